Context: an optimization exercise on an open-source flow, tuned for a short achievable clock period and few clock cycles. The choices shown serve that exercise and are no tape-out recipe.
Function was checked by simulation only, so behaviour that the tests miss may differ from the original.
The runs stand in the order in which they began. Some may have run side by side, so a run need not build on the results above it, and the first need not be the original design.
The series may have gaps, and a smaller design here may also do less where the tests do not look.
No activity file was given, so power comes from the tool's default toggle rates.

File: design/flow/config.mk
export PLATFORM = sky130hd
export DESIGN_NAME = mips_multi_cycle
export DESIGN_NICKNAME = mips_multi_cycle
export VERILOG_FILES = /design/flow/design.v
export SDC_FILE = /design/flow/constraint.sdc
export NUM_CORES = 4
export LEC_CHECK = 0
export CAP_MARGIN = 20
export CORE_MARGIN = 2
export CORE_UTILIZATION = 40
export PLACE_DENSITY = 0.6
export SLEW_MARGIN = 20
File: design/flow/constraint.sdc
create_clock -name core_clock -period 7.5 [get_ports {clk}]
set_input_delay 1.5000 -clock core_clock [delete_from_list [all_inputs] [get_ports {clk}]]
set_output_delay 1.5000 -clock core_clock [all_outputs]
set_load 0.01 [all_outputs]
File: design/flow/design.v
module alu (a, b, ctrl, y, zero);
  input [31:0] a, b;
  input [2:0] ctrl;
  output [31:0] y;
  output zero;
  assign y =  (ctrl == 3'b000) ? (a & b) :
              (ctrl == 3'b001) ? (a | b) : 
              (ctrl == 3'b010) ? (a + b) :
              (ctrl == 3'b110) ? (a - b) : ((a<b) ? 32'd1: 32'd0);
  assign zero = (y == 32'd0) ? 1'b1 : 1'b0;
endmodule
module alu_controller (alu_op, func, operation);
  input [1:0] alu_op;
  input [5:0] func;
  output [2:0] operation;
  reg [2:0] operation;
  always @(alu_op, func)
  begin
    operation = 3'b000;
    if (alu_op == 2'b00)         
      operation = 3'b010;
    else if (alu_op == 2'b01)    
      operation = 3'b110;
    else if(alu_op == 2'b11)
      operation = 3'b111;
    else
      begin
        case (func)
          6'b100000: operation = 3'b010;   
          6'b100011: operation = 3'b110;   
          6'b100100: operation = 3'b000;   
          6'b100101: operation = 3'b001;   
          6'b101010: operation = 3'b111;   
          default:   operation = 3'b000;
        endcase
      end
  end
endmodule
module controller( clk, rst, opcode, func, zero, reg_dst, mem_to_reg, reg_write, 
                   pc_src, operation, PCsig, lord, IRwrite, mem_read,
                  mem_write, alu_srca, alu_srcb);
    input [5:0] opcode;
    input [5:0] func;
    input clk, rst, zero;
    output  reg_write, mem_write, mem_read, PCsig, lord, IRwrite, alu_srca;
    output [1:0] reg_dst, mem_to_reg, pc_src, alu_srcb;
    output [2:0] operation;
    reg     reg_write, mem_write, lord, IRwrite, mem_read, alu_srca, pcwrite, pcwritecond;
    reg [1:0] reg_dst, mem_to_reg, pc_src, alu_srcb;         
    reg [1:0] alu_op;       
    reg [3:0] ps, ns;
   parameter [3:0] IF=4'b0000, ID=4'b0001, memadr=4'b0010, memlw=4'b0011, lw=4'b0100, sw=4'b0101, exe=4'b0110,
		 rt=4'b0111, beq=4'b1000, J=4'b1001, addi=4'b1010 ,  slti=4'b1011, rti=4'b1100, Jr=4'b1101, Jal=4'b1110;
    alu_controller ALU_CTRL(alu_op, func, operation);
    always @(*)begin
	ns = IF;
	case(ps)
		IF: ns = ID;
		ID: ns = (opcode==6'b001001) ? addi :
			 (opcode==6'b000010) ? J:
			 (opcode==6'b000100) ? beq :
			 (opcode==6'b000000) ? exe :
		         (opcode==6'b000110) ? Jr :
			 (opcode==6'b001010) ? slti :
			 (opcode==6'b100011) ? memadr : 
			 (opcode==6'b101011) ? memadr:
			 (opcode==6'b000011) ? Jal :  IF;
		memadr: ns = (opcode==6'b101011) ? sw : memlw;
		memlw: ns = lw;
		lw: ns = IF;
		sw: ns = IF; 
		exe: ns = rt; 
		rt: ns = IF; 
		beq: ns = IF; 
		J: ns = IF;
		addi: ns = rti;
		slti: ns = rti;
		rti: ns = IF;
		Jr: ns = IF; 
		Jal: ns = IF; 
		default: ns = IF;
	endcase
    end
    always @(*)begin
	alu_op = 2'b00;
	{reg_dst, mem_to_reg, reg_write, mem_write, mem_read, lord, IRwrite, alu_srca, alu_srcb, pcwrite, pcwritecond, pc_src}=20'b0;
	case (ps)
		IF: begin  
			mem_read = 1'b1; alu_srca = 1'b0; lord = 1'b0; IRwrite=1'b1; alu_srcb = 2'b01; alu_op = 2'b00; pcwrite = 1'b1; pc_src = 2'b00;
			end
		ID: begin  
			{alu_srca,alu_srcb,alu_op}=5'b01100; end
		memadr: begin  
			{alu_srca,alu_srcb,alu_op}=5'b11000; end
		memlw: begin  
			mem_read = 1'b1; lord = 1'b1;end
		lw: begin  
			{reg_dst,reg_write,mem_to_reg}=5'b00101;end
		sw: begin  
			mem_write = 1'b1; lord = 1'b1;end
		exe: begin  
			{alu_srca,alu_srcb, alu_op}=5'b10010; end
		rt: begin  
			{reg_dst,reg_write,mem_to_reg}=5'b01100; end 
		beq: begin  
			{alu_srca,alu_srcb,alu_op,pcwritecond,pc_src}=8'b10001110; end
		J: begin  
			{pcwrite,pc_src}=3'b101; end 
		addi: begin  
			{alu_srca, alu_srcb, alu_op}=5'b11000; end
		slti: begin  
			{alu_op, alu_srcb, alu_srca}=5'b11101;end
		rti: begin  
			{reg_dst,reg_write,mem_to_reg}=5'b00100; end
		Jr: begin  
			{pcwrite, pc_src}=3'b111; end
		Jal: begin  
			{reg_dst, mem_to_reg, reg_write, pc_src, pcwrite}= 8'b10101011; end
	endcase
    end
    always @(posedge clk)begin
	if(rst) ps<=IF;
	else ps<=ns;
    end
    assign PCsig = (zero & pcwritecond) | pcwrite;
endmodule
module mux2to1_32b (i0, i1, sel, y);
  input [31:0] i0, i1;
  input sel;
  output [31:0] y;
  assign y = (sel==1'b1) ? i1 : i0;
endmodule
module mux4to1_32b (i0, i1, i2, i3, sel, y);
  input [31:0] i0, i1, i2, i3;
  input [1:0]sel;
  output [31:0] y;
  assign y = (sel==2'b00) ? i0 :
	     (sel==2'b01) ? i1 :
	     (sel==2'b10) ? i2 :
	     (sel==2'b11) ? i3 : 32'bx;
endmodule
module mux4to1_5b (i0, i1, i2, i3, sel, y);
  input [4:0] i0, i1, i2, i3;
  input [1:0]sel;
  output [4:0] y;
  assign y = (sel==2'b00) ? i0 :
	     (sel==2'b01) ? i1 :
	     (sel==2'b10) ? i2 :
	     (sel==2'b11) ? i3 : 5'bx;
endmodule
module reg_32b (d_in, sclr, ld, clk, d_out);
  input [31:0] d_in;
  input sclr, ld, clk;
  output [31:0] d_out;
  reg [31:0] d_out;
  always @(posedge clk)
  begin
    if (sclr==1'b1)
      d_out <= 32'd0;
    else if (ld)
      d_out <= d_in;
  end
endmodule
module reg_file (wr_data, rd_reg1, rd_reg2, wr_reg, reg_write, rst, clk, rd_data1, rd_data2);
  input [31:0] wr_data;
  input [4:0] rd_reg1, rd_reg2, wr_reg;
  input reg_write, rst, clk;
  output [31:0] rd_data1, rd_data2;
  reg [31:0] register_file [0:31];
  integer i;
  assign rd_data1 = (rd_reg1 == 5'b0) ? 32'd0 : register_file[rd_reg1];
  assign rd_data2 = (rd_reg2 == 5'b0) ? 32'd0 : register_file[rd_reg2];
  always @(posedge clk)
    if (rst == 1'b1)
      for (i=0; i<32 ; i=i+1 )
        register_file[i] <= 32'd0;
    else if (reg_write == 1'b1)
      if(wr_reg != 5'd0)
        register_file[wr_reg] <= wr_data;
endmodule
module shl2 (d_in, d_out);
  input [31:0] d_in;
  output [31:0] d_out;
  assign d_out = d_in << 2;
endmodule
module shl26 (d_in, d_out);
  input [25:0] d_in;
  output [27:0] d_out;
  assign d_out = d_in << 2;
endmodule
module sign_ext (d_in, d_out);
  input [15:0] d_in;
  output [31:0] d_out;
  assign d_out = {{16{d_in[15]}}, d_in};
endmodule
module datapath ( clk, rst, data_adr, data, wdata, reg_dst, mem_to_reg, pc_src, alu_ctrl, reg_write,zero,
                  PCsig, lord, IRwrite, alu_srca, alu_srcb, instt);
  input  clk, rst;
  input  reg_write, PCsig, lord, IRwrite, alu_srca;
  input [1:0] reg_dst, mem_to_reg, pc_src, alu_srcb;
  input  [2:0] alu_ctrl;
  output [31:0]data_adr;
  output [31:0]wdata;
  output [31:0] instt;
  input [31:0]data;
  output zero;
  wire [31:0] pc_out;
  wire [31:0] read_data1, read_data2, A, B;
  wire [31:0] sgn_ext_out;
  wire [31:0] alu_out;
  wire [27:0] shl2_out;
  wire [31:0] shl22_out;
  wire [31:0] muxa_out;
  wire [31:0] muxb_out; 
  wire [31:0] mux3_out;
  wire [31:0] MemAdr;
  wire [31:0] ALU_out;
  wire [31:0] memout;
  wire [31:0] mdr;
  wire [31:0] inst;
  wire [31:0] instt;
  wire [4:0]  mux1_out;
  wire [31:0] mux12_out;
  reg_32b PC(mux3_out, rst, PCsig, clk, pc_out);
  mux2to1_32b MUX_11(pc_out , ALU_out, lord, MemAdr); 
  reg_32b IR(memout, rst, IRwrite, clk, inst); 
  shl26 SHIFT1(inst[25:0], shl2_out);
  reg_32b MDR(memout, rst, 1'b1, clk, mdr); 
  mux4to1_5b MUX_1(inst[20:16], inst[15:11], 5'd31,,reg_dst, mux1_out);
  mux4to1_32b MUX_12(ALU_out, mdr, pc_out,, mem_to_reg, mux12_out);
  reg_file  RF(mux12_out, inst[25:21], inst[20:16], mux1_out, reg_write, rst, clk, read_data1, read_data2);
  reg_32b Areg(read_data1, rst, 1'b1, clk, A);
  reg_32b Breg(read_data2, rst, 1'b1, clk, B);
  sign_ext SGN_EXT(inst[15:0], sgn_ext_out);
  shl2 SHIFT2(sgn_ext_out, shl22_out);
  mux2to1_32b MUX_A(pc_out, A, alu_srca, muxa_out);
  mux4to1_32b MUX_B(B, 32'd4, sgn_ext_out, shl22_out, alu_srcb, muxb_out);
  alu ALU(muxa_out, muxb_out, alu_ctrl, alu_out, zero);
  reg_32b aluout(alu_out, rst, 1'b1, clk, ALU_out);
  mux4to1_32b pcsrc(alu_out, {pc_out[31:28],shl2_out}, ALU_out, A, pc_src, mux3_out);  
  assign data_adr = MemAdr;
  assign memout = data;
  assign wdata = B;
  assign instt = inst;
endmodule
module mips_multi_cycle (rst, clk, memwrite, memread, adr, inst, writedata);
  input rst, clk;
  output [31:0] adr, writedata;
  input [31:0] inst;
  output memread, memwrite;
  wire [31:0] data_adr, wdata;
  wire reg_write,zero, PCsig, lord, IRwrite, alu_srca;
  wire [1:0] reg_dst, mem_to_reg, pc_src, alu_srcb;
  wire [2:0] alu_ctrl;
  wire [31:0] instt;
  datapath DP( clk, rst, data_adr, inst, wdata, reg_dst, mem_to_reg, pc_src, alu_ctrl, reg_write,zero,
                  PCsig, lord, IRwrite, alu_srca, alu_srcb, instt);
  controller CU( clk, rst, instt[31:26], instt[5:0], zero, reg_dst, mem_to_reg, reg_write, 
                   pc_src, alu_ctrl, PCsig, lord, IRwrite, memread, memwrite, alu_srca, alu_srcb);
  assign adr = data_adr;
  assign writedata = wdata;
endmodule
File: design/flow/run.sh
#!/bin/bash
# synth_recipe.tcl (not shown) runs the flow's synth.tcl, then flattens the netlist and writes it again
# the make line also repeats each setting of config.mk as NAME=value (left out here)
make -C /OpenROAD-flow-scripts/flow DESIGN_CONFIG=/design/flow/config.mk WORK_HOME=/design/flow/orfs CLKGATE_MAP_FILE= SYNTH_SCRIPT=/design/flow/synth_recipe.tcl finish
==> flow_summary.json, run 1 <==
{
  "grt_pass1_vias": 47800,
  "irDropWorstVdd_uv": 203,
  "cpMostUsedCell": "mux2i_1",
  "grt_overflow": 0,
  "grt_pass1_wl_um": 346000,
  "path_cells": "mux2_2 -> a22o_1 -> ha_1 -> nor2b_1 -> a211oi_1 -> o221ai_1 -> o211ai_1 -> nand2_1 -> mux2i_1 -> o32ai_1 -> nand4_1 -> nor4_2 -> a31oi_4 -> buf_4 -> mux2i_1",
  "r2r-start": "DP.MUX_B.sel[0]",
  "critPathCaptureType": "register",
  "final_common_cell": "nor2_1",
  "ys_top_cells_by_area": "edfxtp_1 (46%), mux4_2 (17%), nor2_1 (7.0%), dfxtp_1 (6.4%), mux2i_1 (4.7%)",
  "grt_max_degree": 90,
  "ys_types": 100,
  "io_buffers": 99,
  "worst-setup-path-type": "reg -> reg",
  "nNetsFinal": 5438,
  "dp_hpwl_um": 153000,
  "ys.flop_type": "edfxtp_1",
  "r2r_end": "DP.PC.d_out[10]",
  "p_leak_nw": 25.0,
  "holdCritPathClass": "reg -> reg",
  "synth_top_cell_area_share_pct": 46.0,
  "ys_warn_count": 41,
  "via_per_inst": 6.30,
  "fin_skew_ns": 0.0361,
  "drive_gt1_share_pct": 21.1,
  "die_h_um": 413,
  "cts_setup_buffers": 0,
  "cpMaxStageDelayCell": "o32ai_1",
  "die_w_um": 413,
  "netlist_area_sq_um": 66800,
  "stdcell_count": 7611,
  "clkLatencyLatePin_ns": 0.80,
  "globalRouteMet2Util_pct": 46.1,
  "clk_pin_slew_ns": 0.06,
  "cts_sinks": 1237,
  "post-route-period-util_pct": 86.1,
  "cp-startpoint": "DP.MUX_B.sel[0]",
  "clockRootBuffer": "clkbuf_16",
  "hold_viol": 0,
  "antenna_found_initial": 9,
  "wire_per_inst_um": 32.1,
  "crit_path_end": "DP.PC.d_out[10]",
  "floorplan.initialDensity_pct": 40.1,
  "period_needed_ns": 6.46,
  "worst_slew_pin_slew_ns": 1.20,
  "gp_congestion": 0.944,
  "holdBufCountCts": 0,
  "power_density_nw_per_um2": 337,
  "areaGrowthSynthToFinish_pct": 11.9,
  "htreeDepth": 4,
  "slew_violations": 0,
  "core_sq_um": 166000,
  "final_cell_mix": "nor2_1 (1242), edfxtp_1 (1024), mux4_2 (496)",
  "io_pins": 100,
  "synth_area_per_cell_sq_um": 12.5,
  "drv_cap": 0,
  "arrival_ns": 7.11,
  "setup_violations": 0,
  "dp.cells": 7370,
  "cpPeakStageDelay_ns": 0.83,
  "r2r_setup_slack_ns": 1.04,
  "fin_setup_tns_ns": 0,
  "clockBufferDepth": 3,
  "grt_busiest_layer": "met2",
  "synth-seq-cells": 1237,
  "use_met3_pct": 6.11,
  "synth_cells": 5354,
  "ys_seq_area_share_pct": 52.4,
  "row_count": 150,
  "cts_made_buffers": 132,
  "grt_use_met1_pct": 36.8,
  "vias": 48000,
  "synth_top_area_cell": "edfxtp_1",
  "drt.antenna.violating_nets": 0,
  "drtPass1Iterations": 6,
  "crit_path_start_kind": "register",
  "reg2reg_depth": 15,
  "first_iter_violations": 6183,
  "drt-total-wl_um": 244000,
  "rsz0062_at_grt": "no",
  "path_max_fanout": 14,
  "max_freq_mhz": 155,
  "outcome": "timing/DRC/antenna clean",
  "synth-edff-count": 1024,
  "drc_errors": 0,
  "async_reset_ff_share_pct": 0,
  "cts_tree": "done",
  "post_cts_resized": 0,
  "critPathRequiredTime_ns": 8.15,
  "dieArea_sq_um": 170000,
  "track_usage_pct": 28.4,
  "slew_headroom_pct": 19.0
}
[routing by layer]
layer	wire length, um	vias to the layer above
met1	92100	24500
met4	11300	2
met2	116000	2788
met3	24900	596
met5	13	-
li1	-	20000
[sequential cells by signal (all words and copies together) (netlist names), 2 cells and up]
name and flops:
CU.ALU_CTRL.alu_op 2, DP.MUX_12.sel 2, DP.RF.register_file 1024, DP.Breg.d_out 32
CU.ps 4, DP.MDR.d_out 32, DP.Areg.d_out 32, DP.IR.d_out 32
DP.pcsrc.sel 2, DP.MUX_B.sel 2, DP.PC.d_out 32, DP.aluout.d_out 32
[layout make-up]
cell class / count / area (sq um)
Antenna cell: 1 / 2.50
Clock buffer: 178 / 3630
Clock inverter: 62 / 509
Fill cell: 15000 / 91700
Inverter: 121 / 455
Multi-Input combinational cell: 3527 / 29900
Sequential cell: 1237 / 35100
Tap cell: 2204 / 2760
Timing Repair Buffer: 281 / 2450
[Yosys cell counts (all sizes together) (101+ instances only)]
cell    number
clkbuf     399
a21oi      172
dfxtp      213
edfxtp    1024
ha         102
nand2      214
buf        101
nor2      1245
mux2i      313
mux2       120
mux4       496
inv        120
[kinds of logic after synthesis]
| group | count (synthesis) | synth area share, % |
|---|---|---|
| buffers and inverters | 621 | 3.57 |
| flip-flops | 1237 | 52.4 |
| XOR/XNOR | 12 | 0.157 |
| AND/OR/NAND/NOR | 1739 | 10.9 |
| AO/OA/AOI/OAI | 711 | 7.59 |
| other | 1 | 0.00561 |
| adder cells (fa/ha/maj) | 104 | 1.97 |
| multiplexers | 929 | 23.4 |
[worst min path at each step]
stage / from / end / slack [ns] / cells after the start
final: DP.PC.d_out[25] / DP.PC.d_out[25] / 0.52 / 2
after global routing: DP.PC.d_out[5] / DP.PC.d_out[5] / 0.54 / 2
after floorplan: DP.PC.d_out[10] / DP.PC.d_out[10] / 0.46 / 2
after CTS: DP.PC.d_out[16] / DP.PC.d_out[16] / 0.51 / 2
after detailed placement: DP.PC.d_out[14] / DP.PC.d_out[14] / 0.50 / 2
after global placement: DP.PC.d_out[20] / DP.PC.d_out[20] / 0.49 / 2
[critical path: cells and delay by family (launching register included)]
family | cells | cell delay [ns]
buf+inv | 1 | 0.35
fa+ha+maj | 1 | 0.56
flops | 1 | 0.69
simple gates | 4 | 1.31
compound gates | 6 | 2.66
mux | 3 | 0.73
[where the power goes]
| group | internal [mW] | switching, mW |
|---|---|---|
| registers | 7.93 | 0.682 |
| logic | 3.75 | 6.41 |
| clock network | 3.62 | 2.81 |
[stage by stage]
stage	area [sq um]	hold WS (ns)	power (mW)	setup WS, ns	util (%)
after global routing	74800	0.539	26.0	0.831	44.9
after global placement	70600	0.486	18.7	1.17	42.4
after detailed placement	70600	0.505	18.7	1.16	42.4
after CTS	74700	0.513	25.0	1.11	44.9
final	74800	0.517	25.2	1.04	44.9
after floorplan	66900	0.461	14.9	2.57	-
Testbench counts, summed over its fixed seeds: cycles 200,976.
==> run 2, diff against run 1 <==
==> design/flow/design.v (replaced) <==
module pfx_pg (gh, ph, gl, pl, g, p);
  input gh, ph, gl, pl;
  output g, p;
  assign g = gh | (ph & gl);
  assign p = ph & pl;
endmodule
module pfx_g (gh, ph, gl, g);
  input gh, ph, gl;
  output g;
  assign g = gh | (ph & gl);
endmodule
module pfx_tree (g0, p0, c);
  input [31:0] g0, p0;
  output [31:0] c;
  wire [31:0] g [0:5];
  wire [31:0] p [0:5];
  assign g[0] = g0;
  assign p[0] = p0;
  genvar l, i;
  generate
    for (l = 0; l < 5; l = l + 1) begin : lv
      for (i = 0; i < 32; i = i + 1) begin : bt
        if (i >= (2 << l)) begin : pg
          pfx_pg n (g[l][i], p[l][i], g[l][i - (1 << l)], p[l][i - (1 << l)], g[l+1][i], p[l+1][i]);
        end else if (i >= (1 << l)) begin : go
          pfx_g n (g[l][i], p[l][i], g[l][i - (1 << l)], g[l+1][i]);
          assign p[l+1][i] = p[l][i];
        end else begin : th
          assign g[l+1][i] = g[l][i];
          assign p[l+1][i] = p[l][i];
        end
      end
    end
  endgenerate
  assign c = g[5];
endmodule
module add32 (a, b, s);
  input [31:0] a, b;
  output [31:0] s;
  wire [31:0] p0 = a ^ b;
  wire [31:0] c;
  pfx_tree t (a & b, p0, c);
  assign s = p0 ^ {c[30:0], 1'b0};
endmodule
module sub32 (a, b, s, ltu);
  input [31:0] a, b;
  output [31:0] s;
  output ltu;
  wire [31:0] nb = ~b;
  wire [31:0] p0 = a ^ nb;
  wire [31:0] g0 = a & nb;
  wire [31:0] c;
  pfx_tree t ({g0[31:1], a[0] | nb[0]}, p0, c);
  assign s = p0 ^ {c[30:0], 1'b1};
  assign ltu = ~c[31];
endmodule
module addw (a, b, s, co);
  parameter W = 16;
  parameter L = 4;
  input [W-1:0] a, b;
  output [W-1:0] s;
  output co;
  wire [W-1:0] g [0:L];
  wire [W-1:0] p [0:L];
  assign g[0] = a & b;
  assign p[0] = a ^ b;
  genvar l, i;
  generate
    for (l = 0; l < L; l = l + 1) begin : lv
      for (i = 0; i < W; i = i + 1) begin : bt
        if (i >= (2 << l)) begin : pg
          pfx_pg n (g[l][i], p[l][i], g[l][i - (1 << l)], p[l][i - (1 << l)], g[l+1][i], p[l+1][i]);
        end else if (i >= (1 << l)) begin : go
          pfx_g n (g[l][i], p[l][i], g[l][i - (1 << l)], g[l+1][i]);
          assign p[l+1][i] = p[l][i];
        end else begin : th
          assign g[l+1][i] = g[l][i];
          assign p[l+1][i] = p[l][i];
        end
      end
    end
  endgenerate
  assign s = p[0] ^ {g[L][W-2:0], 1'b0};
  assign co = g[L][W-1];
endmodule
module mips_multi_cycle (rst, clk, memwrite, memread, adr, inst, writedata);
  input rst, clk;
  output [31:0] adr, writedata;
  input [31:0] inst;
  output memread, memwrite;
  localparam [5:0] OP_R = 6'h00, OP_J = 6'h02, OP_JAL = 6'h03, OP_BEQ = 6'h04, OP_JR = 6'h06,
                   OP_ADDI = 6'h09, OP_SLTI = 6'h0A, OP_LW = 6'h23, OP_SW = 6'h2B;
  reg [31:0] adr_q, wdata_q, pc_f;
  reg        memwrite_q, memread_q, mcyc;
  reg        m_lw;
  reg [4:0]  m_rt;
  reg        e_v;
  reg [31:0] e_a, e_b, e_sd, e_bt;
  reg        e_fa, e_fb, e_fsd;                   
  reg        e_add, e_sub, e_and, e_or, e_slt;    
  reg        e_lw, e_sw, e_beq, e_jr;
  reg [4:0]  e_wr;
  reg [31:0] R;
  reg [4:0]  w_rd;
  reg [31:0] rf [1:31];
  localparam ICK = 4;
  localparam ICN = 1 << ICK;
  reg             ic_v   [0:ICN-1];
  reg [12:ICK+2]  ic_tag [0:ICN-1];
  reg [31:0]      ic_d   [0:ICN-1];
  reg             ic_fill;
  reg             icp_hit;
  reg [31:0]      icp_word;
  wire [31:0]     pc4_f   = pc_f + 32'd4;
  wire [ICK-1:0]  ic_idx  = pc_f[ICK+1:2];
  wire [ICK-1:0]  icn_idx = pc4_f[ICK+1:2];
  wire            icn_hit = ic_v[icn_idx] && (ic_tag[icn_idx] == pc4_f[12:ICK+2]) &&
                            (pc4_f[31:13] == 19'd0);
  wire            icc_hit = ic_v[ic_idx] && (ic_tag[ic_idx] == pc_f[12:ICK+2]) &&
                            (pc_f[31:13] == 19'd0);
  wire [31:0] fw = mcyc ? icp_word : inst;
  wire [5:0] f_op = fw[31:26];
  wire [5:0] f_fn = fw[5:0];
  wire [4:0] f_rs = fw[25:21];
  wire [4:0] f_rt = fw[20:16];
  wire [4:0] f_rd = fw[15:11];
  wire f_isR    = f_op == OP_R;
  wire f_isJ    = f_op == OP_J;
  wire f_isJAL  = f_op == OP_JAL;
  wire f_isBEQ  = f_op == OP_BEQ;
  wire f_isJR   = f_op == OP_JR;
  wire f_isADDI = f_op == OP_ADDI;
  wire f_isSLTI = f_op == OP_SLTI;
  wire f_isLW   = f_op == OP_LW;
  wire f_isSW   = f_op == OP_SW;
  wire f_use_rs  = f_isR | f_isADDI | f_isSLTI | f_isLW | f_isSW | f_isBEQ | f_isJR;
  wire f_use_rtb = f_isR | f_isBEQ;           
  wire f_imm     = f_isADDI | f_isSLTI | f_isLW | f_isSW;
  wire [4:0] f_wr = f_isR ? f_rd :
                    (f_isADDI | f_isSLTI | f_isLW) ? f_rt :
                    f_isJAL ? 5'd31 : 5'd0;
  wire f_sub = f_isR && (f_fn == 6'h23);
  wire f_or  = f_isR && (f_fn == 6'h25);
  wire f_slt = (f_isR && (f_fn == 6'h2A)) || f_isSLTI;
  wire f_add = (f_isR && (f_fn == 6'h20)) || !(f_isR || f_isSLTI);
  wire f_and = f_isR && !(f_fn == 6'h20 || f_fn == 6'h23 || f_fn == 6'h25 || f_fn == 6'h2A);
  wire [31:0] f_sext = {{16{fw[15]}}, fw[15:0]};
  wire [15:0] bt_lo;
  wire        bt_c;
  addw #(16) BTA (pc4_f[17:2], fw[15:0], bt_lo, bt_c);
  wire [13:0] pc_hi   = pc4_f[31:18];
  wire [13:0] pc_hi_p = pc_hi + 14'd1;
  wire [13:0] pc_hi_m = pc_hi - 14'd1;
  wire [13:0] bt_hi = (bt_c && !fw[15]) ? pc_hi_p : (!bt_c && fw[15]) ? pc_hi_m : pc_hi;
  wire [31:0] f_btarget = {bt_hi, bt_lo, 2'b00};
  wire f_bsame = f_isBEQ && (f_rs == f_rt);     
  wire [31:0] f_jtarget = {pc4_f[31:28], fw[25:0], 2'b00};
  wire [4:0] e_wr_alu = (e_v && !e_lw) ? e_wr : 5'd0;     
  wire [4:0] e_wr_ld  = (e_v &&  e_lw) ? e_wr : 5'd0;     
  wire fE_rs = (e_wr_alu != 5'd0) && (e_wr_alu == f_rs);
  wire fE_rt = (e_wr_alu != 5'd0) && (e_wr_alu == f_rt);
  wire lu_rs = (e_wr_ld != 5'd0) && (e_wr_ld == f_rs);
  wire lu_rt = (e_wr_ld != 5'd0) && (e_wr_ld == f_rt);
  wire fW_rs = (w_rd != 5'd0) && (w_rd == f_rs);
  wire fW_rt = (w_rd != 5'd0) && (w_rd == f_rt);
  wire fM_rs = m_lw && (m_rt != 5'd0) && (m_rt == f_rs);
  wire fM_rt = m_lw && (m_rt != 5'd0) && (m_rt == f_rt);
  wire [4:0] i_rs = inst[25:21], i_rt = inst[20:16];
  wire [4:0] c_rs = icp_word[25:21], c_rt = icp_word[20:16];
  wire [31:0] rfi_rs = (i_rs == 5'd0) ? 32'd0 : rf[i_rs];
  wire [31:0] rfi_rt = (i_rt == 5'd0) ? 32'd0 : rf[i_rt];
  wire [31:0] rfc_rs = (c_rs == 5'd0) ? 32'd0 : rf[c_rs];
  wire [31:0] rfc_rt = (c_rt == 5'd0) ? 32'd0 : rf[c_rt];
  wire [31:0] rf_rs = mcyc ? rfc_rs : rfi_rs;
  wire [31:0] rf_rt = mcyc ? rfc_rt : rfi_rt;
  wire [31:0] rs_val = fW_rs ? R : fM_rs ? inst : rf_rs;
  wire [31:0] rt_val = fW_rt ? R : fM_rt ? inst : rf_rt;
  wire [31:0] r31_val = (w_rd == 5'd31) ? R : (m_lw && m_rt == 5'd31) ? inst : rf[31];
  wire f_jr31 = f_isJR && (f_rs == 5'd31) && !fE_rs;
  wire f_lu = (lu_rs && f_use_rs) || (lu_rt && (f_use_rtb || f_isSW));
  wire [31:0] opA = e_fa ? R : e_a;
  wire [31:0] opB = e_fb ? R : e_b;
  wire [31:0] sd  = e_fsd ? R : e_sd;
  wire c_ab = !e_fa && !e_fb;
  wire c_rb =  e_fa && !e_fb;
  wire c_ar = !e_fa &&  e_fb;
  wire c_rr =  e_fa &&  e_fb;
  wire [31:0] add_ab, add_rb, add_ar, sub_ab, sub_rb, sub_ar;
  wire        ltu_ab, ltu_rb, ltu_ar;
  add32 ADD_AB (e_a, e_b, add_ab);
  add32 ADD_RB (R, e_b, add_rb);
  add32 ADD_AR (e_a, R, add_ar);
  sub32 SUB_AB (e_a, e_b, sub_ab, ltu_ab);
  sub32 SUB_RB (R, e_b, sub_rb, ltu_rb);
  sub32 SUB_AR (e_a, R, sub_ar, ltu_ar);
  wire [31:0] add_r = ({32{c_ab}} & add_ab) | ({32{c_rb}} & add_rb) |
                      ({32{c_ar}} & add_ar) | ({32{c_rr}} & {R[30:0], 1'b0});
  wire [31:0] sub_r = ({32{c_ab}} & sub_ab) | ({32{c_rb}} & sub_rb) | ({32{c_ar}} & sub_ar);
  wire        ltu   = (c_ab & ltu_ab) | (c_rb & ltu_rb) | (c_ar & ltu_ar);
  wire        eq    = (c_ab & (e_a == e_b)) | (c_rb & (R == e_b)) | (c_ar & (e_a == R)) | c_rr;
  wire [31:0] result = ({32{e_add}} & add_r) | ({32{e_sub}} & sub_r) |
                       ({32{e_and}} & (opA & opB)) | ({32{e_or}} & (opA | opB)) |
                       {31'd0, e_slt & ltu};
  wire redirE = e_v && ((e_beq && eq) || e_jr);
  wire [31:0] tE = e_jr ? opA : e_bt;
  wire e_mem = e_v && (e_lw || e_sw);
  wire fetch_ok = mcyc ? icp_hit : 1'b1;
  wire accept = fetch_ok && !f_lu;           
  wire f_jmp = f_isJ || f_isJAL || f_jr31 || f_bsame;
  wire [31:0] pc_seq = !accept ? pc_f :
                       (f_isJ || f_isJAL) ? f_jtarget :
                       f_jr31 ? r31_val :
                       f_bsame ? f_btarget : pc4_f;
  wire [31:0] pc_next = redirE ? tE : pc_seq;
  wire seq  = accept && !f_jmp;      
  wire hold = !accept;               
  integer i;
  always @(posedge clk) begin
    if (rst) begin
      adr_q <= 32'd0;
      pc_f <= 32'd0;
      memwrite_q <= 1'b0;
      memread_q <= 1'b1;
      mcyc <= 1'b0;
      m_lw <= 1'b0;
      e_v <= 1'b0;
      w_rd <= 5'd0;
      for (i = 1; i < 32; i = i + 1) rf[i] <= 32'd0;
      for (i = 0; i < ICN; i = i + 1) ic_v[i] <= 1'b0;
      ic_fill <= 1'b0;
      icp_hit <= 1'b0;
    end else begin
      pc_f <= pc_next;
      adr_q <= redirE ? tE : e_mem ? add_r : pc_seq;
      mcyc <= e_mem;
      memwrite_q <= e_v && e_sw;
      memread_q <= !(e_v && e_sw);
      m_lw <= e_v && e_lw;
      e_v <= accept && !redirE;
      w_rd <= (e_v && !e_lw) ? e_wr : 5'd0;
      ic_fill <= mcyc && !icp_hit;
      if (!mcyc && ic_fill && pc_f[31:13] == 19'd0) ic_v[ic_idx] <= 1'b1;
      icp_hit <= !redirE && ((icn_hit && seq) || (icc_hit && hold));
      if (m_lw && m_rt != 5'd0) rf[m_rt] <= inst;
      else if (w_rd != 5'd0) rf[w_rd] <= R;
    end
  end
  always @(posedge clk) begin
    m_rt <= e_wr;
    wdata_q <= sd;
    e_a <= f_isJAL ? pc4_f : rs_val;
    e_b <= f_isJAL ? 32'd0 : f_imm ? f_sext : rt_val;
    e_sd <= rt_val;
    e_fa <= fE_rs && !f_isJAL;
    e_fb <= fE_rt && !f_isJAL && !f_imm;
    e_fsd <= fE_rt;
    e_bt <= f_btarget;
    e_add <= f_add;
    e_sub <= f_sub;
    e_and <= f_and;
    e_or  <= f_or;
    e_slt <= f_slt;
    e_lw <= f_isLW;
    e_sw <= f_isSW;
    e_beq <= f_isBEQ && !f_bsame;
    e_jr <= f_isJR && !f_jr31;
    e_wr <= f_wr;
    R <= result;
    if (!rst && !mcyc && ic_fill) begin
      ic_tag[ic_idx] <= pc_f[12:ICK+2];
      ic_d[ic_idx] <= inst;
    end
    icp_word <= hold ? ic_d[ic_idx] : ic_d[icn_idx];
  end
  assign adr = adr_q;
  assign writedata = wdata_q;
  assign memwrite = memwrite_q;
  assign memread = memread_q;
endmodule
--- a/design/flow/config.mk
+++ b/design/flow/config.mk
@@ -5,8 +5,11 @@
 export SDC_FILE = /design/flow/constraint.sdc
 export NUM_CORES = 4
 export LEC_CHECK = 0
+export ABC_CLOCK_PERIOD_IN_PS = 2500
 export CAP_MARGIN = 20
 export CORE_MARGIN = 2
-export CORE_UTILIZATION = 40
-export PLACE_DENSITY = 0.6
+export CORE_UTILIZATION = 35
+export PLACE_DENSITY = 0.5
+export SETUP_SLACK_MARGIN = 4.7
 export SLEW_MARGIN = 20
+export SYNTH_HIERARCHICAL = 1
==> flow_summary.json, run 2 <==
{
  "outcome": "finished with violations",
  "violations": "max-capacitance violations, max-slew violations",
  "clockRootBuffer": "clkbuf_16",
  "areaGrowthSynthToFinish_pct": 44.0,
  "stdcell_count": 16600,
  "grt_overflow": 0,
  "dp.cells": 14400,
  "wire_per_inst_um": 48.6,
  "power_density_nw_per_um2": 249,
  "htreeDepth": 4,
  "io_buffers": 99,
  "vias": 120000,
  "ys_warn_count": 9,
  "synth_area_per_cell_sq_um": 13.4,
  "drv_cap": 2,
  "placedInstanceArea_sq_um": 140000,
  "fin_skew_ns": 0.137,
  "antenna_found_initial": 67,
  "slew_violations": 34,
  "fin_area_sq_um": 190000,
  "cts_sinks": 1984,
  "dp_hpwl_um": 380000,
  "hold_viol": 0,
  "grt_pass1_vias": 109000,
  "arrival_ns": 5.13,
  "drtPass1Iterations": 17,
  "setup_slack_ns": 3.19,
  "gp_congestion": 0.975,
  "post-route-period-util_pct": 57.5,
  "p_leak_nw": 72.9,
  "drt-total-wl_um": 805000,
  "track_usage_pct": 39.5,
  "clk_pin_slew_ns": 0.06,
  "crit_path_start_kind": "primary input",
  "drt.antenna.violating_nets": 0,
  "post-route-util_pct": 50.6,
  "die_w_um": 618,
  "row_count": 225,
  "worst-setup-path-type": "in -> reg",
  "die_h_um": 618,
  "io_pins": 100,
  "drive_gt1_share_pct": 53.4,
  "netlist_area_sq_um": 132000,
  "holdCritPathClass": "reg -> reg",
  "synth_cells": 9871,
  "first_iter_violations": 23500,
  "dieArea_sq_um": 382000,
  "largest_reg_flops": 1024,
  "critPathRequiredTime_ns": 8.32,
  "core_sq_um": 376000,
  "grt_pass1_wl_um": 1010000,
  "cts_tree": "done",
  "drc_errors": 0,
  "clockBufferDepth": 4,
  "max_freq_mhz": 232,
  "worst_slew_pin_slew_ns": 1.54,
  "rsz0062_at_grt": "yes",
  "period_needed_ns": 4.31,
  "clkLatencyLatePin_ns": 1.04,
  "irDropWorstVdd_uv": 230,
  "setup_violations": 0,
  "regMostFlops": "rf",
  "floorplan.initialDensity_pct": 35.2,
  "final_cell_mix": "mux4_2 (1709), edfxtp_1 (1648), nor2_4 (861)",
  "fin_setup_tns_ns": 0,
  "nNetsFinal": 11600,
  "slew_headroom_pct": -5.16,
  "critPathCaptureType": "register",
  "via_per_inst": 7.26,
  "reg_top3": "rf x1024, ic_d x512, ic_tag x112",
  "grt_max_degree": 67,
  "cts_made_buffers": 232,
  "place_worst_setup_slack_ns": 1.38,
  "final_common_cell": "mux4_2",
  "nFillCells": 30600,
  "path_max_fanout": 11
}
[run 2: cell type report]
| class | instances | area (sq um) | share of cell area, % |
|---|---|---|---|
| sequential | 1984 | 56600 | 29.8 |
| clock buffer | 297 | 6210 | 3.26 |
| antenna | 73 | 183 | 0.0960 |
| tap | 4994 | 6250 | 3.29 |
| inverter | 202 | 781 | 0.410 |
| multi-input combinational | 6849 | 85200 | 44.8 |
| timing repair buffer | 2038 | 33600 | 17.7 |
| clock inverter | 128 | 1300 | 0.685 |
[run 2: power by group]
group | internal (mW) | leakage (nW) | switching (mW)
Sequential | 12.4 | 19.2 | 0.891
Combinational | 9.58 | 50.1 | 12.6
Clock | 6.61 | 3.65 | 5.17
Total | 28.6 | 72.9 | 18.7
[run 2: worst paths after layout]
check	to	cells past startpoint	slack (ns)	from
setup / recovery	pc_f[31]	15	3.19	inst[10]
hold / removal	wdata_q[29]	1	0.46	e_sd[29]
setup reg to reg	pc_f[31]	16	3.20	pc_f[13]
hold reg to reg	wdata_q[29]	1	0.46	e_sd[29]
[run 2: metrics by stage]
stage | hold slack (ns) | power (mW)
floorplan | 0.329 | 23.7
global placement | 0.443 | 29.5
detailed placement | 0.449 | 29.4
CTS | 0.468 | 44.9
global route | 0.473 | 47.7
finish | 0.461 | 47.3
[run 2: routing by layer]
metal | GRT usage, % | wire (um)
met5 | 7.82 | 6250
met4 | 31.3 | 90700
met3 | 21.2 | 133000
met2 | 54.8 | 318000
met1 | 44.4 | 258000
[run 2: worst max-delay path, cell delays in order]
cell           delay [ns]
dlygate4sd2_1        0.33
buf_12               0.19
mux2_4               0.33
ha_4                 0.31
and2_4               0.16
and2_4               0.15
and2_4               0.13
a21o_4               0.16
nand2_4              0.08
a211o_1              0.27
or4_4                0.50
and2_4               0.19
or4b_4               0.54
a21oi_2              0.14
o311ai_1             0.11
[run 2: timing repair]
item / CTS / global route
setup endpoints to repair: 2848 / 2446
buffers inserted: 1007 / 271
hold buffers: 0 / 0
pin swaps: 310 / 291
resized for setup: 3100 / 2024
gates cloned: 339 / 51
Testbench counts for the RTL of run 2, summed over its fixed seeds: cycles 62,382.
==> run 3, diff against run 2 <==
--- a/design/flow/config.mk
+++ b/design/flow/config.mk
@@ -8,8 +8,9 @@
 export ABC_CLOCK_PERIOD_IN_PS = 2500
 export CAP_MARGIN = 20
 export CORE_MARGIN = 2
-export CORE_UTILIZATION = 35
-export PLACE_DENSITY = 0.5
+export CORE_UTILIZATION = 45
+export CTS_CLUSTER_SIZE = 40
+export PLACE_DENSITY = 0.65
 export SETUP_SLACK_MARGIN = 4.7
 export SLEW_MARGIN = 20
 export SYNTH_HIERARCHICAL = 1
==> flow_summary.json, run 3 <==
{
  "ys_warn_count": 9,
  "stop_stage": "5_1_grt",
  "cts_sinks": 1984,
  "grt_max_degree": 69,
  "netlist_area_sq_um": 132000,
  "die_h_um": 546,
  "grt_overflow": 3,
  "die_w_um": 546,
  "row_count": 198,
  "htreeDepth": 4,
  "cts_made_buffers": 219,
  "track_usage_pct": 64.0,
  "outcome": "did not finish",
  "io_buffers": 99,
  "dp_hpwl_um": 338000,
  "holdBufCountCts": 0,
  "place_worst_setup_slack_ns": 1.51,
  "gp_congestion": 1.02,
  "synth_area_per_cell_sq_um": 13.4,
  "io_pins": 100,
  "clockBufferDepth": 4,
  "floorplan.initialDensity_pct": 45.3,
  "firstError": "[ERROR GRT-0232] Routing congestion too high. Check the congestion heatmap in the GUI.",
  "clockRootBuffer": "clkbuf_16",
  "synth_cells": 9871
}
run 3: how the worst min path moves through the flow:
stage	start	to	slack (ns)
CTS	e_sd[23]	wdata_q[23]	0.46
detailed placement	e_sd[28]	wdata_q[28]	0.45
global placement	ic_v[8]	ic_v[8]	0.45
floorplan	e_wr[2]	m_rt[2]	0.33
run 3: routing by layer:
layer,global-route usage [%],GRT overflow
met3,57.2,1
met4,58.7,2
met5,49.6,0
met2,74.3,0
met1,62.8,0
run 3: through the flow:
stage	utilization (%)	cell area, sq um	std cells
2_1_floorplan	-	137000	9902
3_3_place_gp	47.4	138000	13300
3_5_place_dp	47.5	138000	13300
4_1_cts	60.7	177000	15100
run 3: what timing repair did:
| action | CTS |
|---|---|
| hold endpoints to repair | 0 |
| cloned | 345 |
| resized for setup | 3131 |
| pin swaps | 402 |
| setup buffers | 1045 |
| setup endpoints to repair | 2964 |
run 3: power by group through the flow:
| stage | clock, mW | sequential, mW | combinational [mW] |
|---|---|---|---|
| after floorplan | 0 | 13.0 | 10.7 |
| after CTS | 11.3 | 13.2 | 19.6 |
| after detailed placement | 0 | 13.6 | 15.4 |
| after global placement | 0 | 13.6 | 15.4 |
==> run 4, diff against run 3 <==
--- a/design/flow/design.v
+++ b/design/flow/design.v
@@ -83,6 +83,36 @@
   assign s = p[0] ^ {g[L][W-2:0], 1'b0};
   assign co = g[L][W-1];
 endmodule
+module addw1 (a, b, s, co);
+  parameter W = 16;
+  parameter L = 4;
+  input [W-1:0] a, b;
+  output [W-1:0] s;
+  output co;
+  wire [W-1:0] g [0:L];
+  wire [W-1:0] p [0:L];
+  wire [W-1:0] x = a ^ b;
+  assign g[0] = {a[W-1:1] & b[W-1:1], a[0] | b[0]};
+  assign p[0] = x;
+  genvar l, i;
+  generate
+    for (l = 0; l < L; l = l + 1) begin : lv
+      for (i = 0; i < W; i = i + 1) begin : bt
+        if (i >= (2 << l)) begin : pg
+          pfx_pg n (g[l][i], p[l][i], g[l][i - (1 << l)], p[l][i - (1 << l)], g[l+1][i], p[l+1][i]);
+        end else if (i >= (1 << l)) begin : go
+          pfx_g n (g[l][i], p[l][i], g[l][i - (1 << l)], g[l+1][i]);
+          assign p[l+1][i] = p[l][i];
+        end else begin : th
+          assign g[l+1][i] = g[l][i];
+          assign p[l+1][i] = p[l][i];
+        end
+      end
+    end
+  endgenerate
+  assign s = x ^ {g[L][W-2:0], 1'b1};
+  assign co = g[L][W-1];
+endmodule
 module mips_multi_cycle (rst, clk, memwrite, memread, adr, inst, writedata);
   input rst, clk;
   output [31:0] adr, writedata;
@@ -92,6 +122,8 @@
                    OP_ADDI = 6'h09, OP_SLTI = 6'h0A, OP_LW = 6'h23, OP_SW = 6'h2B;
   reg [31:0] adr_q, wdata_q, pc_f;
   reg        memwrite_q, memread_q, mcyc;
+  reg        mc_wh, mc_wl, mc_rs, mc_rt;        
+  reg [31:1] wen;                               
   reg        m_lw;
   reg [4:0]  m_rt;
   reg        e_v;
@@ -99,6 +131,9 @@
   reg        e_fa, e_fb, e_fsd;                   
   reg        e_add, e_sub, e_and, e_or, e_slt;    
   reg        e_lw, e_sw, e_beq, e_jr;
+  reg        e_mem1, e_mem2;                      
+  reg        e_rp;                                
+  reg [31:0] e_pc;
   reg [4:0]  e_wr;
   reg [31:0] R;
   reg [4:0]  w_rd;
@@ -118,7 +153,8 @@
                             (pc4_f[31:13] == 19'd0);
   wire            icc_hit = ic_v[ic_idx] && (ic_tag[ic_idx] == pc_f[12:ICK+2]) &&
                             (pc_f[31:13] == 19'd0);
-  wire [31:0] fw = mcyc ? icp_word : inst;
+  wire [31:0] fw = {mc_wh ? icp_word[31:16] : inst[31:16],
+                    mc_wl ? icp_word[15:0] : inst[15:0]};
   wire [5:0] f_op = fw[31:26];
   wire [5:0] f_fn = fw[5:0];
   wire [4:0] f_rs = fw[25:21];
@@ -147,16 +183,17 @@
   wire [31:0] f_sext = {{16{fw[15]}}, fw[15:0]};
   wire [15:0] bt_lo;
   wire        bt_c;
-  addw #(16) BTA (pc4_f[17:2], fw[15:0], bt_lo, bt_c);
-  wire [13:0] pc_hi   = pc4_f[31:18];
+  addw1 #(16, 4) BTA (pc_f[17:2], fw[15:0], bt_lo, bt_c);
+  wire [13:0] pc_hi   = pc_f[31:18];
   wire [13:0] pc_hi_p = pc_hi + 14'd1;
   wire [13:0] pc_hi_m = pc_hi - 14'd1;
   wire [13:0] bt_hi = (bt_c && !fw[15]) ? pc_hi_p : (!bt_c && fw[15]) ? pc_hi_m : pc_hi;
   wire [31:0] f_btarget = {bt_hi, bt_lo, 2'b00};
   wire f_bsame = f_isBEQ && (f_rs == f_rt);     
   wire [31:0] f_jtarget = {pc4_f[31:28], fw[25:0], 2'b00};
-  wire [4:0] e_wr_alu = (e_v && !e_lw) ? e_wr : 5'd0;     
-  wire [4:0] e_wr_ld  = (e_v &&  e_lw) ? e_wr : 5'd0;     
+  wire e_go = e_v && !e_rp;                                
+  wire [4:0] e_wr_alu = (e_go && !e_lw) ? e_wr : 5'd0;    
+  wire [4:0] e_wr_ld  = (e_go &&  e_lw) ? e_wr : 5'd0;    
   wire fE_rs = (e_wr_alu != 5'd0) && (e_wr_alu == f_rs);
   wire fE_rt = (e_wr_alu != 5'd0) && (e_wr_alu == f_rt);
   wire lu_rs = (e_wr_ld != 5'd0) && (e_wr_ld == f_rs);
@@ -165,14 +202,10 @@
   wire fW_rt = (w_rd != 5'd0) && (w_rd == f_rt);
   wire fM_rs = m_lw && (m_rt != 5'd0) && (m_rt == f_rs);
   wire fM_rt = m_lw && (m_rt != 5'd0) && (m_rt == f_rt);
-  wire [4:0] i_rs = inst[25:21], i_rt = inst[20:16];
-  wire [4:0] c_rs = icp_word[25:21], c_rt = icp_word[20:16];
-  wire [31:0] rfi_rs = (i_rs == 5'd0) ? 32'd0 : rf[i_rs];
-  wire [31:0] rfi_rt = (i_rt == 5'd0) ? 32'd0 : rf[i_rt];
-  wire [31:0] rfc_rs = (c_rs == 5'd0) ? 32'd0 : rf[c_rs];
-  wire [31:0] rfc_rt = (c_rt == 5'd0) ? 32'd0 : rf[c_rt];
-  wire [31:0] rf_rs = mcyc ? rfc_rs : rfi_rs;
-  wire [31:0] rf_rt = mcyc ? rfc_rt : rfi_rt;
+  wire [4:0] r_rs = mc_rs ? icp_word[25:21] : inst[25:21];
+  wire [4:0] r_rt = mc_rt ? icp_word[20:16] : inst[20:16];
+  wire [31:0] rf_rs = (r_rs == 5'd0) ? 32'd0 : rf[r_rs];
+  wire [31:0] rf_rt = (r_rt == 5'd0) ? 32'd0 : rf[r_rt];
   wire [31:0] rs_val = fW_rs ? R : fM_rs ? inst : rf_rs;
   wire [31:0] rt_val = fW_rt ? R : fM_rt ? inst : rf_rt;
   wire [31:0] r31_val = (w_rd == 5'd31) ? R : (m_lw && m_rt == 5'd31) ? inst : rf[31];
@@ -201,11 +234,11 @@
   wire [31:0] result = ({32{e_add}} & add_r) | ({32{e_sub}} & sub_r) |
                        ({32{e_and}} & (opA & opB)) | ({32{e_or}} & (opA | opB)) |
                        {31'd0, e_slt & ltu};
-  wire redirE = e_v && ((e_beq && eq) || e_jr);
-  wire [31:0] tE = e_jr ? opA : e_bt;
-  wire e_mem = e_v && (e_lw || e_sw);
+  wire redirE = e_v && (e_rp || (e_beq && eq) || e_jr);
+  wire [31:0] tE = e_rp ? e_pc : e_jr ? opA : e_bt;
+  wire e_mem = e_go && (e_lw || e_sw);
   wire fetch_ok = mcyc ? icp_hit : 1'b1;
-  wire accept = fetch_ok && !f_lu;           
+  wire accept = fetch_ok;                    
   wire f_jmp = f_isJ || f_isJAL || f_jr31 || f_bsame;
   wire [31:0] pc_seq = !accept ? pc_f :
                        (f_isJ || f_isJAL) ? f_jtarget :
@@ -222,6 +255,11 @@
       memwrite_q <= 1'b0;
       memread_q <= 1'b1;
       mcyc <= 1'b0;
+      mc_wh <= 1'b0;
+      mc_wl <= 1'b0;
+      mc_rs <= 1'b0;
+      mc_rt <= 1'b0;
+      wen <= 31'd0;
       m_lw <= 1'b0;
       e_v <= 1'b0;
       w_rd <= 5'd0;
@@ -233,16 +271,21 @@
       pc_f <= pc_next;
       adr_q <= redirE ? tE : e_mem ? add_r : pc_seq;
       mcyc <= e_mem;
-      memwrite_q <= e_v && e_sw;
-      memread_q <= !(e_v && e_sw);
-      m_lw <= e_v && e_lw;
+      mc_wh <= (e_go && e_lw) || (e_go && e_sw);
+      mc_wl <= e_go && (e_lw ^ e_sw);    
+      mc_rs <= e_go && e_mem1;
+      mc_rt <= e_go && e_mem2;
+      for (i = 1; i < 32; i = i + 1) wen[i] <= e_go && (e_wr == i);
+      memwrite_q <= e_go && e_sw;
+      memread_q <= !(e_go && e_sw);
+      m_lw <= e_go && e_lw;
       e_v <= accept && !redirE;
-      w_rd <= (e_v && !e_lw) ? e_wr : 5'd0;
+      w_rd <= (e_go && !e_lw) ? e_wr : 5'd0;
       ic_fill <= mcyc && !icp_hit;
       if (!mcyc && ic_fill && pc_f[31:13] == 19'd0) ic_v[ic_idx] <= 1'b1;
       icp_hit <= !redirE && ((icn_hit && seq) || (icc_hit && hold));
-      if (m_lw && m_rt != 5'd0) rf[m_rt] <= inst;
-      else if (w_rd != 5'd0) rf[w_rd] <= R;
+      for (i = 1; i < 32; i = i + 1)
+        if (wen[i]) rf[i] <= m_lw ? inst : R;
     end
   end
   always @(posedge clk) begin
@@ -264,6 +307,10 @@
     e_sw <= f_isSW;
     e_beq <= f_isBEQ && !f_bsame;
     e_jr <= f_isJR && !f_jr31;
+    e_rp <= f_lu;
+    e_mem1 <= f_isLW | f_isSW;
+    e_mem2 <= f_isLW ^ f_isSW;
+    e_pc <= pc_f;
     e_wr <= f_wr;
     R <= result;
     if (!rst && !mcyc && ic_fill) begin
--- a/design/flow/config.mk
+++ b/design/flow/config.mk
@@ -8,9 +8,8 @@
 export ABC_CLOCK_PERIOD_IN_PS = 2500
 export CAP_MARGIN = 20
 export CORE_MARGIN = 2
-export CORE_UTILIZATION = 45
-export CTS_CLUSTER_SIZE = 40
-export PLACE_DENSITY = 0.65
-export SETUP_SLACK_MARGIN = 4.7
+export CORE_UTILIZATION = 35
+export PLACE_DENSITY = 0.5
+export SETUP_SLACK_MARGIN = 4.2
 export SLEW_MARGIN = 20
 export SYNTH_HIERARCHICAL = 1
==> flow_summary.json, run 4 <==
{
  "stdcell_count": 16600,
  "cts_sinks": 2022,
  "htreeDepth": 4,
  "outcome": "timing/DRC/antenna clean",
  "vias": 114000,
  "power_density_nw_per_um2": 211,
  "clockRootBuffer": "clkbuf_16",
  "fin_setup_tns_ns": 0,
  "drtPass1Iterations": 9,
  "grt_pass1_wl_um": 963000,
  "period_needed_ns": 3.95,
  "holdCritPathClass": "reg -> reg",
  "cp_num_buf_inv": 7,
  "reg2reg_depth": 13,
  "max_freq_mhz": 253,
  "arrival_ns": 4.65,
  "cts_tree": "done",
  "largest_reg_flops": 992,
  "die_h_um": 574,
  "dp_hpwl_um": 479000,
  "cpMaxStageDelayCell": "a222oi_1",
  "path_max_fanout": 8,
  "die_w_um": 574,
  "min_path_cells": 0,
  "setup_violations": 0,
  "fin_skew_ns": 0.139,
  "row_count": 209,
  "clkLatencyLatePin_ns": 0.99,
  "clockBufferDepth": 4,
  "core_sq_um": 323000,
  "p_leak_nw": 56.1,
  "clk_pin_slew_ns": 0.06,
  "dieArea_sq_um": 329000,
  "ys_warn_count": 42,
  "grt_overflow": 0,
  "regMostFlops": "rf",
  "via_per_inst": 6.87,
  "io_buffers": 99,
  "areaGrowthSynthToFinish_pct": 28.4,
  "hp-start": "pc_f[1]",
  "rsz0062_at_grt": "yes",
  "grt_max_degree": 181,
  "worst_slew_pin_slew_ns": 1.29,
  "critPathCaptureType": "register",
  "nNetsFinal": 12300,
  "grt_pass1_vias": 104000,
  "nFillCells": 30400,
  "netlist_area_sq_um": 114000,
  "worst-setup-path-type": "in -> reg",
  "r2r_setup_slack_ns": 3.57,
  "drt-total-wl_um": 735000,
  "final_common_cell": "dfxtp_1",
  "layout.area.seq_sq_um": 47200,
  "cp-startpoint": "inst[20]",
  "slew_headroom_pct": 14.1,
  "path_cells": "buf_16 -> mux2i_4 -> buf_4 -> buf_6 -> buf_12 -> a221oi_4 -> buf_12 -> buf_4 -> a221oi_2 -> and4_1 -> nand4_1 -> a222oi_1 -> inv_1",
  "drc_errors": 0,
  "final_cell_mix": "dfxtp_1 (1251), nor2_1 (1192), a211oi_1 (1046)",
  "drv_cap": 0,
  "r2r_end": "e_sd[22]",
  "cpPeakStageDelay_ns": 0.58,
  "drive_gt1_share_pct": 27.4,
  "post-route-period-util_pct": 52.6,
  "track_usage_pct": 42.7,
  "synth_area_per_cell_sq_um": 9.98,
  "r2r-start": "mc_rt",
  "wire_per_inst_um": 44.2,
  "first_iter_violations": 18600,
  "floorplan.initialDensity_pct": 35.1,
  "hold_viol": 0,
  "drt.antenna.violating_nets": 0,
  "dp.cells": 15200,
  "gp_congestion": 1.06,
  "crit_path_start_kind": "primary input",
  "slew_violations": 0,
  "multi_input_area_sq_um": 68000,
  "synth_cells": 11400,
  "irDropWorstVdd_uv": 243,
  "critPathRequiredTime_ns": 8.21,
  "cts_made_buffers": 229,
  "reg_top3": "rf x992, ic_d x512, ic_tag x112",
  "io_pins": 100,
  "min_to": "e_pc[1]",
  "holdBufCountCts": 0,
  "antenna_found_initial": 83,
  "critPathTopFamily": "buffers and inverters"
}
[run 4: what timing repair did]
action                                   CTS  global route
buffers inserted                         608           229
endpoints found under the setup margin   667           365
pin swaps                                270           266
endpoints found under the hold margin      0             0
resized for setup                       1231           514
gates cloned                              37            13
[run 4: per-stage QoR]
step / worst slack (ns) / total power, mW / hold slack (ns) / cell area, sq um / utilization (%)
finish: 3.55 / 30.8 / 0.356 / 146000 / 45.1
global placement: 0.755 / 17.6 / 0.341 / 122000 / 37.6
detailed placement: 0.969 / 17.6 / 0.339 / 122000 / 37.7
global route: 3.64 / 31.4 / 0.363 / 146000 / 45.1
CTS: 3.87 / 30.2 / 0.353 / 141000 / 43.5
floorplan: 3.20 / 15.4 / 0.329 / 117000 / -
[run 4: per-layer routing]
| layer | share of wire, % | track usage (%) | vias to the layer above |
|---|---|---|---|
| met5 | 0.16 | 1.61 | - |
| met4 | 10 | 34.0 | 66 |
| met3 | 12 | 15.5 | 3182 |
| met2 | 41 | 60.7 | 9286 |
| met1 | 37 | 51.7 | 56700 |
| li1 | - | - | 44800 |
[run 4: power by group]
| part | switching, mW | internal, mW | total, mW |
|---|---|---|---|
| sequential | 0.346 | 11.4 | 11.8 |
| clock | 5.10 | 6.97 | 12.1 |
| combinational | 4.28 | 2.67 | 6.96 |
[run 4: cell type report]
cell class | count | share of cell area [%]
clock buffers | 303 | 4.45
inverters | 165 | 0.433
flip-flops and latches | 2022 | 32.3
multi-input cells | 8093 | 46.6
well taps | 4325 | 3.71
clock inverters | 119 | 1.01
diodes | 73 | 0.125
repair buffers | 1507 | 11.4
[run 4: worst reg2reg max path: stages (launching register included)]
cell	delay [ns]
dfxtp_4	0.42
buf_12	0.18
mux2i_4	0.38
buf_4	0.17
buf_6	0.09
buf_12	0.15
a221oi_4	0.07
buf_12	0.18
buf_4	0.16
a221oi_2	0.31
and4_1	0.28
nand4_1	0.52
a222oi_1	0.58
inv_1	0.20
[run 4: how the worst max path moves through the flow]
stage | endpoint | slack, ns | cells after the start
6_report | e_sd[22] | 3.55 | 13
5_1_grt | e_b[22] | 3.64 | 14
4_1_cts | adr_q[26] | 3.87 | 15
3_5_place_dp | e_a[19] | 0.97 | 11
3_3_place_gp | e_a[24] | 0.75 | 10
2_1_floorplan | adr_q[30] | 3.20 | 17
Testbench counts for the RTL of run 4, summed over its fixed seeds: cycles 62,511.
==> run 5, diff against run 4 <==
--- a/design/flow/design.v
+++ b/design/flow/design.v
@@ -113,6 +113,29 @@
   assign s = x ^ {g[L][W-2:0], 1'b1};
   assign co = g[L][W-1];
 endmodule
+module mux32 (d, s, y);
+  input [31:0] d;
+  input [4:0] s;
+  output y;
+  wire [7:0] l1;
+  wire [1:0] l2;
+  genvar i;
+  generate
+    for (i = 0; i < 8; i = i + 1) begin : m1
+      mux4 m (d[4*i+3:4*i], s[1:0], l1[i]);
+    end
+    for (i = 0; i < 2; i = i + 1) begin : m2
+      mux4 m (l1[4*i+3:4*i], s[3:2], l2[i]);
+    end
+  endgenerate
+  assign y = s[4] ? l2[1] : l2[0];
+endmodule
+module mux4 (d, s, y);
+  input [3:0] d;
+  input [1:0] s;
+  output y;
+  assign y = s[1] ? (s[0] ? d[3] : d[2]) : (s[0] ? d[1] : d[0]);
+endmodule
 module mips_multi_cycle (rst, clk, memwrite, memread, adr, inst, writedata);
   input rst, clk;
   output [31:0] adr, writedata;
@@ -204,10 +227,25 @@
   wire fM_rt = m_lw && (m_rt != 5'd0) && (m_rt == f_rt);
   wire [4:0] r_rs = mc_rs ? icp_word[25:21] : inst[25:21];
   wire [4:0] r_rt = mc_rt ? icp_word[20:16] : inst[20:16];
-  wire [31:0] rf_rs = (r_rs == 5'd0) ? 32'd0 : rf[r_rs];
-  wire [31:0] rf_rt = (r_rt == 5'd0) ? 32'd0 : rf[r_rt];
-  wire [31:0] rs_val = fW_rs ? R : fM_rs ? inst : rf_rs;
-  wire [31:0] rt_val = fW_rt ? R : fM_rt ? inst : rf_rt;
+  wire [31:0] rf_rs, rf_rt;
+  genvar gb, gr;
+  generate
+    for (gb = 0; gb < 32; gb = gb + 1) begin : rd
+      wire [31:0] col;                  
+      assign col[0] = 1'b0;
+      for (gr = 1; gr < 32; gr = gr + 1) begin : c
+        assign col[gr] = rf[gr][gb];
+      end
+      mux32 RS (col, r_rs, rf_rs[gb]);
+      mux32 RT (col, r_rt, rf_rt[gb]);
+    end
+  endgenerate
+  wire        a_rf = !f_isJAL && !fW_rs && !fM_rs;
+  wire        b_rf = !f_isJAL && !f_imm && !fW_rt && !fM_rt;
+  wire        s_rf = !fW_rt && !fM_rt;
+  wire [31:0] a_other = f_isJAL ? pc4_f : fW_rs ? R : inst;
+  wire [31:0] b_other = f_isJAL ? 32'd0 : f_imm ? f_sext : fW_rt ? R : inst;
+  wire [31:0] s_other = fW_rt ? R : inst;
   wire [31:0] r31_val = (w_rd == 5'd31) ? R : (m_lw && m_rt == 5'd31) ? inst : rf[31];
   wire f_jr31 = f_isJR && (f_rs == 5'd31) && !fE_rs;
   wire f_lu = (lu_rs && f_use_rs) || (lu_rt && (f_use_rtb || f_isSW));
@@ -291,9 +329,9 @@
   always @(posedge clk) begin
     m_rt <= e_wr;
     wdata_q <= sd;
-    e_a <= f_isJAL ? pc4_f : rs_val;
-    e_b <= f_isJAL ? 32'd0 : f_imm ? f_sext : rt_val;
-    e_sd <= rt_val;
+    e_a <= a_rf ? rf_rs : a_other;
+    e_b <= b_rf ? rf_rt : b_other;
+    e_sd <= s_rf ? rf_rt : s_other;
     e_fa <= fE_rs && !f_isJAL;
     e_fb <= fE_rt && !f_isJAL && !f_imm;
     e_fsd <= fE_rt;
--- a/design/flow/config.mk
+++ b/design/flow/config.mk
@@ -6,10 +6,10 @@
 export NUM_CORES = 4
 export LEC_CHECK = 0
 export ABC_CLOCK_PERIOD_IN_PS = 2500
-export CAP_MARGIN = 20
+export CAP_MARGIN = 40
 export CORE_MARGIN = 2
 export CORE_UTILIZATION = 35
 export PLACE_DENSITY = 0.5
 export SETUP_SLACK_MARGIN = 4.2
-export SLEW_MARGIN = 20
+export SLEW_MARGIN = 40
 export SYNTH_HIERARCHICAL = 1
==> flow_summary.json, run 5 <==
{
  "outcome": "timing/DRC/antenna clean",
  "htreeDepth": 4,
  "areaGrowthSynthToFinish_pct": 19.7,
  "largest_reg_flops": 992,
  "rsz0062_at_grt": "yes",
  "p_leak_nw": 52.9,
  "critPathCaptureType": "register",
  "nNetsFinal": 10500,
  "drive_gt1_share_pct": 27.1,
  "clkLatencyLatePin_ns": 0.95,
  "drc_errors": 0,
  "hold_viol": 0,
  "max_freq_mhz": 262,
  "drv_cap": 0,
  "track_usage_pct": 29.0,
  "cts_tree": "done",
  "vias": 91400,
  "die_h_um": 577,
  "path_max_fanout": 12,
  "slew_violations": 0,
  "post-route-period-util_pct": 50.9,
  "final_common_cell": "dfxtp_1",
  "io_pins": 100,
  "top_layer_used": "met5",
  "grt_pass1_wl_um": 690000,
  "holdCritPathClass": "reg -> reg",
  "netlist_area_sq_um": 115000,
  "drt-total-wl_um": 496000,
  "row_count": 210,
  "ys_warn_count": 10,
  "nFillCells": 30500,
  "grt_max_degree": 128,
  "first_iter_violations": 11200,
  "path_cells": "clkdlybuf4s15_2 -> mux2i_4 -> buf_12 -> inv_8 -> ha_4 -> and2_4 -> and2_4 -> and2_4 -> a21o_4 -> clkinv_8 -> buf_8 -> nor4_4 -> a2bb2oi_2 -> xor2_1 -> mux2i_1 -> nor2_1 -> nor3_1 -> o32ai_1",
  "final_cell_mix": "dfxtp_1 (1247), nor2_1 (1193), mux4_2 (1063)",
  "cts_sinks": 2022,
  "cpMostUsedCell": "and2_4",
  "die_w_um": 577,
  "floorplan.initialDensity_pct": 35.1,
  "dieArea_sq_um": 332000,
  "slew_headroom_pct": 36.8,
  "gp_congestion": 0.975,
  "irDropWorstVdd_uv": 286,
  "arrival_ns": 4.59,
  "antenna_found_initial": 40,
  "wire_per_inst_um": 33.4,
  "synth_area_per_cell_sq_um": 11.4,
  "worst_slew_pin_slew_ns": 0.944,
  "holdBufCountCts": 0,
  "grt_overflow": 0,
  "regMostFlops": "rf",
  "period_needed_ns": 3.81,
  "synth_cells": 10100,
  "power_density_nw_per_um2": 242,
  "worst-setup-path-type": "in -> reg",
  "dp_hpwl_um": 319000,
  "cpPeakStageDelay_ns": 0.33,
  "clk_pin_slew_ns": 0.06,
  "reg_top3": "rf x992, ic_d x512, ic_tag x112",
  "core_sq_um": 327000,
  "setup_violations": 0,
  "wl_met2_um": 223000,
  "drt.antenna.violating_nets": 0,
  "clockBufferDepth": 4,
  "fin_setup_tns_ns": 0,
  "clockRootBuffer": "clkbuf_16",
  "cts_made_buffers": 223,
  "wl_met3_um": 41900,
  "via_per_inst": 6.15,
  "io_buffers": 99,
  "crit_path_start_kind": "primary input",
  "fin_skew_ns": 0.104,
  "critPathRequiredTime_ns": 8.28,
  "met1_length_um": 204000,
  "post-route-util_pct": 42.1,
  "grt_pass1_vias": 88200,
  "drtPass1Iterations": 6,
  "cpMaxStageDelayCell": "nor4_4"
}
## run 5: critical path, delay by kind of cell
| family | cells | cell delay (ns) |
|---|---|---|
| and+or+nand+nor | 6 | 0.97 |
| AOI/OAI and AO/OA | 3 | 0.69 |
| buffers and inverters | 5 | 0.64 |
| adders and majority gates | 1 | 0.29 |
| muxes | 2 | 0.27 |
| xor gates and xnor gates | 1 | 0.20 |
## run 5: cell type report
| cell class | count | area (sq um) | area share, % |
|---|---|---|---|
| antenna | 23 | 57.6 | 0.0419 |
| clock buffer | 308 | 6320 | 4.61 |
| clock inverter | 108 | 1330 | 0.966 |
| inverter | 157 | 617 | 0.449 |
| multi-input combinational | 7101 | 66900 | 48.7 |
| sequential | 2022 | 47200 | 34.3 |
| tap | 4346 | 5440 | 3.96 |
| timing repair buffer | 781 | 9540 | 6.94 |
## run 5: what timing repair did
item,in CTS,in global routing
endpoints found under the setup margin,550,347
cloned,57,10
gates resized for setup,780,249
buffers inserted,195,115
pin swaps,74,75
## run 5: power breakdown
part / internal [mW] / switching, mW / leakage [nW]
sequential: 11.6 / 0.580 / 17.0
clock: 6.76 / 4.84 / 3.76
combinational: 4.32 / 5.19 / 32.1
## run 5: path summary, 6_finish.rpt
kind                 start         to  slack (ns)  cells after the start
setup / recovery  inst[15]  adr_q[25]        3.69                     18
hold / removal     pc_f[0]    e_pc[0]        0.37                      0
setup reg to reg     mc_wl  adr_q[25]        3.73                     19
hold reg to reg    pc_f[0]    e_pc[0]        0.37                      0
## run 5: metrics by stage
step | worst slack (ns) | area (sq um) | instances | hold WS, ns | power, mW
4_1_cts | 3.76 | 135000 | 14700 | 0.371 | 33.0
6_report | 3.69 | 137000 | 14800 | 0.374 | 33.3
2_1_floorplan | 2.13 | 116000 | 10100 | 0.329 | 18.1
3_5_place_dp | 1.37 | 122000 | 14000 | 0.366 | 20.7
3_3_place_gp | 1.34 | 121000 | 14000 | 0.363 | 20.6
5_1_grt | 3.56 | 137000 | 14800 | 0.380 | 34.3
## run 5: layer usage
layer / track usage [%] / vias up
li1: - / 38800
met1: 39.1 / 46900
met2: 44.8 / 4565
met3: 5.40 / 1018
met4: 14.0 / 14
met5: 0 / -
Testbench counts for the RTL of run 5, summed over its fixed seeds: cycles 62,511.
==> run 6, diff against run 5 <==
--- a/design/flow/design.v
+++ b/design/flow/design.v
@@ -212,7 +212,6 @@
   wire [13:0] pc_hi_m = pc_hi - 14'd1;
   wire [13:0] bt_hi = (bt_c && !fw[15]) ? pc_hi_p : (!bt_c && fw[15]) ? pc_hi_m : pc_hi;
   wire [31:0] f_btarget = {bt_hi, bt_lo, 2'b00};
-  wire f_bsame = f_isBEQ && (f_rs == f_rt);     
   wire [31:0] f_jtarget = {pc4_f[31:28], fw[25:0], 2'b00};
   wire e_go = e_v && !e_rp;                                
   wire [4:0] e_wr_alu = (e_go && !e_lw) ? e_wr : 5'd0;    
@@ -277,11 +276,10 @@
   wire e_mem = e_go && (e_lw || e_sw);
   wire fetch_ok = mcyc ? icp_hit : 1'b1;
   wire accept = fetch_ok;                    
-  wire f_jmp = f_isJ || f_isJAL || f_jr31 || f_bsame;
+  wire f_jmp = f_isJ || f_isJAL || f_jr31;
   wire [31:0] pc_seq = !accept ? pc_f :
                        (f_isJ || f_isJAL) ? f_jtarget :
-                       f_jr31 ? r31_val :
-                       f_bsame ? f_btarget : pc4_f;
+                       f_jr31 ? r31_val : pc4_f;
   wire [31:0] pc_next = redirE ? tE : pc_seq;
   wire seq  = accept && !f_jmp;      
   wire hold = !accept;               
@@ -343,7 +341,7 @@
     e_slt <= f_slt;
     e_lw <= f_isLW;
     e_sw <= f_isSW;
-    e_beq <= f_isBEQ && !f_bsame;
+    e_beq <= f_isBEQ;
     e_jr <= f_isJR && !f_jr31;
     e_rp <= f_lu;
     e_mem1 <= f_isLW | f_isSW;
==> flow_summary.json, run 6 <==
{
  "cpPeakStageDelay_ns": 0.68,
  "cpMostUsedCell": "buf_12",
  "drv_cap": 0,
  "placedInstanceArea_sq_um": 121000,
  "largest_reg_flops": 992,
  "dp.cells": 13900,
  "nNetsFinal": 10300,
  "irDropWorstVdd_uv": 180,
  "drt-total-wl_um": 491000,
  "die_h_um": 575,
  "worst-setup-path-type": "reg -> reg",
  "arrival_ns": 4.13,
  "synth_area_per_cell_sq_um": 11.5,
  "vias": 89500,
  "critPathCaptureType": "register",
  "final_common_cell": "dfxtp_1",
  "cts_tree": "done",
  "p_leak_nw": 52.2,
  "setup_violations": 0,
  "slew_headroom_pct": 33.0,
  "max_freq_mhz": 296,
  "first_iter_violations": 10300,
  "fin_skew_ns": 0.0737,
  "core_sq_um": 325000,
  "grt_pass1_wl_um": 680000,
  "die_w_um": 575,
  "grt_max_degree": 199,
  "cts_sinks": 2022,
  "outcome": "timing/DRC/antenna clean",
  "ys_warn_count": 10,
  "clockRootBuffer": "clkbuf_16",
  "synth_cells": 9924,
  "antenna_found_initial": 36,
  "power_mw": 28.6,
  "regMostFlops": "rf",
  "areaGrowthSynthToFinish_pct": 19.0,
  "critPathRequiredTime_ns": 8.26,
  "cpMaxStageDelayCell": "dfxtp_4",
  "power_density_nw_per_um2": 210,
  "final_cell_mix": "dfxtp_1 (1261), nor2_1 (1230), mux4_2 (1064)",
  "track_usage_pct": 28.7,
  "grt_pass1_vias": 86800,
  "dp_hpwl_um": 308000,
  "clkLatencyLatePin_ns": 0.92,
  "path_cells": "buf_12 -> nor4b_1 -> nand3_1 -> a31oi_4 -> buf_12 -> nand2_1 -> a21oi_1",
  "drt.antenna.violating_nets": 0,
  "dieArea_sq_um": 331000,
  "via_per_inst": 6.12,
  "drc_errors": 0,
  "io_buffers": 99,
  "drive_gt1_share_pct": 26.2,
  "whs_ns": 0.449,
  "gp_congestion": 0.980,
  "slew_violations": 0,
  "grt_overflow": 0,
  "crit_path_start_kind": "register",
  "wire_per_inst_um": 33.6,
  "holdCritPathClass": "reg -> reg",
  "hold_viol": 0,
  "drtPass1Iterations": 6,
  "fin_setup_tns_ns": 0,
  "stdcell_count": 14600,
  "holdBufCountCts": 0,
  "post-route-period-util_pct": 45.0,
  "htreeDepth": 4,
  "row_count": 209,
  "period_needed_ns": 3.37,
  "reg_top3": "rf x992, ic_d x512, ic_tag x112",
  "worst_slew_pin_slew_ns": 0.997,
  "cts_made_buffers": 219,
  "clk_pin_slew_ns": 0.06,
  "netlist_area_sq_um": 114000,
  "path_max_fanout": 77,
  "clockBufferDepth": 4,
  "rsz0062_at_grt": "yes",
  "floorplan.initialDensity_pct": 35.2,
  "io_pins": 100,
  "fin_area_sq_um": 136000
}
run 6: routing by layer:
layer	share of wire, %	global-route usage, %	up-vias
met5	0.011	0	-
met4	6.2	15.6	8
met3	8.3	5.65	1055
met2	45	44.9	4461
met1	40	37.4	45900
li1	-	-	38100
run 6: stage by stage:
| stage | utilization, % | worst slack [ns] |
|---|---|---|
| after floorplan | - | 2.45 |
| after global routing | 41.9 | 4.08 |
| final | 41.9 | 4.13 |
| after detailed placement | 37.4 | 1.80 |
| after CTS | 41.1 | 4.01 |
| after global placement | 37.1 | 1.59 |
run 6: power by group:
part / leakage [nW] / internal (mW) / switching, mW
registers: 17.0 / 11.4 / 0.226
clock network: 3.79 / 6.97 / 4.88
logic: 31.4 / 2.21 / 2.95
run 6: worst max-delay path, delay by kind of cell (launching register included):
family	cells	cell delay, ns
and+or+nand+nor	3	0.82
DFF	1	0.68
buffers and inverters	2	0.78
AOI/OAI and AO/OA	2	0.71
run 6: final cells by class:
cell class | instances | area [sq um]
antenna | 18 | 45.0
clock buffer | 282 | 6100
fill | 30200 | 189000
tap | 4325 | 5410
sequential | 2022 | 47100
timing repair buffer | 716 | 8960
multi-input combinational | 6952 | 65900
inverter | 182 | 696
clock inverter | 119 | 1680
run 6: what timing repair did:
item                                    in CTS  in global routing
setup buffers                              151                109
gates cloned                                49                  9
gates resized for setup                    587                229
hold endpoints to repair                     0                  0
endpoints found under the setup margin     613                191
pin swaps                                   37                 24
run 6: path summary, 6_finish.rpt:
check,end,slack [ns],cells past startpoint,from
setup / recovery,adr_q[8],4.13,7,e_fb
hold reg to reg,mc_rs,0.45,1,e_mem1
setup reg to reg,adr_q[8],4.13,7,e_fb
hold / removal,mc_rs,0.45,1,e_mem1
Testbench counts for the RTL of run 6, summed over its fixed seeds: cycles 63,068.
==> run 7, diff against run 6 <==
--- a/design/flow/design.v
+++ b/design/flow/design.v
@@ -224,9 +224,7 @@
   wire fW_rt = (w_rd != 5'd0) && (w_rd == f_rt);
   wire fM_rs = m_lw && (m_rt != 5'd0) && (m_rt == f_rs);
   wire fM_rt = m_lw && (m_rt != 5'd0) && (m_rt == f_rt);
-  wire [4:0] r_rs = mc_rs ? icp_word[25:21] : inst[25:21];
-  wire [4:0] r_rt = mc_rt ? icp_word[20:16] : inst[20:16];
-  wire [31:0] rf_rs, rf_rt;
+  wire [31:0] rfi_rs, rfi_rt, rfc_rs, rfc_rt;
   genvar gb, gr;
   generate
     for (gb = 0; gb < 32; gb = gb + 1) begin : rd
@@ -235,10 +233,14 @@
       for (gr = 1; gr < 32; gr = gr + 1) begin : c
         assign col[gr] = rf[gr][gb];
       end
-      mux32 RS (col, r_rs, rf_rs[gb]);
-      mux32 RT (col, r_rt, rf_rt[gb]);
+      mux32 IRS (col, inst[25:21], rfi_rs[gb]);
+      mux32 IRT (col, inst[20:16], rfi_rt[gb]);
+      mux32 CRS (col, icp_word[25:21], rfc_rs[gb]);
+      mux32 CRT (col, icp_word[20:16], rfc_rt[gb]);
     end
   endgenerate
+  wire [31:0] rf_rs = mc_rs ? rfc_rs : rfi_rs;
+  wire [31:0] rf_rt = mc_rt ? rfc_rt : rfi_rt;
   wire        a_rf = !f_isJAL && !fW_rs && !fM_rs;
   wire        b_rf = !f_isJAL && !f_imm && !fW_rt && !fM_rt;
   wire        s_rf = !fW_rt && !fM_rt;
==> flow_summary.json, run 7 <==
{
  "holdCritPathClass": "reg -> reg",
  "critPathRequiredTime_ns": 8.41,
  "slew_violations": 0,
  "row_count": 223,
  "dieArea_sq_um": 376000,
  "die_h_um": 613,
  "min_to": "e_pc[0]",
  "drc_errors": 0,
  "ys_warn_count": 10,
  "cpMaxStageDelayCell": "o21ai_0",
  "min_path_cells": 0,
  "irDropWorstVdd_uv": 261,
  "nFillCells": 34300,
  "clkLatencyLatePin_ns": 1.02,
  "arrival_ns": 4.28,
  "hold_viol": 0,
  "power_density_nw_per_um2": 202,
  "path_max_fanout": 24,
  "drv_cap": 0,
  "clk_pin_slew_ns": 0.07,
  "grt_pass1_vias": 99500,
  "reg2reg_depth": 11,
  "final_common_cell": "mux4_2",
  "clockBufferDepth": 4,
  "reg_top3": "rf x992, ic_d x512, ic_tag x112",
  "antenna_found_initial": 37,
  "synth_area_per_cell_sq_um": 12.3,
  "grt_max_degree": 200,
  "worst_slew_pin_slew_ns": 0.971,
  "cts_tree": "done",
  "regMostFlops": "rf",
  "r2r_setup_slack_ns": 4.16,
  "drtPass1Iterations": 6,
  "r2r-start": "R[5]",
  "critPathCaptureType": "register",
  "io_buffers": 99,
  "cpPeakStageDelay_ns": 0.61,
  "slew_headroom_pct": 35.3,
  "outcome": "timing/DRC/antenna clean",
  "cpMostUsedCell": "o21a_1",
  "first_iter_violations": 14200,
  "netlist_area_sq_um": 130000,
  "worst-setup-path-type": "in -> reg",
  "holdBufCountCts": 0,
  "nNetsFinal": 11200,
  "dp_hpwl_um": 354000,
  "drt.antenna.violating_nets": 0,
  "setup_violations": 0,
  "whs_ns": 0.407,
  "p_leak_nw": 58.3,
  "grt_pass1_wl_um": 794000,
  "areaGrowthSynthToFinish_pct": 19.3,
  "io_pins": 100,
  "floorplan.initialDensity_pct": 35.2,
  "hp-start": "pc_f[0]",
  "cts_made_buffers": 230,
  "fin_setup_tns_ns": 0,
  "drive_gt1_share_pct": 31.8,
  "crit_path_start_kind": "primary input",
  "period_needed_ns": 3.37,
  "largest_reg_flops": 992,
  "fin_skew_ns": 0.133,
  "rsz0062_at_grt": "yes",
  "r2r_end": "adr_q[30]",
  "max_freq_mhz": 297,
  "core_sq_um": 369000,
  "track_usage_pct": 29.7,
  "post-route-period-util_pct": 44.9,
  "path_cells": "clkdlybuf4s50_1 -> buf_12 -> o32a_1 -> or2_2 -> o21ai_0 -> a21oi_1 -> o21a_1 -> o31ai_1 -> o21a_1",
  "clockRootBuffer": "clkbuf_16",
  "htreeDepth": 4,
  "synth_cells": 10600,
  "grt_overflow": 0,
  "via_per_inst": 6.47,
  "wire_per_inst_um": 35.9,
  "cts_sinks": 2022,
  "die_w_um": 613,
  "multi_input_area_sq_um": 82200,
  "final_cell_mix": "mux4_2 (1704), dfxtp_1 (1248), nor2_1 (1197)",
  "gp_congestion": 0.982,
  "layout.area.seq_sq_um": 47200,
  "drt-total-wl_um": 578000,
  "vias": 104000
}
==> run 7: power breakdown <==
group	total (mW)	switching, mW	internal [mW]
clock network	11.7	4.96	6.77
logic	7.83	4.46	3.36
registers	11.7	0.324	11.4
total	31.3	9.75	21.5
==> run 7: worst max-delay path, delay by kind of cell <==
kind	cells	cell delay, ns
simple gates	1	0.50
buf+inv	2	0.64
compound gates	6	1.61
==> run 7: worst max path at each step <==
stage                       startpoint         to  slack [ns]
final                         inst[29]  adr_q[19]        4.13
after global routing          pc_f[12]  adr_q[30]        4.09
after CTS                     inst[16]   e_sd[30]        4.15
after detailed placement      inst[28]   adr_q[2]        2.08
after global placement        inst[27]   adr_q[0]        1.91
after floorplan           icp_word[21]  adr_q[18]        2.28
==> run 7: what timing repair did <==
| action | 4_1_cts | 5_1_grt |
|---|---|---|
| setup buffers | 165 | 170 |
| endpoints found under the hold margin | 0 | 0 |
| setup endpoints to repair | 598 | 220 |
| gates resized for setup | 688 | 244 |
| cloned | 57 | 29 |
| pin swaps | 27 | 43 |
==> run 7: cell type report <==
class / instances / share of cell area, %
clock inverter: 94 / 0.723
inverter: 140 / 0.348
antenna: 29 / 0.0468
sequential: 2022 / 30.4
timing repair buffer: 831 / 7.30
tap: 4950 / 3.99
clock buffer: 322 / 4.21
multi-input combinational: 7707 / 53.0
==> run 7: through the flow <==
| stage | cell area [sq um] | power [mW] | utilization, % | instances | setup slack, ns |
|---|---|---|---|---|---|
| 2_1_floorplan | 131000 | 16.3 | - | 10700 | 2.28 |
| 3_3_place_gp | 137000 | 18.6 | 37.1 | 15200 | 1.91 |
| 3_5_place_dp | 138000 | 18.7 | 37.4 | 15200 | 2.08 |
| 4_1_cts | 152000 | 30.9 | 41.0 | 15900 | 4.15 |
| 5_1_grt | 155000 | 32.1 | 42.0 | 16100 | 4.09 |
| 6_report | 155000 | 31.3 | 42.0 | 16100 | 4.13 |
==> run 7: layer usage <==
metal	vias up	share of wire [%]	global-route usage (%)
li1	42600	-	-
met3	1440	10	6.97
met1	53500	38	38.8
met2	6567	45	45.8
met5	-	0.011	0
met4	10	6.1	15.1
Testbench counts for the RTL of run 7, summed over its fixed seeds: cycles 63,068.
==> run 8, diff against run 7 <==
--- a/design/flow/design.v
+++ b/design/flow/design.v
@@ -152,6 +152,7 @@
   reg        e_v;
   reg [31:0] e_a, e_b, e_sd, e_bt;
   reg        e_fa, e_fb, e_fsd;                   
+  reg        e_cab, e_crb, e_car, e_crr;          
   reg        e_add, e_sub, e_and, e_or, e_slt;    
   reg        e_lw, e_sw, e_beq, e_jr;
   reg        e_mem1, e_mem2;                      
@@ -249,14 +250,13 @@
   wire [31:0] s_other = fW_rt ? R : inst;
   wire [31:0] r31_val = (w_rd == 5'd31) ? R : (m_lw && m_rt == 5'd31) ? inst : rf[31];
   wire f_jr31 = f_isJR && (f_rs == 5'd31) && !fE_rs;
+  wire f_fa = fE_rs && !f_isJAL;
+  wire f_fb = fE_rt && !f_isJAL && !f_imm;
   wire f_lu = (lu_rs && f_use_rs) || (lu_rt && (f_use_rtb || f_isSW));
   wire [31:0] opA = e_fa ? R : e_a;
   wire [31:0] opB = e_fb ? R : e_b;
   wire [31:0] sd  = e_fsd ? R : e_sd;
-  wire c_ab = !e_fa && !e_fb;
-  wire c_rb =  e_fa && !e_fb;
-  wire c_ar = !e_fa &&  e_fb;
-  wire c_rr =  e_fa &&  e_fb;
+  wire c_ab = e_cab, c_rb = e_crb, c_ar = e_car, c_rr = e_crr;
   wire [31:0] add_ab, add_rb, add_ar, sub_ab, sub_rb, sub_ar;
   wire        ltu_ab, ltu_rb, ltu_ar;
   add32 ADD_AB (e_a, e_b, add_ab);
@@ -332,8 +332,12 @@
     e_a <= a_rf ? rf_rs : a_other;
     e_b <= b_rf ? rf_rt : b_other;
     e_sd <= s_rf ? rf_rt : s_other;
-    e_fa <= fE_rs && !f_isJAL;
-    e_fb <= fE_rt && !f_isJAL && !f_imm;
+    e_fa <= f_fa;
+    e_fb <= f_fb;
+    e_cab <= !f_fa && !f_fb;
+    e_crb <=  f_fa && !f_fb;
+    e_car <= !f_fa &&  f_fb;
+    e_crr <=  f_fa &&  f_fb;
     e_fsd <= fE_rt;
     e_bt <= f_btarget;
     e_add <= f_add;
==> flow_summary.json, run 8 <==
{
  "outcome": "timing/DRC/antenna clean",
  "r2r_end": "R[26]",
  "place_worst_setup_slack_ns": 2.10,
  "cp_num_buf_inv": 3,
  "antenna_found_initial": 45,
  "path_max_fanout": 4,
  "grt_pass1_vias": 100000,
  "final_cell_mix": "mux4_2 (1674), dfxtp_1 (1245), nor2_1 (1189)",
  "drv_cap": 0,
  "io_pins": 100,
  "grt_max_degree": 177,
  "drc_errors": 0,
  "synth_cells": 10600,
  "switching_power_mw": 9.77,
  "cpMostUsedCell": "a21o_1",
  "slew_violations": 0,
  "cts_made_buffers": 231,
  "post-route-period-util_pct": 47.4,
  "setup_slack_ns": 3.95,
  "drtPass1Iterations": 10,
  "dp_hpwl_um": 350000,
  "crit_path_start_kind": "register",
  "regMostFlops": "rf",
  "rsz0062_at_grt": "yes",
  "combPwrFrac_pct": 24.9,
  "cpMaxStageDelayCell": "a222oi_1",
  "clockRootBuffer": "clkbuf_16",
  "reg2reg_depth": 13,
  "dp.cells": 15200,
  "drt.antenna.violating_nets": 0,
  "holdBufCountCts": 0,
  "io_buffers": 99,
  "gp_congestion": 0.980,
  "grt_overflow": 0,
  "clock_power_share_pct": 38.0,
  "ys_warn_count": 10,
  "p_leak_nw": 58.5,
  "drive_gt1_share_pct": 33.1,
  "hold_viol": 0,
  "period_needed_ns": 3.55,
  "whs_ns": 0.440,
  "fin_area_sq_um": 156000,
  "p_seq_share_pct": 37.1,
  "max_freq_mhz": 281,
  "swShare_pct": 30.9,
  "dieArea_sq_um": 375000,
  "post-route-util_pct": 42.2,
  "wire_per_inst_um": 36.0,
  "clk_pin_slew_ns": 0.06,
  "track_usage_pct": 30.1,
  "grt_pass1_wl_um": 802000,
  "arrival_ns": 4.29,
  "cp-startpoint": "e_b[9]",
  "areaGrowthSynthToFinish_pct": 20.2,
  "largest_reg_flops": 992,
  "path_cells": "buf_12 -> inv_2 -> ha_4 -> and2_4 -> a21o_1 -> a21o_1 -> a21o_1 -> a21o_1 -> xor2_1 -> a222oi_1 -> inv_1 -> a222oi_1 -> o21ai_1",
  "crit_path_end": "R[26]",
  "htreeDepth": 4,
  "die_h_um": 612,
  "critPathTopFamily": "compound AO/OA/AOI/OAI gates",
  "setup_violations": 0,
  "r2r-start": "e_b[9]",
  "critPathRequiredTime_ns": 8.24,
  "worst_slew_pin_slew_ns": 0.994,
  "netlist_area_sq_um": 130000,
  "fin_skew_ns": 0.123,
  "fin_setup_tns_ns": 0,
  "clockBufferDepth": 4,
  "power_mw": 31.6,
  "die_w_um": 612,
  "nFillCells": 33900,
  "reg_top3": "rf x992, ic_d x512, ic_tag x112",
  "worst-setup-path-type": "reg -> reg",
  "critPathCaptureType": "register",
  "drt-total-wl_um": 581000,
  "cp.depth": 13,
  "placedInstanceArea_sq_um": 138000,
  "final_common_cell": "mux4_2",
  "power_density_nw_per_um2": 203,
  "irDropWorstVdd_uv": 219,
  "nNetsFinal": 11200,
  "internal_power_mw": 21.8,
  "core_sq_um": 369000,
  "vias": 104000,
  "slew_headroom_pct": 33.3,
  "stdcell_count": 16200,
  "via_per_inst": 6.44,
  "row_count": 223,
  "floorplan.initialDensity_pct": 35.1,
  "clkLatencyLatePin_ns": 0.96,
  "synth_area_per_cell_sq_um": 12.2,
  "cts_sinks": 2026,
  "cpPeakStageDelay_ns": 0.75,
  "cts_tree": "done",
  "r2r_setup_slack_ns": 3.95,
  "holdCritPathClass": "reg -> reg",
  "first_iter_violations": 13300
}
run 8: final cells by class:
cell class              count  area, sq um  area share [%]
clock inverters           130         1480           0.951
inverters                 176          676           0.434
well taps                4950         6190            3.98
diodes                     37         92.6          0.0595
clock buffers             301         6480            4.16
flip-flops and latches   2026        47300            30.4
multi-input cells        7656        82200            52.8
repair buffers            876        11300            7.27
run 8: how the worst min path moves through the flow:
| stage | from | to | depth (start not counted) | slack [ns] |
|---|---|---|---|---|
| finish | pc_f[22] | e_pc[22] | 0 | 0.44 |
| global route | pc_f[22] | e_pc[22] | 0 | 0.43 |
| CTS | pc_f[22] | e_pc[22] | 0 | 0.40 |
| detailed placement | e_mem1 | mc_rs | 1 | 0.43 |
| global placement | e_mem2 | mc_rt | 1 | 0.44 |
| floorplan | pc_f[20] | e_pc[20] | 0 | 0.33 |
run 8: repair_timing:
item                       CTS  global route
pin swaps                   76           129
gates cloned                60            18
setup endpoints to repair  407           167
resized for setup          815           283
setup buffers              240           123
run 8: layer usage:
layer	wire length [um]	share of wire (%)	global-route usage, %
met1	224000	39	39.2
met2	264000	46	47.1
met3	54600	9.4	6.05
met4	37300	6.4	16.1
met5	132	0.023	0
run 8: power groups by stage:
stage,registers (mW),clock network (mW),logic (mW)
floorplan,12.4,0,3.87
global placement,12.1,0,6.46
detailed placement,12.1,0,6.54
CTS,11.7,12.2,7.45
global route,11.7,12.6,8.14
finish,11.7,12.0,7.86
Testbench counts for the RTL of run 8, summed over its fixed seeds: cycles 63,068.
==> run 9, diff against run 8 <==
--- a/design/flow/design.v
+++ b/design/flow/design.v
@@ -152,7 +152,6 @@
   reg        e_v;
   reg [31:0] e_a, e_b, e_sd, e_bt;
   reg        e_fa, e_fb, e_fsd;                   
-  reg        e_cab, e_crb, e_car, e_crr;          
   reg        e_add, e_sub, e_and, e_or, e_slt;    
   reg        e_lw, e_sw, e_beq, e_jr;
   reg        e_mem1, e_mem2;                      
@@ -250,13 +249,14 @@
   wire [31:0] s_other = fW_rt ? R : inst;
   wire [31:0] r31_val = (w_rd == 5'd31) ? R : (m_lw && m_rt == 5'd31) ? inst : rf[31];
   wire f_jr31 = f_isJR && (f_rs == 5'd31) && !fE_rs;
-  wire f_fa = fE_rs && !f_isJAL;
-  wire f_fb = fE_rt && !f_isJAL && !f_imm;
   wire f_lu = (lu_rs && f_use_rs) || (lu_rt && (f_use_rtb || f_isSW));
   wire [31:0] opA = e_fa ? R : e_a;
   wire [31:0] opB = e_fb ? R : e_b;
   wire [31:0] sd  = e_fsd ? R : e_sd;
-  wire c_ab = e_cab, c_rb = e_crb, c_ar = e_car, c_rr = e_crr;
+  wire c_ab = !e_fa && !e_fb;
+  wire c_rb =  e_fa && !e_fb;
+  wire c_ar = !e_fa &&  e_fb;
+  wire c_rr =  e_fa &&  e_fb;
   wire [31:0] add_ab, add_rb, add_ar, sub_ab, sub_rb, sub_ar;
   wire        ltu_ab, ltu_rb, ltu_ar;
   add32 ADD_AB (e_a, e_b, add_ab);
@@ -332,12 +332,8 @@
     e_a <= a_rf ? rf_rs : a_other;
     e_b <= b_rf ? rf_rt : b_other;
     e_sd <= s_rf ? rf_rt : s_other;
-    e_fa <= f_fa;
-    e_fb <= f_fb;
-    e_cab <= !f_fa && !f_fb;
-    e_crb <=  f_fa && !f_fb;
-    e_car <= !f_fa &&  f_fb;
-    e_crr <=  f_fa &&  f_fb;
+    e_fa <= fE_rs && !f_isJAL;
+    e_fb <= fE_rt && !f_isJAL && !f_imm;
     e_fsd <= fE_rt;
     e_bt <= f_btarget;
     e_add <= f_add;
--- a/design/flow/config.mk
+++ b/design/flow/config.mk
@@ -9,7 +9,8 @@
 export CAP_MARGIN = 40
 export CORE_MARGIN = 2
 export CORE_UTILIZATION = 35
+export CTS_CLUSTER_SIZE = 24
 export PLACE_DENSITY = 0.5
-export SETUP_SLACK_MARGIN = 4.2
+export SETUP_SLACK_MARGIN = 4.4
 export SLEW_MARGIN = 40
 export SYNTH_HIERARCHICAL = 1
==> flow_summary.json, run 9 <==
{
  "min_path_cells": 0,
  "cpMaxStageDelayCell": "dfxtp_1",
  "drv_cap": 0,
  "final_cell_mix": "mux4_2 (1704), dfxtp_1 (1227), nor2_1 (1191)",
  "rsz0062_at_grt": "yes",
  "worst_slew_pin_slew_ns": 0.992,
  "synth_area_per_cell_sq_um": 12.3,
  "grt_pass1_vias": 102000,
  "drive_gt1_share_pct": 36.6,
  "reg_top3": "rf x992, ic_d x512, ic_tag x112",
  "min_to": "e_pc[1]",
  "antenna_found_initial": 37,
  "wire_per_inst_um": 35.7,
  "synth_cells": 10600,
  "holdBufCountCts": 0,
  "track_usage_pct": 30.2,
  "fin_setup_tns_ns": 0,
  "regMostFlops": "rf",
  "row_count": 223,
  "largest_reg_flops": 992,
  "areaGrowthSynthToFinish_pct": 24.1,
  "cts_made_buffers": 230,
  "cpPeakStageDelay_ns": 0.73,
  "r2r_setup_slack_ns": 4.02,
  "clockBufferDepth": 4,
  "holdCritPathClass": "reg -> reg",
  "slew_violations": 0,
  "final_common_cell": "mux4_2",
  "clkLatencyLatePin_ns": 0.99,
  "fin_skew_ns": 0.107,
  "first_iter_violations": 14400,
  "p_leak_nw": 60.4,
  "power_density_nw_per_um2": 196,
  "drtPass1Iterations": 6,
  "grt_max_degree": 174,
  "vias": 106000,
  "io_buffers": 99,
  "critPathCaptureType": "register",
  "grt_pass1_wl_um": 810000,
  "clk_pin_slew_ns": 0.06,
  "post-route-period-util_pct": 46.4,
  "cts_tree": "done",
  "cts_sinks": 2022,
  "io_pins": 100,
  "htreeDepth": 4,
  "irDropWorstVdd_uv": 218,
  "drt-total-wl_um": 584000,
  "outcome": "timing/DRC/antenna clean",
  "gp_congestion": 0.970,
  "worst-setup-path-type": "reg -> reg",
  "critPathRequiredTime_ns": 8.41,
  "core_sq_um": 369000,
  "r2r_end": "icp_hit",
  "period_needed_ns": 3.48,
  "crit_path_start_kind": "register",
  "hold_viol": 0,
  "r2r-start": "pc_f[24]",
  "die_h_um": 613,
  "dp.cells": 15200,
  "drc_errors": 0,
  "slew_headroom_pct": 33.4,
  "netlist_area_sq_um": 130000,
  "arrival_ns": 4.39,
  "clockRootBuffer": "clkbuf_16",
  "grt_overflow": 0,
  "floorplan.initialDensity_pct": 35.2,
  "nNetsFinal": 11500,
  "reg2reg_depth": 7,
  "die_w_um": 613,
  "drt.antenna.violating_nets": 0,
  "ys_warn_count": 10,
  "dieArea_sq_um": 376000,
  "path_cells": "and4_1 -> nand3_1 -> nor4_1 -> xnor2_1 -> and4b_1 -> a41oi_2 -> nor3_1",
  "via_per_inst": 6.47,
  "max_freq_mhz": 287,
  "path_max_fanout": 11,
  "hp-start": "pc_f[1]",
  "dp_hpwl_um": 356000,
  "stdcell_count": 16400,
  "setup_violations": 0
}
[run 9: what timing repair did]
item | CTS | global route
gates cloned | 102 | 24
buffers inserted | 385 | 177
endpoints found under the setup margin | 798 | 512
resized for setup | 1284 | 384
pin swaps | 119 | 159
[run 9: report_power, final]
group	internal, mW	total, mW	leakage (nW)	switching, mW
combinational	3.64	8.22	39.6	4.59
clock	6.70	11.7	3.78	5.03
sequential	11.4	11.7	17.0	0.324
[run 9: layer usage]
| layer | vias up | GRT usage [%] | part of all wire [%] |
|---|---|---|---|
| met2 | 6924 | 45.9 | 44 |
| met1 | 54100 | 39.4 | 38 |
| li1 | 43100 | - | - |
| met5 | - | 0 | 0.031 |
| met4 | 26 | 17.4 | 6.8 |
| met3 | 1645 | 7.24 | 11 |
[run 9: area by class of cell]
type,count,area [sq um]
clock buffer,315,6550
sequential,2022,47300
clock inverter,108,1170
tap,4950,6190
multi-input combinational,7712,84400
timing repair buffer,1102,15100
inverter,140,539
fill,33600,208000
antenna,21,52.6
[run 9: worst max-delay path: cells and delay by family, from the launching register on]
family | cells | cell delay, ns
xor+xnor | 1 | 0.51
compound gates | 1 | 0.14
flops | 1 | 0.73
simple gates | 5 | 2.01
[run 9: worst max-delay path by stage]
stage	start	end	slack, ns
6_report	pc_f[24]	icp_hit	4.02
5_1_grt	pc_f[24]	icp_hit	4.09
4_1_cts	pc_f[8]	icp_hit	4.17
3_5_place_dp	inst[21]	e_a[8]	2.25
3_3_place_gp	inst[27]	e_a[30]	1.30
2_1_floorplan	icp_word[21]	adr_q[18]	2.28
[run 9: stage by stage]
step	utilization, %	hold slack, ns	setup WS, ns	power (mW)	area, sq um
after global routing	43.6	0.431	4.09	32.5	161000
after floorplan	-	0.326	2.28	16.3	131000
after CTS	42.6	0.431	4.17	31.4	157000
after detailed placement	37.4	0.424	2.25	18.6	138000
final	43.7	0.435	4.02	31.7	161000
after global placement	37.1	0.422	1.30	18.6	137000
Testbench counts for the RTL of run 9, summed over its fixed seeds: cycles 63,068.

port drivers added, routing unchanged:
No port has a modelled driver above. Below, the same layouts with a new extraction and two added sets of constraints. Step 1 sets driving cells, clkbuf_16 on the clock port and buf_2 on the other inputs (assumed; they add their load-dependent delay and slew). Step 2 adds t to the input delays and takes it off the output delays; t is the mean of the earliest and latest rising clock arrival at the registers after step 1. Input paths then give back, and output paths get back, about the clock's delay inside the block. a / b / c = no drivers / after step 1 / after step 2; a / b = the first two.
run	shift t [ns]	setup WS [ns]	worst hold slack (ns)	worst setup path at the end	slew at the worst register clock pin (ns)
run 1	0.865	1.040 / 1.040 / 1.040	0.517 / 0.517 / 0.517	register to register	0.07 / 0.07
run 2	1.087	3.187 / 3.204 / 2.193	0.461 / 0.461 / 0.461	input to register	0.09 / 0.09
run 4	1.033	3.554 / 3.542 / 2.509	0.356 / 0.356 / 0.356	input to register	0.07 / 0.07
run 5	0.994	3.686 / 3.733 / 2.754	0.374 / 0.374 / 0.374	input to register	0.07 / 0.07
run 6	0.992	4.126 / 4.123 / 3.131	0.449 / 0.449 / 0.449	input to register	0.08 / 0.08
run 7	1.050	4.133 / 3.950 / 2.900	0.407 / 0.407 / 0.407	input to register	0.07 / 0.07
run 8	1.002	3.947 / 3.741 / 2.739	0.440 / 0.440 / 0.440	input to register	0.07 / 0.07
run 9	1.034	4.018 / 3.985 / 2.950	0.435 / 0.435 / 0.435	input to register	0.08 / 0.08
For run 7, which loses most, drivers alone change the setup slack by -0.183 ns; drivers and shift together by -1.233 ns.
